Context: an optimization exercise on an open-source flow, tuned for small area and a short achievable clock period. The choices shown serve that exercise and are no tape-out recipe. Only simulation tests tie the RTL to the original design; equivalence was not proved. Order is by start time. A run may have started before the one above it ended, and the first run may already hold edits. Not every run is shown, and edits may drop behaviour that the tests do not exercise. The clock cells of runs 5 to 9 come from the design's own scripts or RTL, not from TritonCTS. The flow treats the clock pin as an ideal source. Dropping or thinning the clock tree relies on that and would not hold on a real chip. Power is estimated from default activity; no workload was simulated.

`design/flow/run.sh`:
```
#!/bin/bash
# synth_recipe.tcl (not shown) runs the flow's synth.tcl, then flattens the netlist and writes it again
# the make line also repeats each setting of config.mk as NAME=value (left out here)
make -C /OpenROAD-flow-scripts/flow DESIGN_CONFIG=/design/flow/config.mk WORK_HOME=/design/flow/orfs CLKGATE_MAP_FILE= SYNTH_SCRIPT=/design/flow/synth_recipe.tcl finish
```
`design/flow/config.mk`:
```
export PLATFORM = sky130hd
export DESIGN_NAME = top
export DESIGN_NICKNAME = top
export VERILOG_FILES = /design/flow/design.v
export SDC_FILE = /design/flow/constraint.sdc
export NUM_CORES = 4
export LEC_CHECK = 0
export CAP_MARGIN = 20
export CORE_MARGIN = 2
export CORE_UTILIZATION = 40
export SLEW_MARGIN = 20
```
`design/flow/constraint.sdc`:
```
create_clock -name core_clock -period 8.5 [get_ports {clk}]
set_input_delay 1.7000 -clock core_clock [delete_from_list [all_inputs] [get_ports {clk}]]
set_output_delay 1.7000 -clock core_clock [all_outputs]
set_load 0.01 [all_outputs]
```
`design/flow/design.v`:
```
`timescale 1ns / 1ps
module top( clk, in_num1, in_num2, out_num);
    input clk;
    input [31:0] in_num1;
    input [31:0] in_num2;
    output reg [63:0] out_num;
    reg [31:0]in_num1_inp;
    reg [31:0]in_num2_inp;
    always@(posedge clk) begin
    in_num1_inp <= in_num1;
    in_num2_inp <= in_num2; 
    out_num <= in_num1_inp * in_num2_inp;
    end
endmodule
```
==> impl_metrics.toml, run 1 <==
[clock_network]
path_clk_slew_ns = 0.07
cts.path.max_buffers = 2
postCtsHoldBufs = 0
cts_tree = "done"
cts-htree-levels = 4
cts_root_buf = "clkbuf_16"
cts_made_buffers = 17
post_cts_buffers = 0
worstSkewPairLatency_ns = 0.54
ctsResizeCount = 0
clock_sinks = 128

[floorplan]
start_util_pct = 40.47
design.portCount = 129
core_um2 = 88510
die_w_um = 303.2
die_h_um = 303.2
fp.dieArea_um2 = 91950
fp-row-count = 109

[detailed_routing]
routedWlPerCell_um = 18.76
drt-vias-per-instance = 4.916
post-route-drc-count = 0
vias = 24859
wl_mm = 94.89
dr.first_iter.drc_count = 1175
ant_nets = 0
drtPass1Iterations = 5

[timing]
slew_violations = 0
finalSetupViolations = 0
finalCritPeriodShare_pct = 95.98
tightest_slew_ns = 0.9585
hold_viol = 0
fin_ws_ns = 0.3417
fmax_ghz = 0.1226
slew_headroom_pct = 36.10
tns_ns = 0
rsz0062_at_grt = "no"
period_needed_ns = 8.158
skew_ns = 0.03147

[grt]
grtUsageTotal_pct = 22.14
grt_pass1_wl_mm = 154.2
grt_pass1_vias = 27722
antenna_found_initial = 0
grt_remaining_overflow = 0
grt_max_degree = 33

[yosys]
synth_compound_area_share_pct = 3.710
synthXorXnorAreaFrac_pct = 1.516
synthMuxAreaShare_pct = 0.02795
synth_edf_count = 0
yosys_most_used_dff = "dfxtp_1"
synth_fp_nets = 5015
synth.yosys.seq_area_share_pct = 7.154
synth_area_um2 = 35820
synth-seq-cells = 128
synth_top_family_by_area = "adder cells"
synth_area_per_cell_um2 = 9.448
synth_simple_gate_area_share_pct = 16.82
synthArstFlopShare_pct = 0
ys_types = 71
yosys.area_share.adder_pct = 59.27
yosys_warnings = 1
synthCells = 3791

[layout]
final_util_pct = 44.62
layout_common_cells = "fa_1, inv_1, and2_1"
nNetsFinal = 5103
fin_area_um2 = 39500
layout-drive-gt1-share_pct = 6.064
final_common_cell = "fa_1"
n_antenna_cell = 0
syn_to_final_growth_pct = 10.27

[critical_path]
worstPathArrival_ns = 8.62
critPathMaxFanout = 17
cpMostUsedCell = "fa_1"
critPathRequiredTime_ns = 8.96
start_kind = "register"
worstSetupPathType = "register to register"
endpoint_kind = "register"
slowest_stage = "fa_1"
critPathMaxStageDelay_ns = 0.59

[placed_design]
place_congestion = 0.8685
port_buffers = 128
post-place-ws_ns = 0.03624
place_hpwl_mm = 80.64
place_area_um2 = 38880

[hold_path]
min_path_type = "register to register"

[status]
status = "no timing/DRC/antenna violations"

[run]
cap_violations = 0
==> final cells by class <==
type	instances	area, um2
flip-flops and latches	128	2613
repair buffers	283	2495
fillers	8676	49010
well taps	1165	1458
inverters	861	3232
clock inverters	14	132.6
multi-input cells	2588	29140
clock buffers	18	429.2
==> metal layers <==
layer | vias to the layer above | routed length, um | global-route usage, %
li1 | 11117 | - | -
met1 | 12990 | 38450 | 27.51
met2 | 603 | 49530 | 39.65
met3 | 149 | 3794 | 2.699
met4 | 0 | 3111 | 7.718
met5 | - | 0 | 0
==> through the flow <==
stage	hold slack, ns	cells
after floorplan	0.4869	3791
after global placement	0.7800	5025
after detailed placement	0.7763	5025
after CTS	0.7867	5057
after global routing	0.7890	5057
final	0.7146	5057
==> Yosys cell counts (3+ instances only) <==
library cell / instances / share of area, %
a211oi_1: 4 / 0.084
a21o_1: 32 / 0.67
a21oi_1: 65 / 0.91
a31oi_1: 15 / 0.26
and2_1: 599 / 10
and3_1: 8 / 0.14
buf_4: 4 / 0.084
clkbuf_1: 204 / 2.1
clkbuf_8: 3 / 0.12
dfxtp_1: 128 / 7.2
fa_1: 896 / 50
ha_1: 263 / 9.2
inv_1: 861 / 9.0
nand2_1: 473 / 5.0
nand2b_1: 3 / 0.052
nand3_1: 10 / 0.14
nand4_1: 18 / 0.31
nor2_1: 31 / 0.32
nor2b_1: 3 / 0.052
nor3_1: 7 / 0.098
o21a_1: 4 / 0.084
o21ai_0: 36 / 0.50
o21ai_1: 4 / 0.056
o21bai_1: 9 / 0.19
xnor2_1: 35 / 0.86
xor2_1: 27 / 0.66
==> state kept, by name, summed over array words and instances (netlist names) <==
signal,cells
in_num1_inp,32
out_num,64
in_num2_inp,32
==> worst max-delay path, delay by kind of cell (launching register included) <==
| kind | cells | cell delay (ns) |
|---|---|---|
| buffers and inverters | 6 | 1.04 |
| and+or+nand+nor | 2 | 0.30 |
| adders and majority gates | 9 | 4.37 |
| AOI/OAI and AO/OA | 7 | 1.75 |
| xor gates and xnor gates | 1 | 0.14 |
| DFF | 1 | 0.46 |
==> path summary, 6_finish.rpt <==
kind | start | endpoint | slack (ns) | cells after the start
min reg2reg | in_num1_inp[0]$_DFF_P_ | out_num[0]$_DFF_P_ | 0.71 | 1
min | in_num1_inp[0]$_DFF_P_ | out_num[0]$_DFF_P_ | 0.71 | 1
max | in_num2_inp[8]$_DFF_P_ | out_num[61]$_DFF_P_ | 0.34 | 25
max reg2reg | in_num2_inp[8]$_DFF_P_ | out_num[61]$_DFF_P_ | 0.34 | 25
==> cells by family (layout without fill, tap and decap cells) <==
group	Yosys count	count (layout)
xor gates and xnor gates	62	62
DFF	128	128
muxes	1	1
adders and majority gates	1159	1159
AOI/OAI and AO/OA	202	202
and+or+nand+nor	1164	1164
buffers and inverters	1075	1176
Power of run 1 is left out: the tool's default activity adds up to more than one toggle a clock period on the data nets, which glitch-free logic cannot reach.
--- run 2: outline of the changes from run 1 ---
design/flow/design.v: 14 -> 2370 lines; modules unchanged: 0
  top: edited, 13 -> 2369 lines, shown in part
==> module top, changes in run 2, first 37 of 2374 lines <==
@@ -4,10 +4,2366 @@
     input [31:0] in_num2;
-    output reg [63:0] out_num;
-    reg [31:0]in_num1_inp;
-    reg [31:0]in_num2_inp;
-    always@(posedge clk) begin
-    in_num1_inp <= in_num1;
-    in_num2_inp <= in_num2; 
-    out_num <= in_num1_inp * in_num2_inp;
+    output [63:0] out_num;
+    reg [31:0] a_q;
+    reg [33:1] t_q;                  
+    reg [15:0] s1, s2, s3;           
+    wire [33:0] t_d = {2'b00, in_num1} + {1'b0, in_num1, 1'b0};
+    integer i;
+    always @(posedge clk) begin
+        a_q <= in_num1;
+        t_q <= t_d[33:1];
+        for (i = 0; i < 16; i = i + 1) begin
+            s1[i] <= ~in_num2[2*i+1] &  in_num2[2*i];
+            s2[i] <=  in_num2[2*i+1] & ~in_num2[2*i];
+            s3[i] <=  in_num2[2*i+1] &  in_num2[2*i];
+        end
     end
+    wire [33:0] t = {t_q, a_q[0]};
+    wire p0_0 = (~s1[0] | ~a_q[0]) & (~s3[0] | ~t[0]);
+    wire p0_1 = (~s1[0] | ~a_q[1]) & (~s2[0] | ~a_q[0]) & (~s3[0] | ~t[1]);
+    wire p0_2 = (~s1[0] | ~a_q[2]) & (~s2[0] | ~a_q[1]) & (~s3[0] | ~t[2]);
+    wire p0_3 = (~s1[0] | ~a_q[3]) & (~s2[0] | ~a_q[2]) & (~s3[0] | ~t[3]);
+    wire p0_4 = (~s1[0] | ~a_q[4]) & (~s2[0] | ~a_q[3]) & (~s3[0] | ~t[4]);
+    wire p0_5 = (~s1[0] | ~a_q[5]) & (~s2[0] | ~a_q[4]) & (~s3[0] | ~t[5]);
+    wire p0_6 = (~s1[0] | ~a_q[6]) & (~s2[0] | ~a_q[5]) & (~s3[0] | ~t[6]);
+    wire p0_7 = (~s1[0] | ~a_q[7]) & (~s2[0] | ~a_q[6]) & (~s3[0] | ~t[7]);
+    wire p0_8 = (~s1[0] | ~a_q[8]) & (~s2[0] | ~a_q[7]) & (~s3[0] | ~t[8]);
+    wire p0_9 = (~s1[0] | ~a_q[9]) & (~s2[0] | ~a_q[8]) & (~s3[0] | ~t[9]);
+    wire p0_10 = (~s1[0] | ~a_q[10]) & (~s2[0] | ~a_q[9]) & (~s3[0] | ~t[10]);
+    wire p0_11 = (~s1[0] | ~a_q[11]) & (~s2[0] | ~a_q[10]) & (~s3[0] | ~t[11]);
removed: design/flow/run.sh
==> design/flow/flow/run.sh (new file) <==
#!/bin/bash
# Standard synthesis, then two netlist passes, each checked for equivalence
# with Yosys before it is used:
#   fapol.py  removes the inverters that Yosys's full-adder extraction leaves
#             around fa cells (flips full adders, writes half adders as gates)
#   addrep.py replaces the final adder (registers -> out_num) with a
#             Kogge-Stone adder in AOI/OAI cells
# then the standard layout from that netlist.  Registers are untouched.
# Each tool's output goes to a log file of its own in the work folder.
set -euo pipefail
W=$(pwd)
R=$W/orfs/results/$FLOW_PLATFORM/top/base
LIB=$FLOW_HOME/platforms/$FLOW_PLATFORM/lib/sky130_fd_sc_hd__tt_025C_1v80.lib

bash standard.sh synth > $W/flow_synth.log 2>&1
cp $R/1_2_yosys.v $W/netlist_standard.v

check() {  # check NAME NETLIST: equivalence of NETLIST with the standard netlist
  sed -e "s#@LIB@#$LIB#g" -e "s#@GOLD@#$W/netlist_standard.v#" -e "s#@GATE@#$2#" \
    flow/eq.ys > $W/eq_$1.ys
  yosys -l $W/flow_equiv_$1.log $W/eq_$1.ys > /dev/null 2>&1
}

CUR=$W/netlist_standard.v
if python3 flow/fapol.py $CUR $W/netlist_fapol.v > $W/flow_fapol.log 2>&1 \
   && check fapol $W/netlist_fapol.v; then
  CUR=$W/netlist_fapol.v
else
  echo "fapol not used" >> $W/flow_fapol.log
fi
if python3 flow/addrep.py $CUR flow/adder_map.json $W/netlist_addrep.v > $W/flow_addrep.log 2>&1 \
   && check addrep $W/netlist_addrep.v; then
  CUR=$W/netlist_addrep.v
else
  echo "addrep not used" >> $W/flow_addrep.log
fi
echo "layout netlist: $CUR" > $W/flow_netlist.log
if [[ $CUR != $W/netlist_standard.v ]]; then
  cp $CUR $R/1_2_yosys.v
  rm -f $R/1_synth.odb $R/1_synth.sdc
fi

bash standard.sh finish > $W/flow_layout.log 2>&1
==> design/flow/flow/adder_map.json (new file) <==
{
"out": "out_num",
"width": 64,
"inv": 1,
"x": [
[
"x_q",
0,
0
],
[
"x_q",
1,
1
],
[
"x_q",
2,
2
],
[
"x_q",
3,
3
],
[
"x_q",
4,
4
],
[
"x_q",
5,
5
],
[
"x_q",
6,
6
],
[
"x_q",
7,
7
],
[
"x_q",
8,
8
],
[
"x_q",
9,
9
],
[
"x_q",
10,
10
],
[
"x_q",
11,
11
],
[
"x_q",
12,
12
],
[
"x_q",
13,
13
],
[
"x_q",
14,
14
],
[
"x_q",
15,
15
],
[
"x_q",
16,
16
],
[
"x_q",
17,
17
],
[
"x_q",
18,
18
],
[
"x_q",
19,
19
],
[
"x_q",
20,
20
],
[
"x_q",
21,
21
],
[
"x_q",
22,
22
],
[
"x_q",
23,
23
],
[
"x_q",
24,
24
],
[
"x_q",
25,
25
],
[
"x_q",
26,
26
],
[
"x_q",
27,
27
],
[
"x_q",
28,
28
],
[
"x_q",
29,
29
],
[
"x_q",
30,
30
],
[
"x_q",
31,
31
],
[
"x_q",
32,
32
],
[
"x_q",
33,
33
],
[
"x_q",
34,
34
],
[
"x_q",
35,
35
],
[
"x_q",
36,
36
],
[
"x_q",
37,
37
],
[
"x_q",
38,
38
],
[
"x_q",
39,
39
],
[
"x_q",
40,
40
],
[
"x_q",
41,
41
],
[
"x_q",
42,
42
],
[
"x_q",
43,
43
],
[
"x_q",
44,
44
],
[
"x_q",
45,
45
],
[
"x_q",
46,
46
],
[
"x_q",
47,
47
],
[
"x_q",
48,
48
],
[
"x_q",
49,
49
],
[
"x_q",
50,
50
],
[
"x_q",
51,
51
],
[
"x_q",
52,
52
],
[
"x_q",
53,
53
],
[
"x_q",
54,
54
],
[
"x_q",
55,
55
],
[
"x_q",
56,
56
],
[
"x_q",
57,
57
],
[
"x_q",
58,
58
],
[
"x_q",
59,
59
],
[
"x_q",
60,
60
],
[
"x_q",
61,
61
],
[
"x_q",
62,
62
],
[
"x_q",
63,
63
]
],
"y": [
[
"y_q",
0,
2
],
[
"y_q",
1,
3
],
[
"y_q",
2,
4
],
[
"y_q",
3,
5
],
[
"y_q",
4,
6
],
[
"y_q",
5,
7
],
[
"y_q",
6,
8
],
[
"y_q",
7,
9
],
[
"y_q",
8,
10
],
[
"y_q",
9,
11
],
[
"y_q",
10,
12
],
[
"y_q",
11,
13
],
[
"y_q",
12,
14
],
[
"y_q",
13,
15
],
[
"y_q",
14,
16
],
[
"y_q",
15,
17
],
[
"y_q",
16,
18
],
[
"y_q",
17,
19
],
[
"y_q",
18,
20
],
[
"y_q",
19,
21
],
[
"y_q",
20,
22
],
[
"y_q",
21,
23
],
[
"y_q",
22,
24
],
[
"y_q",
23,
25
],
[
"y_q",
24,
26
],
[
"y_q",
25,
27
],
[
"y_q",
26,
28
],
[
"y_q",
27,
29
],
[
"y_q",
28,
30
],
[
"y_q",
29,
31
],
[
"y_q",
30,
32
],
[
"y_q",
31,
33
],
[
"y_q",
32,
34
],
[
"y_q",
33,
35
],
[
"y_q",
34,
36
],
[
"y_q",
35,
37
],
[
"y_q",
36,
38
],
[
"y_q",
37,
39
],
[
"y_q",
38,
40
],
[
"y_q",
39,
41
],
[
"y_q",
40,
42
],
[
"y_q",
41,
43
],
[
"y_q",
42,
44
],
[
"y_q",
43,
45
],
[
"y_q",
44,
46
],
[
"y_q",
45,
47
],
[
"y_q",
46,
48
],
[
"y_q",
47,
49
],
[
"y_q",
48,
50
],
[
"y_q",
49,
51
],
[
"y_q",
50,
52
],
[
"y_q",
51,
53
],
[
"y_q",
52,
54
],
[
"y_q",
53,
55
],
[
"y_q",
54,
56
],
[
"y_q",
55,
57
],
[
"y_q",
56,
58
],
[
"y_q",
57,
59
],
[
"y_q",
58,
60
],
[
"y_q",
59,
61
],
[
"y_q",
60,
62
]
]
}
==> design/flow/flow/addrep.py (new file) <==
#!/usr/bin/env python3
"""Replace the final adder of a flat sky130 netlist with a Kogge-Stone adder.

The final adder is the combinational cone that drives the output bus: it
reads only the registers listed in the map file (register base name and
index -> product column) and drives out_num.  This pass deletes that cone
and writes, cell by cell, a Kogge-Stone adder in alternating AOI/OAI logic
in its place.  Registers, ports and the rest of the netlist are unchanged.

usage: addrep.py in.v map.json out.v
"""
import json
import re
import sys

src = open(sys.argv[1]).read()
amap = json.load(open(sys.argv[2]))
OUT = amap.get('out', 'out_num')
W = amap['width']

inst_re = re.compile(r'^  (sky130_fd_sc_hd__\w+)\s+(\S+)\s*\((.*?)\);\n', re.S | re.M)
pin_re = re.compile(r'\.(\w+)\(\s*(.*?)\s*\)(?=,|\s*$)', re.S)
OUTPINS = {'X', 'Y', 'Q', 'Q_N', 'SUM', 'COUT', 'HI', 'LO'}

insts = []
for m in inst_re.finditer(src):
    pins = [(p, n.strip()) for p, n in pin_re.findall(m.group(3))]
    insts.append([m.group(1), m.group(2), pins, m.start(), m.end()])
driver = {}
loads = {}
for i, (typ, name, pins, _, _) in enumerate(insts):
    for p, n in pins:
        if p in OUTPINS:
            driver[n] = i
        else:
            loads.setdefault(n, []).append(i)

def is_ff(i):
    return 'dfxtp' in insts[i][0] or 'dfrtp' in insts[i][0]

if re.search(r'^\s*assign\b', src, re.M):
    sys.exit('netlist has assign statements; not handled')

# the register nets feeding the adder, by column
ffq = {}
for i, (typ, name, pins, _, _) in enumerate(insts):
    if is_ff(i):
        ffq[name] = dict(pins)['Q']
INV = amap.get('inv', 0)
xcol = {}
ycol = {}
for key, tab in (('x', xcol), ('y', ycol)):
    for reg, idx, col in amap[key]:
        nm = f'\\{reg}[{idx}]$_DFF_P_'
        if nm not in ffq:
            sys.exit(f'no register {nm}')
        tab[col] = ffq[nm]
leaves = set(xcol.values()) | set(ycol.values())

# the cone from the outputs back to the leaves
cone = set()
stack = [f'{OUT}[{b}]' for b in range(W)]
seen = set()
while stack:
    n = stack.pop()
    if n in seen or n in leaves:
        continue
    seen.add(n)
    if n not in driver:
        sys.exit(f'net {n} in the adder cone has no driver')
    i = driver[n]
    if is_ff(i):
        sys.exit(f'adder cone reaches register {insts[i][1]} outside the map')
    cone.add(i)
    for p, m in insts[i][2]:
        if p not in OUTPINS:
            stack.append(m)
# the cone must not drive anything outside it
outs = set(f'{OUT}[{b}]' for b in range(W))
for i in cone:
    for p, n in insts[i][2]:
        if p in OUTPINS:
            for j in loads.get(n, []):
                if j not in cone:
                    sys.exit(f'cone cell {insts[i][1]} drives {insts[j][1]} outside the cone')
# the leaves must drive only the cone
for n in leaves:
    for j in loads.get(n, []):
        if j not in cone:
            sys.exit(f'register {n} drives {insts[j][1]} outside the adder')

# ---- build the Kogge-Stone adder -------------------------------------
cells = []
wires = []
cnt = [0]

def esc(n):
    return n + ' ' if n.startswith('\\') else n

def new(prefix):
    cnt[0] += 1
    n = f'_ks_{prefix}{cnt[0]}_'
    wires.append(n)
    return n

def cell(typ, conns):
    cnt[0] += 1
    body = ',\n'.join(f'    .{p}({esc(n)})' for p, n in conns)
    cells.append(f'  sky130_fd_sc_hd__{typ} _ks_c{cnt[0]}_ (\n{body}\n  );\n')

# a signal is (net, inverted) or a constant 0/1
invcache = {}

def get(sig, want_inv):
    """net carrying sig in the requested polarity (want_inv=1: inverted)."""
    net, inv = sig
    if inv == want_inv:
        return net
    key = net
    if key not in invcache:
        o = new('i')
        cell('inv_1', [('A', net), ('Y', o)])
        invcache[key] = o
    return invcache[key]

# level 0: g = x&y (as nand: inverted), t = x|y (as nor: inverted), h = x^y
G = {}
T = {}
H = {}
for c in range(W):
    x = xcol.get(c)
    y = ycol.get(c)
    if x and y and not INV:
        g = new('g')
        cell('nand2_1', [('A', x), ('B', y), ('Y', g)])
        t = new('t')
        cell('nor2_1', [('A', x), ('B', y), ('Y', t)])
        h = new('h')
        cell('xor2_1', [('A', x), ('B', y), ('X', h)])
        G[c], T[c], H[c] = (g, 1), (t, 1), (h, 0)
    elif x and y:
        # registers hold the complements: g = nor, t = nand, h = xor
        g = new('g')
        cell('nor2_1', [('A', x), ('B', y), ('Y', g)])
        t = new('t')
        cell('nand2_1', [('A', x), ('B', y), ('Y', t)])
        h = new('h')
        cell('xor2_1', [('A', x), ('B', y), ('X', h)])
        G[c], T[c], H[c] = (g, 0), (t, 0), (h, 0)
    elif x or y:
        v = x or y
        G[c], T[c], H[c] = 0, (v, INV), (v, INV)
    else:
        G[c], T[c], H[c] = 0, 0, 0

def combine(gi, ti, gj, tj, need_t):
    """(gi, ti) o (gj, tj) -> (gi | ti&gj, ti&tj)."""
    # generate
    if gj == 0 or ti == 0:
        g = gi
    elif gi == 0:
        # ti & gj
        if ti[1] == 1 and gj[1] == 1:
            o = new('g')
            cell('nor2_1', [('A', ti[0]), ('B', gj[0]), ('Y', o)])
            g = (o, 0)
        else:
            o = new('g')
            cell('nand2_1', [('A', get(ti, 0)), ('B', get(gj, 0)), ('Y', o)])
            g = (o, 1)
    elif gi[1] == 1:
        # inverted inputs -> oai21: Y = !((A1|A2)&B1) = gi | ti&gj
        o = new('g')
        cell('o21ai_1', [('A1', get(ti, 1)), ('A2', get(gj, 1)), ('B1', gi[0]), ('Y', o)])
        g = (o, 0)
    else:
        # true inputs -> aoi21: Y = !((A1&A2)|B1)
        o = new('g')
        cell('a21oi_1', [('A1', get(ti, 0)), ('A2', get(gj, 0)), ('B1', gi[0]), ('Y', o)])
        g = (o, 1)
    if not need_t:
        return g, None
    if ti == 0 or tj == 0:
        t = 0
    elif ti[1] == 1 and tj[1] == 1:
        o = new('t')
        cell('nor2_1', [('A', ti[0]), ('B', tj[0]), ('Y', o)])
        t = (o, 0)
    elif ti[1] == 0 and tj[1] == 0:
        o = new('t')
        cell('nand2_1', [('A', ti[0]), ('B', tj[0]), ('Y', o)])
        t = (o, 1)
    else:
        # follow the polarity of gi's output: choose by majority
        if g != 0 and g[1] == 0:
            o = new('t')
            cell('nor2_1', [('A', get(ti, 1)), ('B', get(tj, 1)), ('Y', o)])
            t = (o, 0)
        else:
            o = new('t')
            cell('nand2_1', [('A', get(ti, 0)), ('B', get(tj, 0)), ('Y', o)])
            t = (o, 1)
    return g, t

d = 1
while d < W:
    nG, nT = dict(G), dict(T)
    for i in range(W):
        j = i - d
        if j < 0:
            continue
        need_t = (i - 2 * d) >= 0
        nG[i], nT[i] = combine(G[i], T[i], G[j], T[j], need_t)
    G, T = nG, nT
    d *= 2

# sums: s_i = h_i ^ carry_i, carry_i = G[i-1]
for c in range(W):
    o = f'{OUT}[{c}]'
    h = H[c]
    cin = G[c - 1] if c > 0 else 0
    if h == 0 and cin == 0:
        cell('conb_1', [('LO', o)])
    elif cin == 0:
        cell('buf_1', [('A', get(h, 0)), ('X', o)])
    elif h == 0:
        cell('buf_1', [('A', get(cin, 0)), ('X', o)])
    else:
        if h[1] ^ cin[1]:
            cell('xnor2_1', [('A', h[0]), ('B', cin[0]), ('Y', o)])
        else:
            cell('xor2_1', [('A', h[0]), ('B', cin[0]), ('X', o)])

# ---- rewrite -------------------------------------------------------------
out = []
pos = 0
for i, (typ, name, pins, st, en) in enumerate(insts):
    out.append(src[pos:st])
    pos = en
    if i in cone:
        continue
    out.append(src[st:en])
out.append(src[pos:])
res = ''.join(out)
k = res.rindex('endmodule')
res = res[:k] + ''.join(cells) + res[k:]
k = res.index(';', res.index('module')) + 2
res = res[:k] + ''.join(f'  wire {w};\n' for w in wires) + res[k:]
open(sys.argv[3], 'w').write(res)
print(f'adder cone of {len(cone)} cells replaced by {len(cells)} cells', file=sys.stderr)
==> design/flow/flow/eq.ys (new file) <==
read_liberty -ignore_miss_func @LIB@
read_verilog @GOLD@
rename top gold
read_verilog @GATE@
rename top gate
flatten gold gate
hierarchy -check
equiv_make gold gate equiv
hierarchy -top equiv
opt_clean
equiv_simple -seq 1
equiv_status -assert
==> design/flow/flow/fapol.py (new file) <==
#!/usr/bin/env python3
"""Remove inverters around full-adder cells in a flat sky130 gate netlist.

A full adder is self-dual: FA(~a,~b,~c) = (~cout, ~sum).  Yosys's extract_fa
often leaves an FA working in the opposite polarity to its neighbours, with
inverters on its inputs and outputs.  This pass chooses, for every fa_* cell,
whether to flip it (complement all its inputs and outputs) so that the number
of signals that need an inverter is smallest, then rebuilds the inverters.
Registers, ports and every other cell keep their names and functions.

usage: fapol.py in.v out.v
"""
import re
import sys
import random

src = open(sys.argv[1]).read()

inst_re = re.compile(r'^  (sky130_fd_sc_hd__\w+)\s+(\S+)\s*\((.*?)\);\n', re.S | re.M)
pin_re = re.compile(r'\.(\w+)\(\s*(.*?)\s*\)(?=,|\s*$)', re.S)

OUTPINS = {'X', 'Y', 'Q', 'Q_N', 'SUM', 'COUT', 'HI', 'LO'}

insts = []   # [type, name, [(pin, net)], start, end]
for m in inst_re.finditer(src):
    typ, name, body = m.group(1), m.group(2), m.group(3)
    pins = [(p, n.strip()) for p, n in pin_re.findall(body)]
    insts.append([typ, name, pins, m.start(), m.end()])

driver = {}          # net -> inst index
loads = {}           # net -> [(inst index, pin)]
for i, (typ, name, pins, _, _) in enumerate(insts):
    for p, n in pins:
        if p in OUTPINS:
            driver[n] = i
        else:
            loads.setdefault(n, []).append((i, p))

def is_inv(i):
    return re.match(r'sky130_fd_sc_hd__(inv|clkinv)_\d+$', insts[i][0]) is not None

def is_fa(i):
    return re.match(r'sky130_fd_sc_hd__fa_\d+$', insts[i][0]) is not None

def is_ha(i):
    return re.match(r'sky130_fd_sc_hd__ha_\d+$', insts[i][0]) is not None

# nets that are ports or otherwise referenced outside cells (assign statements)
body_wo_insts = inst_re.sub('', src)
port_like = set()
for tok in re.findall(r'assign\s+(.*?);', body_wo_insts, re.S):
    for n in re.findall(r'(\\\S+ |[A-Za-z_][\w\[\]]*)', tok):
        port_like.add(n.strip())
m = re.search(r'module\s+\w+\s*\((.*?)\);', src, re.S)
ports = [p.strip() for p in m.group(1).split(',')]
decl = {}
for d, rng, names in re.findall(r'^\s*(input|output)\s*(\[\d+:\d+\])?\s*(.*?);', src, re.M):
    for nm in names.split(','):
        nm = nm.strip()
        if rng:
            hi, lo = map(int, rng[1:-1].split(':'))
            for b in range(min(hi, lo), max(hi, lo) + 1):
                port_like.add(f'{nm}[{b}]')
        port_like.add(nm)

def base_of(net):
    """(base net, inversion) following inverter chains backwards."""
    inv = 0
    while net in driver and is_inv(driver[net]) and net not in port_like:
        i = driver[net]
        a = dict(insts[i][2])['A']
        net = a
        inv ^= 1
    return net, inv

# every inverter whose output is not a port is removable: its loads are
# re-expressed against the base signal.
removable = set(i for i in range(len(insts)) if is_inv(i)
                and dict(insts[i][2])['Y'] not in port_like)

# consumers: base net -> list of (consumer inst or None for port, pin, inv)
consumers = {}
for i, (typ, name, pins, _, _) in enumerate(insts):
    if i in removable:
        continue
    for p, n in pins:
        if p in OUTPINS:
            continue
        b, inv = base_of(n)
        consumers.setdefault(b, []).append((i, p, inv))
for n in port_like:
    if n in driver and not (is_inv(driver[n]) and driver[n] in removable):
        pass
# ports driven through removable inverters cannot happen (excluded above)

fa_idx = [i for i in range(len(insts)) if is_fa(i)]
ha_idx = [i for i in range(len(insts)) if is_ha(i)]
flip = {i: 0 for i in fa_idx}
hflip = {}                      # HA output net -> flip
for i in ha_idx:
    for p, n in insts[i][2]:
        if p in OUTPINS:
            hflip[n] = 0

def base_flip(b):
    if b in hflip:
        return hflip[b]
    i = driver.get(b)
    if i is not None and i in flip:
        return flip[i]
    return 0

def need_inv(b):
    """True if base net b needs an inverter under the current flips."""
    fb = base_flip(b)
    for (i, p, inv) in consumers.get(b, []):
        if i in ha_set:
            continue            # a half adder takes either polarity
        fc = flip.get(i, 0)
        if inv ^ fb ^ fc:
            return True
    return False
ha_set = set(ha_idx)

# nets touched by each FA
fa_nets = {}
for i in fa_idx:
    s = set()
    for p, n in insts[i][2]:
        if p in OUTPINS:
            s.add(n)
        else:
            s.add(base_of(n)[0])
    fa_nets[i] = s

def cost_nets(nets):
    return sum(1 for b in nets if need_inv(b))

all_bases = set(consumers.keys())
before = sum(1 for i in removable)
start = cost_nets(all_bases)

random.seed(1)
improved = True
rounds = 0
while improved and rounds < 50:
    improved = False
    rounds += 1
    order = fa_idx[:]
    random.shuffle(order)
    for i in order:
        nets = fa_nets[i]
        c0 = cost_nets(nets)
        flip[i] ^= 1
        c1 = cost_nets(nets)
        if c1 < c0:
            improved = True
        else:
            flip[i] ^= 1
    for b in hflip:
        c0 = cost_nets([b])
        hflip[b] ^= 1
        c1 = cost_nets([b])
        if c1 < c0:
            improved = True
        else:
            hflip[b] ^= 1
end = cost_nets(all_bases)
print(f'inverters before {before} (signals {start}), after {end}, '
      f'flipped {sum(flip.values())} of {len(fa_idx)} FAs, {len(ha_idx)} HAs as gates', file=sys.stderr)

# rebuild
newinv = {}
lines = []
cnt = 0
def inv_net(b):
    global cnt
    if b not in newinv:
        cnt += 1
        newinv[b] = f'_fapol_n{cnt}_'
    return newinv[b]

def esc(n):
    return n + ' ' if n.startswith('\\') else n

def cell(typ, name, conns):
    body = ',\n'.join(f'    .{p}({esc(n)})' for p, n in conns)
    return f'  sky130_fd_sc_hd__{typ} {name} (\n{body}\n  );\n'

def ha_gates(i, name, pins):
    """A half adder as two gates that take the base nets directly."""
    d = dict(pins)
    (ba, ia), (bb, ib) = base_of(d['A']), base_of(d['B'])
    ia ^= base_flip(ba)
    ib ^= base_flip(bb)
    co, so = d['COUT'], d['SUM']
    oc, os_ = hflip[co], hflip[so]
    res = ''
    if ia == ib:
        # cout = (A^ia) & (B^ia), output inverted if oc
        typ = {(0, 0): 'and2_1', (0, 1): 'nand2_1', (1, 0): 'nor2_1', (1, 1): 'or2_1'}[(ia, oc)]
        res += cell(typ, name + '_c', [('A', ba), ('B', bb), ('X' if typ in ('and2_1', 'or2_1') else 'Y', co)])
    else:
        if ia:                  # !A & B
            na, pb = ba, bb
        else:
            na, pb = bb, ba
        if not oc:              # nor2b: Y = !A & B_N
            res += cell('nor2b_1', name + '_c', [('A', na), ('B_N', pb), ('Y', co)])
        else:                   # nand2b: Y = A_N | !B
            res += cell('nand2b_1', name + '_c', [('A_N', na), ('B', pb), ('Y', co)])
    if ia ^ ib ^ os_:
        res += cell('xnor2_1', name + '_s', [('A', ba), ('B', bb), ('Y', so)])
    else:
        res += cell('xor2_1', name + '_s', [('A', ba), ('B', bb), ('X', so)])
    return res

out = []
pos = 0
for i, (typ, name, pins, st, en) in enumerate(insts):
    out.append(src[pos:st])
    pos = en
    if i in removable:
        continue
    if i in ha_set:
        out.append(ha_gates(i, name, pins))
        continue
    newpins = []
    for p, n in pins:
        if p in OUTPINS:
            newpins.append((p, n))
            continue
        b, inv = base_of(n)
        if i not in removable:
            fb = base_flip(b)
            fc = flip.get(i, 0)
            if inv ^ fb ^ fc:
                newpins.append((p, inv_net(b)))
            else:
                newpins.append((p, b))
    body = ',\n'.join(f'    .{p}({esc(n)})' for p, n in newpins)
    out.append(f'  {typ} {name} (\n{body}\n  );\n')
out.append(src[pos:])
res = ''.join(out)
add = []
decl_w = []
for b, n in newinv.items():
    decl_w.append(f'  wire {n};\n')
    add.append(f'  sky130_fd_sc_hd__inv_1 {n}inv (\n    .A({esc(b)}),\n    .Y({n})\n  );\n')
k = res.rindex('endmodule')
res = res[:k] + ''.join(add) + res[k:]
# declare new wires after the module header's port declarations
k = res.index(';', res.index('module')) + 2
res = res[:k] + ''.join(decl_w) + res[k:]
open(sys.argv[2], 'w').write(res)
==> design/flow/standard.sh (new file) <==
#!/bin/bash
# synth_recipe.tcl (not shown) runs the flow's synth.tcl, then flattens the netlist and writes it again
# the make line also repeats each setting of config.mk as NAME=value (left out here)
make -C /OpenROAD-flow-scripts/flow DESIGN_CONFIG=/design/flow/config.mk WORK_HOME=/design/flow/orfs CLKGATE_MAP_FILE= SYNTH_SCRIPT=/design/flow/synth_recipe.tcl "${@:-finish}"
--- a/design/flow/config.mk
+++ b/design/flow/config.mk
@@ -9,3 +9,5 @@
 export CORE_MARGIN = 2
-export CORE_UTILIZATION = 40
+export CORE_UTILIZATION = 30
+export PLACE_DENSITY = 0.5
+export SETUP_SLACK_MARGIN = 4.4
 export SLEW_MARGIN = 20
==> run 2 against run 1 <==
  * Setup slack better by 3.9 ns
  * Still clean on timing, DRC and antenna
  * Critical endpoint is now out_num[49]
  * Count of clock-buffer cells in the layout up 18
  * Global-route usage rose by 5.0 points
  * First-iteration DRC count grew to 6.1 times the previous value
  * Synthesized cell count shrank 13%
  * Register-to-register slack improved by 4.0 ns
  * Non-clock buffer count is 60 higher
  * Critical path depth down 16
==> impl_metrics.toml, run 2 <==
[grt]
grt_pass1_wl_mm = 197.3
grt_max_degree = 35
grt_pass1_vias = 29007
grtUsageTotal_pct = 27.11
grt_remaining_overflow = 0
antenna_found_initial = 15

[timing]
skew_ns = 0.01138
hold_viol = 0
slew_headroom_pct = 51.12
finalSetupViolations = 0
slew_violations = 0
tightest_slew_ns = 0.7307
finalCritPeriodShare_pct = 50.05
period_needed_ns = 4.254
tns_ns = 0
fin_ws_ns = 4.246
fmax_ghz = 0.2351
rsz0062_at_grt = "yes"

[clock_network]
clock_sinks = 238
worstSkewPairLatency_ns = 0.60
postCtsHoldBufs = 0
cts_tree = "done"
cts.path.max_buffers = 3
path_clk_slew_ns = 0.06
cts_root_buf = "clkbuf_16"
cts-htree-levels = 1
cts_made_buffers = 29

[placed_design]
place_congestion = 1.011
post-place-ws_ns = 3.436
place_hpwl_mm = 86.24
port_buffers = 128

[layout]
nNetsFinal = 3926
layout-drive-gt1-share_pct = 28.65
layout_common_cells = "inv_1, a222oi_1, fa_1"
fillerInstances = 9298
syn_to_final_growth_pct = 30.27
regMostFlops = "x_q"
reg_top3 = "x_q (64), y_q (61), t_q (33)"
largest_reg_flops = 64
final_common_cell = "inv_1"
final_util_pct = 39.56

[critical_path]
worstSetupPathType = "register to output pin"
worstSetupStartpoint = "x_q[28]$_DFF_P_"
r2r_start = "s1[12]$_DFF_P_"
critPathRequiredTime_ns = 6.80
critPathMaxFanout = 3
worstPathArrival_ns = 2.55
start_kind = "register"
endpoint_kind = "output pin"

[detailed_routing]
vias = 29030
ant_nets = 0
dr.first_iter.drc_count = 7178
post-route-drc-count = 0
wl_mm = 142.2
drtPass1Iterations = 17
drt-vias-per-instance = 6.234
routedWlPerCell_um = 30.52

[floorplan]
die_w_um = 311.8
start_util_pct = 30.37
fp-row-count = 112
fp.dieArea_um2 = 97230
die_h_um = 311.8
design.portCount = 129
core_um2 = 93610

[hold_path]
worst_hold_startpoint = "s3[15]$_DFF_P_"
min_path_type = "register to register"

[yosys]
synth_fp_nets = 3847
synth_area_per_cell_um2 = 8.614
synth_area_um2 = 28430
synthCells = 3300
yosys_warnings = 1

[status]
status = "no timing/DRC/antenna violations"

[run]
cap_violations = 0
## run 2: layout make-up
class	instances	area [um2]	area share [%]
clock inverters	16	191.4	0.5170
clock buffers	36	772.0	2.085
repair buffers	343	3383	9.137
flip-flops and latches	238	5110	13.80
inverters	736	2765	7.467
multi-input cells	2031	23230	62.74
well taps	1254	1569	4.237
diodes	3	7.507	0.02027
## run 2: stage by stage
step / cell area, um2 / hold WS, ns / std cells
global placement: 30880 / 0.6526 / 4476
CTS: 34630 / 0.6594 / 4598
detailed placement: 30880 / 0.6499 / 4476
global route: 37020 / 0.6570 / 4654
floorplan: 28430 / 0.5814 / 3300
finish: 37030 / 0.6548 / 4657
## run 2: path summary, 6_finish.rpt
path / end / slack (ns) / depth (start not counted)
max: out_num[49] / 4.25 / 9
min: x_q[63]$_DFF_P_ / 0.65 / 2
max reg2reg: y_q[25]$_DFF_P_ / 4.36 / 11
min reg2reg: x_q[63]$_DFF_P_ / 0.65 / 2
## run 2: critical path, cell delays in order (launching register included)
cell,delay [ns]
dfxtp_2,0.35
nand2_2,0.14
nand2_2,0.14
nor2_4,0.21
nand2_2,0.13
nor2_1,0.25
nand2_1,0.15
o21ai_4,0.23
xor2_2,0.19
clkbuf_2,0.16
## run 2: per-layer routing
metal | GRT usage (%) | share of wire, % | up-vias
met5 | 0 | 0.040 | -
met2 | 39.75 | 41 | 2622
li1 | - | - | 11654
met4 | 11.74 | 5.9 | 10
met1 | 35.38 | 37 | 14168
met3 | 10.36 | 16 | 576
## run 2: what timing repair did
action                     in CTS  in global routing
cloned                          4                  5
pin swaps                      94                184
gates resized for setup       740                545
setup endpoints to repair     102                 96
setup buffers                  66                 51
Power of run 2 is not shown: the default activity estimate is doubtful for this run.
==> run 3, diff against run 2 <==
--- a/design/flow/config.mk
+++ b/design/flow/config.mk
@@ -11,3 +11,2 @@
 export PLACE_DENSITY = 0.5
-export SETUP_SLACK_MARGIN = 4.4
 export SLEW_MARGIN = 20
==> run 3 against run 2 <==
  * Count of clock-buffer cells in the layout did not move
  * Die area is the same
  * First-iteration DRC count is 0.84% lower
  * Critical path depth did not move
  * Core utilization shrank 5.5 points
  * Synthesized area stayed put
  * Sequential share of layout area increased by 1.3 points
  * Register-to-register slack worse by 0.57 ns
  * Worst hold slack improved by 0.024 ns
  * Fmax is 20% lower
  * Via count fell by 4.6%
  * Critical endpoint is now out_num[50]
  * Largest cell class unchanged
==> impl_metrics.toml, run 3 <==
[status]
status = "no timing/DRC/antenna violations"

[grt]
grtUsageTotal_pct = 26.56
grt_pass1_vias = 28285
grt_pass1_wl_mm = 192.7
antenna_found_initial = 9
grt_max_degree = 35
grt_remaining_overflow = 0

[clock_network]
clock_sinks = 238
cts_tree = "done"
cts.path.max_buffers = 3
path_clk_slew_ns = 0.06
cts-htree-levels = 1
ctsResizeCount = 0
post_cts_buffers = 0
postCtsHoldBufs = 0
worstSkewPairLatency_ns = 0.60
cts_made_buffers = 29
cts_root_buf = "clkbuf_16"

[layout]
fin_area_um2 = 31840
syn_to_final_growth_pct = 12.03
layout_common_cells = "inv_1, a222oi_1, fa_1"
reg_top3 = "x_q (64), y_q (61), t_q (33)"
n_antenna_cell = 0
regMostFlops = "x_q"
layout-drive-gt1-share_pct = 5.284
final_common_cell = "inv_1"
largest_reg_flops = 64
nNetsFinal = 3800

[detailed_routing]
drtPass1Iterations = 17
met3_length_mm = 21.25
wl_met1_mm = 50.24
vias = 27709
dr.first_iter.drc_count = 7118
wl_mm = 133.4
ant_nets = 0
highest_layer = "met5"
post-route-drc-count = 0
drt-vias-per-instance = 6.119
routedWlPerCell_um = 29.46
wl_met2_mm = 55.63

[floorplan]
fp-row-count = 112
fp.dieArea_um2 = 97230
die_h_um = 311.8
core_um2 = 93610
start_util_pct = 30.37
die_w_um = 311.8
design.portCount = 129

[timing]
rsz0062_at_grt = "no"
tightest_slew_ns = 1.327
finalCritPeriodShare_pct = 62.19
period_needed_ns = 5.286
finalSetupViolations = 0
hold_viol = 0
skew_ns = 0.01652
slew_headroom_pct = 11.41
slew_violations = 0
tns_ns = 0
fmax_ghz = 0.1892

[yosys]
synth_area_per_cell_um2 = 8.614
synth_area_um2 = 28430
yosys_warnings = 1
synth_fp_nets = 3847
synthCells = 3300

[hold_path]
min_path_type = "register to register"

[placed_design]
place_area_um2 = 30880
port_buffers = 128
place_hpwl_mm = 86.24
place_congestion = 1.011

[critical_path]
start_kind = "register"
worstSetupPathType = "register to output pin"
worstPathArrival_ns = 3.59
endpoint_kind = "output pin"
critPathRequiredTime_ns = 6.80
critPathMaxFanout = 5

[run]
cap_violations = 0
-- run 3: critical path, cell delays in order (launching register included) --
cell and delay (ns):
dfxtp_1 0.32, nor2_1 0.34, a21oi_1 0.27, o21ai_1 0.38
a21oi_1 0.21, o21ai_1 0.40, inv_1 0.08, o21ai_1 0.26
xor2_1 0.18, clkdlybuf4s50_1 0.55
-- run 3: path summary, 6_finish.rpt --
kind	slack [ns]	endpoint	startpoint	depth (start not counted)
setup / recovery	3.21	out_num[50]	x_q[2]$_DFF_P_	9
hold / removal	0.68	x_q[63]$_DFF_P_	t_q[33]$_DFF_P_	2
hold reg to reg	0.68	x_q[63]$_DFF_P_	t_q[33]$_DFF_P_	2
setup reg to reg	3.79	y_q[36]$_DFF_P_	s1[13]$_DFF_P_	10
-- run 3: final cells by class --
type | count | area [um2]
multi-input cells | 2031 | 19790
fillers | 9889 | 61770
clock inverters | 16 | 191.4
inverters | 736 | 2763
well taps | 1254 | 1569
clock buffers | 36 | 772.0
repair buffers | 217 | 1949
flip-flops and latches | 238 | 4808
-- run 3: per-stage QoR --
stage | instances | util [%] | hold slack [ns] | setup slack [ns]
after floorplan | 3300 | - | 0.5814 | 4.593
after global placement | 4476 | 32.99 | 0.6526 | 3.401
after detailed placement | 4476 | 32.99 | 0.6499 | 3.436
after CTS | 4528 | 34.02 | 0.6596 | 3.227
after global routing | 4528 | 34.02 | 0.6872 | 2.966
final | 4528 | 34.02 | 0.6792 | 3.214
-- run 3: layer usage --
metal  global-route usage [%]  vias up
met4                    10.72        8
met1                    34.71    13396
met3                    9.943      439
li1                         -    11396
met2                    39.35     2470
met5                   0.3953        -
Power of run 3 is not shown: the default activity estimate is doubtful for this run.
==> run 4, diff against run 3 <==
--- a/design/flow/flow/run.sh
+++ b/design/flow/flow/run.sh
@@ -42,2 +42,3 @@
 
+export BUFFER_PORTS_ARGS="-buffer_cell sky130_fd_sc_hd__buf_2"
 bash standard.sh finish > $W/flow_layout.log 2>&1
--- a/design/flow/flow/adder_map.json
+++ b/design/flow/flow/adder_map.json
@@ -4,2 +4,3 @@
 "inv": 1,
+"arch": "ks",
 "x": [
--- a/design/flow/flow/addrep.py
+++ b/design/flow/flow/addrep.py
@@ -204,13 +204,37 @@
 
-d = 1
-while d < W:
+ARCH = amap.get('arch', 'ks')
+if ARCH == 'ks':
+    d = 1
+    while d < W:
+        nG, nT = dict(G), dict(T)
+        for i in range(W):
+            j = i - d
+            if j < 0:
+                continue
+            need_t = (i - 2 * d) >= 0
+            nG[i], nT[i] = combine(G[i], T[i], G[j], T[j], need_t)
+        G, T = nG, nT
+        d *= 2
+else:
+    # Han-Carlson: Kogge-Stone on the odd bits (after pairing each odd bit
+    # with the even bit below it), then one level for the even bits
     nG, nT = dict(G), dict(T)
-    for i in range(W):
-        j = i - d
-        if j < 0:
-            continue
-        need_t = (i - 2 * d) >= 0
-        nG[i], nT[i] = combine(G[i], T[i], G[j], T[j], need_t)
+    for i in range(1, W, 2):
+        nG[i], nT[i] = combine(G[i], T[i], G[i - 1], T[i - 1], i >= 3)
     G, T = nG, nT
-    d *= 2
+    d = 2
+    while d < W:
+        nG, nT = dict(G), dict(T)
+        for i in range(1, W, 2):
+            j = i - d
+            if j < 0:
+                continue
+            need_t = (i - 2 * d) >= 0
+            nG[i], nT[i] = combine(G[i], T[i], G[j], T[j], need_t)
+        G, T = nG, nT
+        d *= 2
+    nG = dict(G)
+    for i in range(2, W, 2):
+        nG[i], _ = combine(G[i], T[i], G[i - 1], None, False)
+    G = nG
 
--- a/design/flow/flow/eq.ys
+++ b/design/flow/flow/eq.ys
@@ -7,2 +7,3 @@
 hierarchy -check
+rename -hide w:* w:*.IQ %d i:* %d o:* %d
 equiv_make gold gate equiv
--- a/design/flow/flow/fapol.py
+++ b/design/flow/flow/fapol.py
@@ -142,2 +142,14 @@
 
+# cells whose outputs are ports keep their polarity
+pinned = set()
+for i in fa_idx + ha_idx:
+    for p, n in insts[i][2]:
+        if p in OUTPINS and n in port_like:
+            pinned.add(i)
+            if n in hflip:
+                hflip[n] = None
+pinned_nets = set(n for n, v in hflip.items() if v is None)
+for n in pinned_nets:
+    hflip[n] = 0
+
 random.seed(1)
@@ -151,2 +163,4 @@
     for i in order:
+        if i in pinned:
+            continue
         nets = fa_nets[i]
@@ -160,2 +174,4 @@
     for b in hflip:
+        if b in pinned_nets:
+            continue
         c0 = cost_nets([b])
--- a/design/flow/config.mk
+++ b/design/flow/config.mk
@@ -8,5 +8,6 @@
 export CAP_MARGIN = 20
+export CELL_PAD_IN_SITES_DETAIL_PLACEMENT = 1
 export CORE_MARGIN = 2
-export CORE_UTILIZATION = 30
-export PLACE_DENSITY = 0.5
+export CORE_UTILIZATION = 40
+export SETUP_SLACK_MARGIN = 4.2
 export SLEW_MARGIN = 20
==> run 4 against run 3 <==
  * Setup slack gained 0.94 ns
  * Fmax grew 22%
  * Sequential share of layout area grew 1.3 points
  * Critical path depth shrank 2
  * Via count shrank 3.9%
  * Global-route usage grew 9.8 points
  * Largest cell class unchanged
  * Final cell count shrank 23%
  * Clock skew grew 0.012 ns
  * Core utilization grew 12 points
==> impl_metrics.toml, run 4 <==
[timing]
finalSetupViolations = 0
rsz0062_at_grt = "yes"
tns_ns = 0
period_needed_ns = 4.346
tightest_slew_ns = 1.291
slew_violations = 0
skew_ns = 0.02867
slew_headroom_pct = 13.83
finalCritPeriodShare_pct = 51.13
fmax_ghz = 0.2301
hold_viol = 0

[layout]
final_cells = 3508
syn_to_final_growth_pct = 13.67
ff_latch_area_um2 = 4836
reg_top3 = "x_q (64), y_q (61), t_q (33)"
fin_area_um2 = 29520
nNetsFinal = 3118
final_util_pct = 45.87
largest_reg_flops = 64
fillerInstances = 7029
layout-drive-gt1-share_pct = 21.38
multi_input_area_um2 = 21100
final_common_cell = "a222oi_1"
layout_common_cells = "a222oi_1, fa_1, nand2_1"
regMostFlops = "x_q"

[hold_path]
hold-path-cell-count = 2
min_path_type = "register to register"
worst_hold_startpoint = "t_q[33]$_DFF_P_"
min_to = "x_q[63]$_DFF_P_"

[critical_path]
critPathRequiredTime_ns = 8.93
cpMostUsedCell = "fa_1"
r2r_setup_slack_ns = 4.15
reg2reg_depth = 7
rr_endpoint = "y_q[32]$_DFF_P_"
critPathMaxFanout = 32
start_kind = "register"
critPathMaxStageDelay_ns = 0.96
slowest_stage = "dfxtp_2"
r2r_start = "a_q[9]$_DFF_P_"
endpoint_kind = "register"
worstPathArrival_ns = 4.78
worstSetupPathType = "register to register"
worstPathCellList = "a222oi_1 > fa_1 > fa_1 > fa_1 > fa_1 > fa_1 > fa_1"

[clock_network]
path_clk_slew_ns = 0.06
worstSkewPairLatency_ns = 0.57
clock_sinks = 238
cts_tree = "done"
cts-htree-levels = 1
cts_root_buf = "clkbuf_16"
cts.path.max_buffers = 3
cts_made_buffers = 27
postCtsHoldBufs = 0

[grt]
grt_pass1_wl_mm = 182.3
grt.busiest_layer = "met2"
grtUsageTotal_pct = 36.37
grt_pass1_vias = 28460
use_met1_pct = 42.09
grt_max_degree = 35
grt_remaining_overflow = 0
use_met3_pct = 16.39
antenna_found_initial = 4
use_met2_pct = 55.74

[detailed_routing]
post-route-drc-count = 0
ant_nets = 0
drt-vias-per-instance = 7.593
wl_mm = 126.1
dr.first_iter.drc_count = 7392
vias = 26637
routedWlPerCell_um = 35.94
drtPass1Iterations = 19

[yosys]
synth_area_per_cell_um2 = 9.730
synth_area_um2 = 25970
yosys_warnings = 1
synth_fp_nets = 3154
synthCells = 2669

[placed_design]
place_congestion = 1.075
place_hpwl_mm = 80.35
dpl.cell_count = 3432
port_buffers = 128
place_area_um2 = 27180

[floorplan]
design.portCount = 129
die_w_um = 258.8
start_util_pct = 40.36
fp-row-count = 93
die_h_um = 258.8
fp.dieArea_um2 = 66980
core_um2 = 64350

[run]
cap_violations = 0

[status]
status = "no timing/DRC/antenna violations"
==> run 4: through the flow <==
stage / worst slack (ns) / hold slack, ns
final: 4.154 / 0.6862
after global routing: 4.051 / 0.6870
after CTS: 4.123 / 0.6589
after detailed placement: 3.563 / 0.6398
after global placement: 3.626 / 0.6346
after floorplan: 4.505 / 0.5814
==> run 4: how the worst max path moves through the flow <==
| stage | startpoint | endpoint | depth (start not counted) |
|---|---|---|---|
| after floorplan | in_num1[1] | t_q[29]$_DFF_P_ | 12 |
| after global placement | in_num1[1] | t_q[29]$_DFF_P_ | 13 |
| after detailed placement | in_num1[1] | t_q[29]$_DFF_P_ | 13 |
| after CTS | y_q[33]$_DFF_P_ | out_num[42] | 9 |
| after global routing | y_q[40]$_DFF_P_ | out_num[49] | 9 |
| final | a_q[9]$_DFF_P_ | y_q[32]$_DFF_P_ | 7 |
==> run 4: layout make-up <==
type,instances,area share [%]
Antenna cell,1,0.008477
Clock buffer,30,2.395
Clock inverter,18,0.7714
Inverter,45,0.5722
Multi-Input combinational cell,2091,71.48
Sequential cell,238,16.38
Tap cell,855,3.624
Timing Repair Buffer,230,4.764
==> run 4: critical path, delay by kind of cell (launching register included) <==
kind	cells	cell delay [ns]
fa+ha+maj	6	2.93
flops	1	0.96
compound gates	1	0.29
==> run 4: timing repair <==
| action | CTS | global route |
|---|---|---|
| pin swaps | 8 | 23 |
| buffers inserted | 16 | 11 |
| endpoints found under the setup margin | 51 | 49 |
| gates resized for setup | 146 | 166 |
==> run 4: layer usage <==
metal | share of wire (%) | vias to the layer above
met5 | 0.040 | -
met4 | 7.4 | 6
met3 | 16 | 790
met2 | 43 | 2712
met1 | 33 | 12990
li1 | - | 10139
Power of run 4 is not shown: the default activity estimate is doubtful for this run.
==> run 5, diff against run 4 <==
--- a/design/flow/flow/run.sh
+++ b/design/flow/flow/run.sh
@@ -2,8 +2,13 @@
 # Standard synthesis, then two netlist passes, each checked for equivalence
-# with Yosys before it is used:
-#   fapol.py  removes the inverters that Yosys's full-adder extraction leaves
-#             around fa cells (flips full adders, writes half adders as gates)
-#   addrep.py replaces the final adder (registers -> out_num) with a
-#             Kogge-Stone adder in AOI/OAI cells
-# then the standard layout from that netlist.  Registers are untouched.
+# with the standard netlist by Yosys before it is used:
+#   fapol.py    removes the inverters that Yosys's full-adder extraction
+#               leaves around fa cells (flips full adders, writes half adders
+#               as gates)
+#   conerep.py  rebuilds the final adder (registers -> out_num) as a
+#               Han-Carlson adder and the 3A adder (in_num1 -> t_q) as a
+#               Brent-Kung adder, in AOI/OAI cells, and the partial products
+#               and adder tree (first -> second registers) cell by cell, from
+#               the description gen.py (a copy of gen/gen.py) writes
+# then the standard layout from that netlist, with buf_2 port buffers and a
+# two-level clock network (post_cts.tcl).  Registers are untouched.
 # Each tool's output goes to a log file of its own in the work folder.
@@ -30,7 +35,8 @@
 fi
-if python3 flow/addrep.py $CUR flow/adder_map.json $W/netlist_addrep.v > $W/flow_addrep.log 2>&1 \
-   && check addrep $W/netlist_addrep.v; then
-  CUR=$W/netlist_addrep.v
+if python3 flow/gen.py sk $W/cone_spec.json hc > $W/gen_rtl.v 2> $W/flow_gen.log \
+   && python3 flow/conerep.py $CUR $W/cone_spec.json $W/netlist_conerep.v > $W/flow_conerep.log 2>&1 \
+   && check conerep $W/netlist_conerep.v; then
+  CUR=$W/netlist_conerep.v
 else
-  echo "addrep not used" >> $W/flow_addrep.log
+  echo "conerep not used" >> $W/flow_conerep.log
 fi
@@ -43,2 +49,3 @@
 export BUFFER_PORTS_ARGS="-buffer_cell sky130_fd_sc_hd__buf_2"
+export POST_CTS_TCL=$W/flow/post_cts.tcl
 bash standard.sh finish > $W/flow_layout.log 2>&1
==> design/flow/flow/conerep.py (new file) <==
#!/usr/bin/env python3
"""Rebuild the adders and the adder tree of a flat sky130 netlist cell by cell.

Each adder in the spec names its two operand rows (register outputs or input
ports, per product column, optionally stored inverted) and the nets its sum
bits must drive (output ports or register D pins).  The pass finds the
combinational cone between those, checks that it is closed (it reads only the
operands and drives only the sum nets), deletes it and writes a prefix adder
(Kogge-Stone, Han-Carlson, Sklansky or Brent-Kung) in AOI/OAI cells in its
place.  With a "tree" section it also rebuilds the partial products and the
full-adder tree between the first and second registers from the generator's
description (gen.py), choosing the cells and their pins.  Registers, ports
and the rest of the netlist are unchanged.

usage: conerep.py in.v spec.json out.v
"""
import json
import re
import sys

src = open(sys.argv[1]).read()
spec = json.load(open(sys.argv[2]))

inst_re = re.compile(r'^  (sky130_fd_sc_hd__\w+)\s+(\S+)\s*\((.*?)\);\n', re.S | re.M)
pin_re = re.compile(r'\.(\w+)\(\s*(.*?)\s*\)(?=,|\s*$)', re.S)
OUTPINS = {'X', 'Y', 'Q', 'Q_N', 'SUM', 'COUT', 'HI', 'LO'}

if re.search(r'^\s*assign\b', src, re.M):
    sys.exit('netlist has assign statements; not handled')

insts = []
for m in inst_re.finditer(src):
    pins = [(p, n.strip()) for p, n in pin_re.findall(m.group(3))]
    insts.append([m.group(1), m.group(2), pins, m.start(), m.end()])
driver = {}
loads = {}
byname = {}
for i, (typ, name, pins, _, _) in enumerate(insts):
    byname[name] = i
    for p, n in pins:
        if p in OUTPINS:
            driver[n] = i
        else:
            loads.setdefault(n, []).append(i)


def is_ff(i):
    return 'dfxtp' in insts[i][0]


def resolve(ns):
    """net name for a netspec."""
    if 'port' in ns:
        return ns['port']
    nm = '\\' + ns.get('ff_q', ns.get('ff_d')) + '$_DFF_P_'
    if nm not in byname:
        sys.exit(f'no register {nm}')
    return dict(insts[byname[nm]][2])['Q' if 'ff_q' in ns else 'D']


cells = []
wires = []
cnt = [0]
all_cone = set()


def esc(n):
    return n + ' ' if n.startswith('\\') else n


def new(prefix):
    cnt[0] += 1
    n = f'_cr_{prefix}{cnt[0]}_'
    wires.append(n)
    return n


def cell(typ, conns):
    cnt[0] += 1
    body = ',\n'.join(f'    .{p}({esc(n)})' for p, n in conns)
    cells.append(f'  sky130_fd_sc_hd__{typ} _cr_c{cnt[0]}_ (\n{body}\n  );\n')


invcache = {}


def get(sig, want_inv):
    """net carrying sig (net, inverted) in the requested polarity."""
    net, inv = sig
    if inv == want_inv:
        return net
    if net not in invcache:
        o = new('i')
        cell('inv_1', [('A', net), ('Y', o)])
        invcache[net] = o
    return invcache[net]


def gate_and(a, b):
    """a & b for signals (net, inv) or constants 0/1."""
    if a == 0 or b == 0:
        return 0
    if a == 1:
        return b
    if b == 1:
        return a
    o = new('t')
    if a[1] == 1 and b[1] == 1:
        cell('nor2_1', [('A', a[0]), ('B', b[0]), ('Y', o)])
        return (o, 0)
    cell('nand2_1', [('A', get(a, 0)), ('B', get(b, 0)), ('Y', o)])
    return (o, 1)


def combine(gi, ti, gj, tj, need_t):
    """(gi, ti) o (gj, tj) -> (gi | ti&gj, ti&tj)."""
    if gj == 0 or ti == 0:
        g = gi
    elif gi == 0:
        g = gate_and(ti, gj)
    elif gi[1] == 1:
        o = new('g')          # Y = !((A1|A2)&B1)
        cell('o21ai_1', [('A1', get(ti, 1)), ('A2', get(gj, 1)), ('B1', gi[0]), ('Y', o)])
        g = (o, 0)
    else:
        o = new('g')          # Y = !((A1&A2)|B1)
        cell('a21oi_1', [('A1', get(ti, 0)), ('A2', get(gj, 0)), ('B1', gi[0]), ('Y', o)])
        g = (o, 1)
    t = gate_and(ti, tj) if need_t else None
    return g, t


def build(ad):
    W = ad['width']
    arch = ad.get('arch', 'ks')
    xs = {c: (resolve(ns), inv) for c, ns, inv in ad['x']}
    ys = {c: (resolve(ns), inv) for c, ns, inv in ad['y']}
    outs = {c: resolve(ns) for c, ns in ad['outs']}
    leaves = set(n for n, _ in xs.values()) | set(n for n, _ in ys.values())

    # the cone between the sum nets and the operands
    cone = set()
    stack = list(outs.values())
    seen = set()
    while stack:
        n = stack.pop()
        if n in seen or n in leaves:
            continue
        seen.add(n)
        if n not in driver:
            sys.exit(f'{ad["name"]}: net {n} has no driver')
        i = driver[n]
        if is_ff(i):
            sys.exit(f'{ad["name"]}: cone reaches register {insts[i][1]}')
        cone.add(i)
        for p, m in insts[i][2]:
            if p not in OUTPINS:
                stack.append(m)
    outnets = set(outs.values())
    for i in cone:
        for p, n in insts[i][2]:
            if p in OUTPINS:
                for j in loads.get(n, []):
                    if j not in cone and not (n in outnets):
                        sys.exit(f'{ad["name"]}: cone cell {insts[i][1]} drives {insts[j][1]}')
                if n in outnets:
                    for j in loads.get(n, []):
                        if j in cone:
                            sys.exit(f'{ad["name"]}: sum net {n} feeds the cone')
    if cone & all_cone:
        sys.exit(f'{ad["name"]}: cones overlap')
    all_cone.update(cone)

    # level 0
    G, T, H, LO = {}, {}, {}, {}
    for c in range(W):
        x, y = xs.get(c), ys.get(c)
        LO[c] = c
        if x and y:
            if x[1] != y[1]:
                y = (get(y, x[1]), x[1])
            g = new('g')
            t = new('t')
            h = new('h')
            if x[1] == 0:
                cell('nand2_1', [('A', x[0]), ('B', y[0]), ('Y', g)])
                cell('nor2_1', [('A', x[0]), ('B', y[0]), ('Y', t)])
                G[c], T[c] = (g, 1), (t, 1)
            else:
                cell('nor2_1', [('A', x[0]), ('B', y[0]), ('Y', g)])
                cell('nand2_1', [('A', x[0]), ('B', y[0]), ('Y', t)])
                G[c], T[c] = (g, 0), (t, 0)
            cell('xor2_1', [('A', x[0]), ('B', y[0]), ('X', h)])
            H[c] = (h, 0)
        elif x or y:
            v = x or y
            G[c], T[c], H[c] = 0, v, v
        else:
            G[c], T[c], H[c] = 0, 0, 0

    def node(i, j):
        """combine node i with node j (j covers the bits just below i's)."""
        done = LO[j] == 0
        G[i], T[i] = combine(G[i], T[i], G[j], T[j], not done)
        LO[i] = LO[j]

    if arch == 'ks':
        d = 1
        while d < W:
            pairs = [(i, i - d) for i in range(W) if i - d >= 0 and LO[i] > 0]
            snap = {j: (G[j], T[j], LO[j]) for _, j in pairs}
            for i, j in pairs:
                gj, tj, lj = snap[j]
                G[i], T[i] = combine(G[i], T[i], gj, tj, lj > 0)
                LO[i] = lj
            d *= 2
    elif arch == 'hc':
        for i in range(1, W, 2):
            node(i, i - 1)
        d = 2
        while d < W:
            pairs = [(i, i - d) for i in range(1, W, 2) if i - d >= 0 and LO[i] > 0]
            snap = {j: (G[j], T[j], LO[j]) for _, j in pairs}
            for i, j in pairs:
                gj, tj, lj = snap[j]
                G[i], T[i] = combine(G[i], T[i], gj, tj, lj > 0)
                LO[i] = lj
            d *= 2
        for i in range(2, W, 2):
            node(i, i - 1)
    elif arch == 'sk':
        d = 1
        while d < W:
            for i in range(W):
                if (i // d) % 2 == 1:
                    node(i, (i // d) * d - 1)
            d *= 2
    elif arch == 'bk':
        d = 1
        while d < W:
            for i in range(2 * d - 1, W, 2 * d):
                node(i, i - d)
            d *= 2
        d //= 2
        while d >= 1:
            for i in range(3 * d - 1, W, 2 * d):
                node(i, i - d)
            d //= 2
    else:
        sys.exit(f'unknown arch {arch}')
    for c in range(W):
        if c > 0 and LO[c] != 0:
            sys.exit(f'{ad["name"]}: column {c} prefix incomplete ({LO[c]})')

    # sums: s_c = h_c ^ carry_c, carry_c = G[c-1]
    for c, o in outs.items():
        h = H.get(c, 0)
        cin = G[c - 1] if c > 0 else 0
        if h == 0 and cin == 0:
            cell('conb_1', [('LO', o)])
        elif cin == 0 or h == 0:
            v = h if cin == 0 else cin
            if v[1]:
                cell('inv_1', [('A', v[0]), ('Y', o)])
            else:
                cell('buf_1', [('A', v[0]), ('X', o)])
        elif h[1] ^ cin[1]:
            cell('xnor2_1', [('A', h[0]), ('B', cin[0]), ('Y', o)])
        else:
            cell('xor2_1', [('A', h[0]), ('B', cin[0]), ('X', o)])
    n0 = len(cells)
    print(f'{ad["name"]}: cone of {len(cone)} cells replaced ({arch})', file=sys.stderr)


def build_tree(tr):
    """The partial products and the adder tree, from the generator's netlist:
    pp cells are AOI gates (their outputs are the inverted partial products),
    full adders are fa cells with the latest input on CIN, half adders on
    inverted bits are an XNOR and an OR."""
    def ffq(name):
        nm = '\\' + name + '$_DFF_P_'
        if nm not in byname:
            sys.exit(f'tree: no register {nm}')
        return dict(insts[byname[nm]][2])['Q']

    outs = {sig: resolve({'ff_d': reg}) for sig, reg in tr['outs']}
    leaves = set()
    for pp in tr['pp']:
        for sel, a in pp['terms']:
            leaves.add(ffq(sel))
            leaves.add(ffq(a))
    cone = set()
    stack = list(outs.values())
    seen = set()
    while stack:
        n = stack.pop()
        if n in seen or n in leaves:
            continue
        seen.add(n)
        if n not in driver:
            sys.exit(f'tree: net {n} has no driver')
        i = driver[n]
        if is_ff(i):
            sys.exit(f'tree: cone reaches register {insts[i][1]}')
        cone.add(i)
        for p, m in insts[i][2]:
            if p not in OUTPINS:
                stack.append(m)
    outnets = set(outs.values())
    for i in cone:
        for p, n in insts[i][2]:
            if p in OUTPINS and n not in outnets:
                for j in loads.get(n, []):
                    if j not in cone:
                        sys.exit(f'tree: cone cell {insts[i][1]} drives {insts[j][1]}')
    for n in leaves:
        for j in loads.get(n, []):
            if j not in cone:
                sys.exit(f'tree: register output {n} drives {insts[j][1]} outside the tree')
    if cone & all_cone:
        sys.exit('tree: cones overlap')
    all_cone.update(cone)

    net = {}

    def sig(name):
        if name in outs:
            return outs[name]
        if name not in net:
            net[name] = new('s')
        return net[name]

    for pp in tr['pp']:
        o = sig(pp['out'])
        t = [(ffq(a), ffq(b)) for a, b in pp['terms']]
        if len(t) == 3:
            # the t_q term on the slow A inputs, the others on B and C
            t = [t[2], t[0], t[1]]
            cell('a222oi_1', [('A1', t[0][0]), ('A2', t[0][1]), ('B1', t[1][0]), ('B2', t[1][1]),
                              ('C1', t[2][0]), ('C2', t[2][1]), ('Y', o)])
        elif len(t) == 2:
            cell('a22oi_1', [('A1', t[0][0]), ('A2', t[0][1]), ('B1', t[1][0]), ('B2', t[1][1]), ('Y', o)])
        else:
            cell('nand2_1', [('A', t[0][0]), ('B', t[0][1]), ('Y', o)])
    for fa in tr['fa']:
        cell('fa_1', [('A', sig(fa['a'])), ('B', sig(fa['b'])), ('CIN', sig(fa['c'])),
                      ('COUT', sig(fa['co'])), ('SUM', sig(fa['s']))])
    for ha in tr['ha']:
        cell('xnor2_1', [('A', sig(ha['a'])), ('B', sig(ha['b'])), ('Y', sig(ha['s']))])
        cell('or2_1', [('A', sig(ha['a'])), ('B', sig(ha['b'])), ('X', sig(ha['co']))])
    print(f'tree: cone of {len(cone)} cells replaced', file=sys.stderr)


for ad in spec['adders']:
    build(ad)
if 'tree' in spec:
    build_tree(spec['tree'])

out = []
pos = 0
for i, (typ, name, pins, st, en) in enumerate(insts):
    out.append(src[pos:st])
    pos = en
    if i in all_cone:
        continue
    out.append(src[st:en])
out.append(src[pos:])
res = ''.join(out)
k = res.rindex('endmodule')
res = res[:k] + ''.join(cells) + res[k:]
k = res.index(';', res.index('module')) + 2
res = res[:k] + ''.join(f'  wire {w};\n' for w in wires) + res[k:]
open(sys.argv[3], 'w').write(res)
print(f'{len(all_cone)} cells replaced by {len(cells)}', file=sys.stderr)
==> design/flow/flow/gen.py (new file) <==
#!/usr/bin/env python3
"""Generate rtl/mult.v: a 32x32 unsigned multiplier with two-edge latency.

Edge 1 registers A, 3A and one-hot radix-4 digit selects of B.  Between the
edges: radix-4 partial products (digits 0..3 select 0, A, 2A, 3A) and a
Dadda tree of full and half adders, with the earliest bits of each column
taken first, down to two rows, registered at edge 2.  The two rows are
added after that register.  Partial products and the tree are kept
inverted (a full adder is self-dual; a half adder on inverted bits is
an OR and an XNOR).

usage: python3 gen.py > ../rtl/mult.v
"""
import sys

ADDER = sys.argv[1] if len(sys.argv) > 1 else 'plus'

N = 32
ROWS = N // 2
PPW = N + 2
W = 2 * N

# delay model (ns), sky130hd fa_1 worst edge, latest input on CIN
D_SUM = (0.56, 0.53, 0.51)
D_CARRY = (0.44, 0.42, 0.39)
HA_S, HA_C = 0.35, 0.30
D_PP = 0.40

out = []
emit = out.append
TREE = {"pp": [], "fa": [], "ha": [], "outs": []}

emit("`timescale 1ns / 1ps")
emit("")
emit("// 32x32 unsigned multiplier, two-edge latency, one result per cycle.")
emit("// Edge 1 registers A, 3A and one-hot radix-4 digit selects of B.")
emit("// Between the edges: partial products (digits 0..3 select 0, A, 2A, 3A)")
emit("// and a Dadda adder tree down to two rows, registered at edge 2.  The")
emit("// two rows are added after it.  Partial products and the tree are kept")
emit("// inverted (a full adder is self-dual).  Generated by gen/gen.py.")
emit("")
emit("module top( clk, in_num1, in_num2, out_num);")
emit("    input clk;")
emit("    input [31:0] in_num1;")
emit("    input [31:0] in_num2;")
emit("    output [63:0] out_num;")
emit("")
emit("    reg [31:0] a_q;")
emit("    reg [33:1] t_q;                 // 3A (bit 0 equals a_q[0])")
emit("    reg [15:0] s1, s2, s3;          // digit k of B is 1, 2 or 3")
emit("")
emit("    wire [33:0] t_d = {2'b00, in_num1} + {1'b0, in_num1, 1'b0};")
emit("")
emit("    integer i;")
emit("    always @(posedge clk) begin")
emit("        a_q <= in_num1;")
emit("        t_q <= t_d[33:1];")
emit("        for (i = 0; i < 16; i = i + 1) begin")
emit("            s1[i] <= ~in_num2[2*i+1] &  in_num2[2*i];")
emit("            s2[i] <=  in_num2[2*i+1] & ~in_num2[2*i];")
emit("            s3[i] <=  in_num2[2*i+1] &  in_num2[2*i];")
emit("        end")
emit("    end")
emit("")
emit("    wire [33:0] t = {t_q, a_q[0]};")
emit("")
emit("    // inverted partial products: pK_J has weight 2^(2K+J)")

cols = [[] for _ in range(W)]
for k in range(ROWS):
    for j in range(PPW):
        c = 2 * k + j
        if c >= W:
            continue
        terms = []
        tt = []
        if j < N:
            tt.append([f"s1[{k}]", f"a_q[{j}]"])
            terms.append(f"(~s1[{k}] | ~a_q[{j}])")
        if 1 <= j <= N:
            tt.append([f"s2[{k}]", f"a_q[{j-1}]"])
            terms.append(f"(~s2[{k}] | ~a_q[{j-1}])")
        tt.append([f"s3[{k}]", f"t_q[{j}]" if j > 0 else "a_q[0]"])
        terms.append(f"(~s3[{k}] | ~t[{j}])")
        TREE["pp"].append({"out": f"p{k}_{j}", "terms": tt})
        name = f"p{k}_{j}"
        emit(f"    wire {name} = {' & '.join(terms)};")
        cols[c].append((D_PP, name))

emit("")
emit("    // Dadda tree (inverted domain)")
hs = [2]
while hs[-1] * 3 // 2 < max(len(x) for x in cols):
    hs.append(hs[-1] * 3 // 2)
nfa = nha = 0
for h in reversed(hs):
    nxt = [[] for _ in range(W)]
    for c in range(W):
        cur = sorted(cols[c])
        while len(cur) + len(nxt[c]) > h:
            ex = len(cur) + len(nxt[c]) - h
            if ex >= 2 and len(cur) >= 3:
                (ta, a), (tb, b), (tc, cc) = cur[:3]
                del cur[:3]
                s, co = f"fs{nfa}", f"fc{nfa}"
                nfa += 1
                emit(f"    wire {s} = {a} ^ {b} ^ {cc};")
                TREE["fa"].append({"a": a, "b": b, "c": cc, "s": s, "co": co})
                emit(f"    wire {co} = ({a} & {b}) | ({a} & {cc}) | ({b} & {cc});")
                ts = max(ta + D_SUM[0], tb + D_SUM[1], tc + D_SUM[2])
                tco = max(ta + D_CARRY[0], tb + D_CARRY[1], tc + D_CARRY[2])
            elif len(cur) >= 2:
                (ta, a), (tb, b) = cur[:2]
                del cur[:2]
                s, co = f"hs{nha}", f"hc{nha}"
                nha += 1
                emit(f"    wire {s} = ~({a} ^ {b});")
                TREE["ha"].append({"a": a, "b": b, "s": s, "co": co})
                emit(f"    wire {co} = {a} | {b};")
                ts = max(ta, tb) + HA_S
                tco = max(ta, tb) + HA_C
            else:
                break
            nxt[c].append((ts, s))
            if c + 1 < W:
                nxt[c + 1].append((tco, co))
        nxt[c].extend(cur)
    cols = nxt

tmax = max(t for col in cols for t, _ in col)
r1 = [c for c in range(W) if len(cols[c]) >= 1]
r2 = [c for c in range(W) if len(cols[c]) >= 2]
emit("")
emit(f"    // {nfa} full adders, {nha} half adders, modelled tree delay {tmax:.2f} ns")
emit(f"    reg [{len(r1)-1}:0] x_q;         // complement of the two rows")
emit(f"    reg [{len(r2)-1}:0] y_q;")
emit("    always @(posedge clk) begin")
for i, c in enumerate(r1):
    emit(f"        x_q[{i}] <= {cols[c][0][1]};")
    TREE["outs"].append([cols[c][0][1], f"x_q[{i}]"])
for i, c in enumerate(r2):
    emit(f"        y_q[{i}] <= {cols[c][1][1]};")
    TREE["outs"].append([cols[c][1][1], f"y_q[{i}]"])
emit("    end")
emit("")
xs, ys = [], []
for c in reversed(range(W)):
    xs.append(f"~x_q[{r1.index(c)}]" if c in r1 else "1'b0")
    ys.append(f"~y_q[{r2.index(c)}]" if c in r2 else "1'b0")
emit("    wire [63:0] x = {" + ", ".join(xs) + "};")
emit("    wire [63:0] y = {" + ", ".join(ys) + "};")
if ADDER == 'plus':
    emit("    assign out_num = x + y;")
else:
    # explicit prefix adder
    emit("    wire [63:0] g0 = x & y;")
    emit("    wire [63:0] p0 = x ^ y;")
    lvl = 0
    g, p = "g0", "p0"
    d = 1
    while d < 64:
        lvl += 1
        emit(f"    wire [63:0] g{lvl}, p{lvl};")
        for i in range(64):
            if ADDER == 'ks':
                j = i - d
            else:  # sklansky
                j = (i // (2 * d)) * (2 * d) + d - 1 if (i // d) % 2 == 1 else -1
            if j >= 0:
                emit(f"    assign g{lvl}[{i}] = g{lvl-1}[{i}] | (p{lvl-1}[{i}] & g{lvl-1}[{j}]);")
                emit(f"    assign p{lvl}[{i}] = p{lvl-1}[{i}] & p{lvl-1}[{j}];")
            else:
                emit(f"    assign g{lvl}[{i}] = g{lvl-1}[{i}];")
                emit(f"    assign p{lvl}[{i}] = p{lvl-1}[{i}];")
        d *= 2
    emit(f"    assign out_num = p0 ^ {{g{lvl}[62:0], 1'b0}};")
emit("")
emit("endmodule")
print("\n".join(out))
if len(sys.argv) > 2:
    # the adders that flow/conerep.py rebuilds: the final adder (its operand
    # registers hold the complements of the two rows) and 3A = A + 2A
    import json
    fin = {"name": "final", "arch": sys.argv[3] if len(sys.argv) > 3 else "ks", "width": W,
           "x": [[c, {"ff_q": f"x_q[{i}]"}, 1] for i, c in enumerate(r1)],
           "y": [[c, {"ff_q": f"y_q[{i}]"}, 1] for i, c in enumerate(r2)],
           "outs": [[c, {"port": f"out_num[{c}]"}] for c in range(W)]}
    t3 = {"name": "times3", "arch": "bk", "width": 34,
          "x": [[i, {"port": f"in_num1[{i}]"}, 0] for i in range(32)],
          "y": [[i, {"port": f"in_num1[{i-1}]"}, 0] for i in range(1, 33)],
          "outs": [[k, {"ff_d": f"t_q[{k}]"}] for k in range(1, 34)]}
    json.dump({"adders": [fin, t3], "tree": TREE}, open(sys.argv[2], "w"))
==> design/flow/flow/post_cts.tcl (new file) <==
# Sourced by ORFS cts.tcl after clock_tree_synthesis and its timing repair
# (POST_CTS_TCL).  Rebuilds the clock network with two balanced levels of
# clkbuf_16: the clock port drives 4 root buffers, each drives 5 leaf
# buffers, each leaf drives one cluster of at most 13 registers.  CTS built
# three levels; two give a lower insertion delay for every register alike.

proc flat_clock_tree { nbuf master_name {nroot 0} {root_name ""} } {
  set block [ord::get_db_block]
  set db [ord::get_db]
  set master [$db findMaster $master_name]
  set clk_net [$block findNet clk]

  # registers: every CLK pin in the design
  set sinks {}
  foreach inst [$block getInsts] {
    set it [$inst findITerm CLK]
    if { $it != "NULL" } {
      lappend sinks $it
    }
  }
  # old clock buffers: instances driven (directly or not) from the clock net
  set old {}
  foreach inst [$block getInsts] {
    set m [[$inst getMaster] getName]
    if { [string match "sky130_fd_sc_hd__clkbuf_*" $m] || [string match "sky130_fd_sc_hd__clkinv_*" $m] } {
      set a [$inst findITerm A]
      if { $a != "NULL" && [$a getNet] != "NULL" } {
        set n [$a getNet]
        if { [$n getSigType] == "CLOCK" } {
          lappend old $inst
        }
      }
    }
  }
  # k-means on register locations
  set pts {}
  foreach it $sinks {
    set bb [[$it getInst] getBBox]
    lappend pts [list [expr {([$bb xMin] + [$bb xMax]) / 2.0}] [expr {([$bb yMin] + [$bb yMax]) / 2.0}]]
  }
  set n [llength $pts]
  set cents {}
  for { set k 0 } { $k < $nbuf } { incr k } {
    lappend cents [lindex $pts [expr {int(($k + 0.5) * $n / $nbuf)}]]
  }
  # seed by sorted x then y for a stable start
  set sorted [lsort -real -index 0 $pts]
  set cents {}
  for { set k 0 } { $k < $nbuf } { incr k } {
    lappend cents [lindex $sorted [expr {int(($k + 0.5) * $n / $nbuf)}]]
  }
  # capacitated k-means: each cluster takes at most cap registers; points
  # are assigned in order of how much they lose by not getting their
  # nearest centre
  set cap [expr {($n + $nbuf - 1) / $nbuf + 1}]
  for { set iter 0 } { $iter < 30 } { incr iter } {
    set cand {}
    set idx 0
    foreach p $pts {
      set ds {}
      for { set k 0 } { $k < $nbuf } { incr k } {
        set c [lindex $cents $k]
        lappend ds [list $k [expr {abs([lindex $p 0] - [lindex $c 0]) + abs([lindex $p 1] - [lindex $c 1])}]]
      }
      set ds [lsort -real -index 1 $ds]
      set regret [expr {[lindex $ds 1 1] - [lindex $ds 0 1]}]
      lappend cand [list $idx $regret $ds]
      incr idx
    }
    set cand [lsort -real -decreasing -index 1 $cand]
    set fill [lrepeat $nbuf 0]
    set assign [lrepeat $n 0]
    foreach cd $cand {
      foreach kd [lindex $cd 2] {
        set k [lindex $kd 0]
        if { [lindex $fill $k] < $cap } {
          lset assign [lindex $cd 0] $k
          lset fill $k [expr {[lindex $fill $k] + 1}]
          break
        }
      }
    }
    set sx [lrepeat $nbuf 0.0]
    set sy [lrepeat $nbuf 0.0]
    set sc [lrepeat $nbuf 0]
    set i 0
    foreach p $pts {
      set k [lindex $assign $i]
      lset sx $k [expr {[lindex $sx $k] + [lindex $p 0]}]
      lset sy $k [expr {[lindex $sy $k] + [lindex $p 1]}]
      lset sc $k [expr {[lindex $sc $k] + 1}]
      incr i
    }
    for { set k 0 } { $k < $nbuf } { incr k } {
      if { [lindex $sc $k] > 0 } {
        lset cents $k [list [expr {[lindex $sx $k] / [lindex $sc $k]}] [expr {[lindex $sy $k] / [lindex $sc $k]}]]
      }
    }
  }
  puts "clock clusters: $sc"
  # remove the old tree
  set old_nets {}
  foreach inst $old {
    set z [$inst findITerm X]
    if { $z == "NULL" } { set z [$inst findITerm Y] }
    if { [$z getNet] != "NULL" } { lappend old_nets [$z getNet] }
  }
  # dummy loads CTS hung on its nets (cells other than registers and the
  # old buffers) go too, or their inputs would float
  set dummies {}
  foreach net $old_nets {
    foreach it [$net getITerms] {
      set inst [$it getInst]
      if { [$inst findITerm CLK] == "NULL" && [lsearch -exact $old $inst] < 0
           && [lsearch -exact $dummies $inst] < 0 } {
        lappend dummies $inst
      }
    }
  }
  foreach it $sinks { $it disconnect }
  foreach inst $dummies { odb::dbInst_destroy $inst }
  foreach inst $old { odb::dbInst_destroy $inst }
  foreach net $old_nets {
    if { [$net getName] != "clk" } { odb::dbNet_destroy $net }
  }
  # new buffers
  set bufs {}
  for { set k 0 } { $k < $nbuf } { incr k } {
    set inst [odb::dbInst_create $block $master "clkbuf_flat_$k"]
    set net [odb::dbNet_create $block "clknet_flat_$k"]
    $net setSigType CLOCK
    [$inst findITerm A] connect $clk_net
    [$inst findITerm X] connect $net
    set c [lindex $cents $k]
    $inst setLocation [expr {int([lindex $c 0])}] [expr {int([lindex $c 1])}]
    $inst setPlacementStatus PLACED
    lappend bufs $net
  }
  set i 0
  foreach it $sinks {
    $it connect [lindex $bufs [lindex $assign $i]]
    incr i
  }
  if { $nroot > 0 } {
    # a root level: nroot buffers on the clock port, each driving the leaf
    # buffers nearest to it (leaves split by x)
    set order [lsort -integer -indices [lmap c $cents {expr {int([lindex $c 0])}}]]
    set per [expr {($nbuf + $nroot - 1) / $nroot}]
    for { set r 0 } { $r < $nroot } { incr r } {
      if { $root_name == "" } { set root_name $master_name }
      set inst [odb::dbInst_create $block [$db findMaster $root_name] "clkbuf_flat_root_$r"]
      set net [odb::dbNet_create $block "clknet_flat_root_$r"]
      $net setSigType CLOCK
      [$inst findITerm A] connect $clk_net
      [$inst findITerm X] connect $net
      set sx 0.0
      set sy 0.0
      set cnt 0
      foreach k [lrange $order [expr {$r * $per}] [expr {($r + 1) * $per - 1}]] {
        set leaf [$block findInst "clkbuf_flat_$k"]
        [$leaf findITerm A] disconnect
        [$leaf findITerm A] connect $net
        set c [lindex $cents $k]
        set sx [expr {$sx + [lindex $c 0]}]
        set sy [expr {$sy + [lindex $c 1]}]
        incr cnt
      }
      $inst setLocation [expr {int($sx / $cnt)}] [expr {int($sy / $cnt)}]
      $inst setPlacementStatus PLACED
    }
  }
  puts "flat clock tree: [llength $old] old buffers and [llength $dummies] dummy loads removed, $nbuf $master_name added for $n registers"
}

flat_clock_tree 20 sky130_fd_sc_hd__clkbuf_16 4 sky130_fd_sc_hd__clkbuf_16
set result [catch { detailed_placement } msg]
if { $result != 0 } {
  error "Detailed placement failed after the clock rebuild: $msg"
}
estimate_parasitics -placement
report_clock_latency
repair_timing_helper
set result [catch { detailed_placement } msg]
if { $result != 0 } {
  error "Detailed placement failed after the clock rebuild: $msg"
}
check_placement -verbose
--- a/design/flow/config.mk
+++ b/design/flow/config.mk
@@ -10,4 +10,7 @@
 export CORE_MARGIN = 2
-export CORE_UTILIZATION = 40
-export SETUP_SLACK_MARGIN = 4.2
+export CORE_UTILIZATION = 30
+export CTS_CLUSTER_DIAMETER = 150
+export CTS_CLUSTER_SIZE = 40
+export PLACE_DENSITY = 0.45
+export SETUP_SLACK_MARGIN = 4.4
 export SLEW_MARGIN = 20
removed: design/flow/flow/adder_map.json
removed: design/flow/flow/addrep.py
==> run 5 against run 4 <==
  * Still clean
  * Global-route usage down 5.3 points
  * Register-to-register slack better by 0.19 ns
  * Synthesized area down 10%
  * Via count down 10%
  * Critical path depth unchanged
  * Setup slack better by 0.19 ns
  * Flip-flop and latch count unchanged
  * Largest cell class unchanged
  * Routed wire length up 1.0%
  * Sequential share of layout area up 0.91 points
==> impl_metrics.toml, run 5 <==
[status]
status = "no timing/DRC/antenna violations"

[grt]
grt_pass1_vias = 26047
grt_remaining_overflow = 0
grt_pass1_wl_mm = 180.8
grt_max_degree = 49
antenna_found_initial = 7
grtUsageTotal_pct = 31.09

[timing]
tns_ns = 0
finalCritPeriodShare_pct = 48.90
finalSetupViolations = 0
tightest_slew_ns = 1.149
slew_violations = 0
fmax_ghz = 0.2406
rsz0062_at_grt = "yes"
skew_ns = 0.03831
slew_headroom_pct = 23.39
hold_viol = 0
period_needed_ns = 4.156

[clock_network]
path_clk_slew_ns = 0.06
worstSkewPairLatency_ns = 0.36
clock_sinks = 238

[critical_path]
worstSetupStartpoint = "a_q[25]$_DFF_P_"
critPathMaxFanout = 32
r2r_setup_slack_ns = 4.34
r2r_start = "a_q[25]$_DFF_P_"
start_kind = "register"
rr_endpoint = "y_q[26]$_DFF_P_"
worstSetupPathType = "register to register"
worstPathArrival_ns = 4.35
endpoint_kind = "register"
critPathRequiredTime_ns = 8.70
reg2reg_depth = 7

[layout]
nNetsFinal = 2870
regMostFlops = "x_q"
largest_reg_flops = 64
syn_to_final_growth_pct = 26.79
final_common_cell = "a222oi_1"
reg_top3 = "x_q (64), y_q (61), t_q (33)"
n_antenna_cell = 0
layout_common_cells = "a222oi_1, fa_1, xor2_1"
fillerInstances = 8304
layout-drive-gt1-share_pct = 32.84

[detailed_routing]
vias = 23971
ant_nets = 0
drtPass1Iterations = 20
post-route-drc-count = 0
routedWlPerCell_um = 37.20
drt-vias-per-instance = 7.001
dr.first_iter.drc_count = 6174
wl_mm = 127.4

[yosys]
synth_fp_nets = 2567
synthCells = 2083
synth_area_per_cell_um2 = 11.18
yosys_warnings = 1
synth_area_um2 = 23280

[hold_path]
worst_hold_startpoint = "t_q[33]$_DFF_P_"
min_path_type = "register to register"
min_to = "x_q[63]$_DFF_P_"
hold-path-cell-count = 2

[floorplan]
start_util_pct = 30.20
die_w_um = 282.6
fp.dieArea_um2 = 79850
design.portCount = 129
core_um2 = 77080
fp-row-count = 102
die_h_um = 282.6

[placed_design]
place_congestion = 0.9837
place_hpwl_mm = 76.25
port_buffers = 128

[run]
cap_violations = 0
==> run 5: cell count changes in the layout (fill, tap and decap cells not counted), sizes merged, moves of 22 or more <==
cell / previous run / this run
o21ai: 163 / 107
a21oi: 183 / 128
buf: 230 / 277
and2: 61 / 16
nand2: 217 / 185
a22oi: 7 / 32
inv: 49 / 27
==> run 5: metal layers <==
metal | share of wire [%] | track usage [%] | routed length, um | up-vias
met1 | 36 | 39.15 | 45240 | 12131
li1 | - | - | - | 9145
met3 | 15 | 10.98 | 18970 | 501
met4 | 6.3 | 16.08 | 7964 | 2
met2 | 43 | 46.88 | 55170 | 2192
met5 | 0.010 | 0 | 13 | -
==> run 5: area by class of cell <==
| cell class | instances | area (um2) | area share (%) |
|---|---|---|---|
| buffer | 24 | 600.6 | 2.035 |
| inverter | 27 | 101.3 | 0.3434 |
| multi-input combinational | 1816 | 20370 | 69.00 |
| sequential | 238 | 5104 | 17.29 |
| tap | 1040 | 1301 | 4.408 |
| timing repair buffer | 279 | 2043 | 6.922 |
==> run 5: metrics by stage <==
step / hold WS, ns / instance area (um2) / util (%) / cells / setup slack, ns
global route: 0.6795 / 29520 / 38.29 / 3424 / 4.367
detailed placement: 0.6510 / 25760 / 33.42 / 3313 / 3.625
finish: 0.6849 / 29520 / 38.29 / 3424 / 4.344
global placement: 0.6509 / 25760 / 33.42 / 3313 / 3.793
floorplan: 0.5307 / 23280 / - / 2083 / 4.573
==> run 5: worst max-delay path, cell delays in order, from the launching register on <==
cell	delay [ns]
dfxtp_2	1.05
a222oi_1	0.24
or2_1	0.36
fa_1	0.53
fa_1	0.43
fa_1	0.39
fa_1	0.56
fa_1	0.43
==> run 5: how the worst max path moves through the flow <==
stage               slack, ns               to
finish                   4.34  y_q[26]$_DFF_P_
detailed placement       3.63      out_num[59]
floorplan                4.57  y_q[30]$_DFF_P_
global route             4.37      out_num[37]
global placement         3.79      out_num[59]
Power of run 5 is not shown: the default activity estimate is doubtful for this run.
==> run 6, diff against run 5 <==
--- a/design/flow/config.mk
+++ b/design/flow/config.mk
@@ -11,6 +11,4 @@
 export CORE_UTILIZATION = 30
-export CTS_CLUSTER_DIAMETER = 150
-export CTS_CLUSTER_SIZE = 40
 export PLACE_DENSITY = 0.45
-export SETUP_SLACK_MARGIN = 4.4
+export SETUP_SLACK_MARGIN = 4.25
 export SLEW_MARGIN = 20
==> run 6 against run 5 <==
  * Critical endpoint is now y_q[41]$_DFF_P_
  * Setup slack got worse by 0.082 ns
  * Worst hold slack improved by 0.036 ns
  * Critical path depth is 1 lower
  * Via count decreased by 0.91%
  * Synthesized area unchanged
  * Critical path type unchanged
  * Still clean
  * Die area unchanged
  * Synthesized cell count stayed put
  * Routed wire length shrank 2.5%
  * Register-to-register slack worse by 0.08 ns
  * Flip-flop and latch count is the same
  * First-iteration DRC count is 3.8% higher
==> impl_metrics.toml, run 6 <==
[placed_design]
port_buffers = 128
place_hpwl_mm = 75.68
place_congestion = 0.9193

[floorplan]
core_um2 = 77080
start_util_pct = 30.20
fp.dieArea_um2 = 79850
design.portCount = 129
die_w_um = 282.6
fp-row-count = 102
die_h_um = 282.6

[clock_network]
clock_sinks = 238
path_clk_slew_ns = 0.07
worstSkewPairLatency_ns = 0.35

[detailed_routing]
drt-vias-per-instance = 7.032
ant_nets = 0
routedWlPerCell_um = 36.78
drtPass1Iterations = 17
post-route-drc-count = 0
dr.first_iter.drc_count = 6407
wl_mm = 124.2
vias = 23753

[layout]
reg_top3 = "x_q (64), y_q (61), t_q (33)"
final_common_cell = "a222oi_1"
layout_common_cells = "a222oi_1, fa_1, xor2_1"
syn_to_final_growth_pct = 22.20
nNetsFinal = 2822
largest_reg_flops = 64
layout-drive-gt1-share_pct = 27.87
regMostFlops = "x_q"

[grt]
grt_pass1_wl_mm = 177.7
grtUsageTotal_pct = 30.46
antenna_found_initial = 7
use_met1_pct = 37.56
grt_max_degree = 49
use_met2_pct = 47.22
use_met3_pct = 11.36
grt_pass1_vias = 25783
grt_remaining_overflow = 0
grt.busiest_layer = "met2"

[yosys]
synthCells = 2083
synth_area_per_cell_um2 = 11.18
synth_area_um2 = 23280
synth_fp_nets = 2567
yosys_warnings = 1

[timing]
slew_violations = 0
hold_viol = 0
period_needed_ns = 4.238
skew_ns = 0.03774
tightest_slew_ns = 1.188
rsz0062_at_grt = "no"
slew_headroom_pct = 20.80
fmax_ghz = 0.2359
finalSetupViolations = 0
tns_ns = 0
finalCritPeriodShare_pct = 49.86

[status]
status = "no timing/DRC/antenna violations"

[hold_path]
min_path_type = "register to register"

[critical_path]
worstSetupPathType = "register to register"
critPathRequiredTime_ns = 8.66
start_kind = "register"
endpoint_kind = "register"
critPathMaxFanout = 34
worstPathArrival_ns = 4.40

[run]
cap_violations = 0
[run 6: area by class of cell]
class / count / area, um2
Antenna cell: 2 / 5.005
Buffer: 24 / 600.6
Fill cell: 8484 / 48640
Inverter: 27 / 101.3
Multi-Input combinational cell: 1816 / 20040
Sequential cell: 238 / 4980
Tap cell: 1040 / 1301
Timing Repair Buffer: 231 / 1425
[run 6: worst paths after layout]
path / to / start / depth (start not counted) / slack [ns]
max reg2reg: y_q[41]$_DFF_P_ / s3[7]$_DFF_P_ / 6 / 4.26
max: y_q[41]$_DFF_P_ / s3[7]$_DFF_P_ / 6 / 4.26
min: x_q[63]$_DFF_P_ / t_q[33]$_DFF_P_ / 2 / 0.72
min reg2reg: x_q[63]$_DFF_P_ / t_q[33]$_DFF_P_ / 2 / 0.72
[run 6: layer usage]
layer	wire [um]	vias to the layer above	share of wire, %
li1	-	9053	-
met1	44070	12078	35
met2	54850	2158	44
met3	18580	456	15
met4	6653	8	5.4
met5	84	-	0.068
[run 6: worst max-delay path: stages, from the launching register on]
cell	delay, ns
dfxtp_2	1.04
a222oi_1	0.32
fa_1	0.61
fa_1	0.49
fa_1	0.43
fa_1	0.58
fa_1	0.53
[run 6: through the flow]
step,cells,setup WS (ns),area [um2],utilization [%],hold slack (ns)
floorplan,2083,4.372,23280,-,0.5307
global placement,3314,3.766,25770,33.43,0.6482
detailed placement,3314,3.761,25770,33.43,0.6515
global route,3376,4.251,28440,36.90,0.7369
finish,3378,4.262,28450,36.91,0.7207
Power of run 6 is not shown: the default activity estimate is doubtful for this run.
==> run 7, diff against run 6 <==
--- a/design/flow/config.mk
+++ b/design/flow/config.mk
@@ -12,3 +12,3 @@
 export PLACE_DENSITY = 0.45
-export SETUP_SLACK_MARGIN = 4.25
+export SETUP_SLACK_MARGIN = 4.1
 export SLEW_MARGIN = 20
==> run 7 against run 6 <==
  * Setup slack worse by 0.13 ns
  * Core utilization shrank 1.8 points
  * Worst hold slack got worse by 0.0043 ns
  * Critical endpoint is now y_q[35]$_DFF_P_
  * Die area stayed put
  * Routed wire length decreased by 0.35%
  * Still clean on timing, DRC and antenna
  * Via count decreased by 0.58%
  * Clock skew increased by 0.0020 ns
  * First-iteration DRC count grew 1.6%
  * Highest routed layer unchanged
  * Flip-flop and latch count is the same
==> impl_metrics.toml, run 7 <==
[critical_path]
worstSetupStartpoint = "s2[12]$_DFF_P_"
start_kind = "register"
worstPathArrival_ns = 4.55
critPathMaxFanout = 32
r2r_start = "s2[12]$_DFF_P_"
critPathRequiredTime_ns = 8.68
worstSetupPathType = "register to register"
endpoint_kind = "register"

[yosys]
synth_area_per_cell_um2 = 11.18
synth_fp_nets = 2567
synth_area_um2 = 23280
synthCells = 2083
yosys_warnings = 1

[floorplan]
fp-row-count = 102
fp.dieArea_um2 = 79850
start_util_pct = 30.20
die_w_um = 282.6
design.portCount = 129
core_um2 = 77080
die_h_um = 282.6

[grt]
grt_max_degree = 49
grtUsageTotal_pct = 30.28
grt_remaining_overflow = 0
grt_pass1_wl_mm = 176.2
antenna_found_initial = 7
grt_pass1_vias = 25501

[timing]
tns_ns = 0
slew_headroom_pct = 17.77
skew_ns = 0.03974
fmax_ghz = 0.2289
rsz0062_at_grt = "yes"
hold_viol = 0
slew_violations = 0
fin_hold_ws_ns = 0.7164
finalSetupViolations = 0
finalCritPeriodShare_pct = 51.41
tightest_slew_ns = 1.233
period_needed_ns = 4.370

[layout]
regMostFlops = "x_q"
final_util_pct = 35.14
nNetsFinal = 2798
syn_to_final_growth_pct = 16.35
layout-drive-gt1-share_pct = 17.52
largest_reg_flops = 64
n_antenna_cell = 0
layout_common_cells = "a222oi_1, fa_1, nand2_1"
reg_top3 = "x_q (64), y_q (61), t_q (33)"
final_common_cell = "a222oi_1"

[status]
status = "no timing/DRC/antenna violations"

[clock_network]
clock_sinks = 238
worstSkewPairLatency_ns = 0.35
path_clk_slew_ns = 0.07

[detailed_routing]
drtPass1Iterations = 17
drt-vias-per-instance = 7.045
routedWlPerCell_um = 36.93
wl_mm = 123.8
vias = 23615
ant_nets = 0
dr.first_iter.drc_count = 6511
post-route-drc-count = 0

[run]
cap_violations = 0

[placed_design]
port_buffers = 128
place_hpwl_mm = 75.68
place_congestion = 0.9193

[hold_path]
min_path_type = "register to register"
worst_hold_startpoint = "t_q[33]$_DFF_P_"
==> run 7: area by class of cell <==
cell class	count	area, um2
plain buffers	24	600.6
fillers	8594	50000
inverters	27	101.3
multi-input cells	1816	18990
flip-flops and latches	238	4860
well taps	1040	1301
repair buffers	207	1234
==> run 7: per-stage QoR <==
stage	instance area (um2)	setup WS, ns	std cells
2_1_floorplan	23280	4.372	2083
3_3_place_gp	25770	3.766	3314
3_5_place_dp	25770	3.761	3314
5_1_grt	27090	4.072	3352
6_report	27090	4.130	3352
==> run 7: per-layer routing <==
| layer | GRT usage [%] | share of wire (%) |
|---|---|---|
| met5 | 0.1221 | 0.045 |
| met4 | 14.64 | 5.5 |
| met3 | 11.27 | 15 |
| met2 | 46.19 | 44 |
| met1 | 37.70 | 36 |
==> run 7: worst max-delay path, cell delays in order, from the launching register on <==
cell	delay, ns
dfxtp_2	0.98
a222oi_1	0.24
fa_1	0.58
fa_1	0.44
fa_1	0.49
fa_1	0.40
fa_1	0.54
fa_1	0.47
==> run 7: worst paths after layout <==
| path | slack, ns | cells after the start | endpoint |
|---|---|---|---|
| worst max register to register | 4.13 | 7 | y_q[35]$_DFF_P_ |
| worst min-delay path | 0.72 | 2 | x_q[63]$_DFF_P_ |
| worst min register to register | 0.72 | 2 | x_q[63]$_DFF_P_ |
| worst max-delay path | 4.13 | 7 | y_q[35]$_DFF_P_ |
Power of run 7 is not shown: the default activity estimate is doubtful for this run.
==> run 8, diff against run 7 <==
--- a/design/flow/config.mk
+++ b/design/flow/config.mk
@@ -12,3 +12,3 @@
 export PLACE_DENSITY = 0.45
-export SETUP_SLACK_MARGIN = 4.1
+export SETUP_SLACK_MARGIN = 3.9
 export SLEW_MARGIN = 20
==> run 8 against run 7 <==
  * Die area is the same
  * Worst hold slack lost 0.00058 ns
  * Final cell count shrank 0.12%
  * Largest cell class unchanged
  * Register-to-register slack lost 0.11 ns
  * Clock skew is essentially flat
==> impl_metrics.toml, run 8 <==
[status]
status = "no timing/DRC/antenna violations"

[layout]
final_cells = 3348
largest_reg_flops = 64
nNetsFinal = 2794
reg_top3 = "x_q (64), y_q (61), t_q (33)"
final_util_pct = 34.63
final_common_cell = "a222oi_1"
syn_to_final_growth_pct = 14.67
regMostFlops = "x_q"
layout-drive-gt1-share_pct = 14.38
layout_common_cells = "a222oi_1, fa_1, nand2_1"
n_antenna_cell = 0

[timing]
fin_hold_ws_ns = 0.7158
slew_violations = 0
tightest_slew_ns = 1.226
fin_ws_ns = 4.024
rsz0062_at_grt = "no"
hold_viol = 0
period_needed_ns = 4.476
tns_ns = 0
finalCritPeriodShare_pct = 52.66
fmax_ghz = 0.2234
skew_ns = 0.03960
finalSetupViolations = 0
slew_headroom_pct = 18.24

[run]
cap_violations = 0

[power_and_ir_drop]
ir_worst_vdd_mv = 0.2728
power_leakage_nw = 8.856
power.density_nw_per_um2 = 474.6

[critical_path]
start_kind = "register"
worstPathArrival_ns = 4.65
reg2reg_depth = 7
r2r_setup_slack_ns = 4.02
r2r_start = "s3[13]$_DFF_P_"
critPathMaxFanout = 34
worstSetupPathType = "register to register"
rr_endpoint = "y_q[35]$_DFF_P_"
critPathRequiredTime_ns = 8.68
endpoint_kind = "register"

[grt]
grt_remaining_overflow = 0
grt_max_degree = 49
use_met1_pct = 37.36
grt.busiest_layer = "met2"
grt_pass1_wl_mm = 175.3
use_met2_pct = 45.68
grt_pass1_vias = 25419
use_met3_pct = 11.38
grtUsageTotal_pct = 30.13
antenna_found_initial = 7

[yosys]
synth_area_um2 = 23280
yosys_warnings = 1
synthCells = 2083
synth_area_per_cell_um2 = 11.18
synth_fp_nets = 2567

[detailed_routing]
post-route-drc-count = 0
drt-vias-per-instance = 7.027
dr.first_iter.drc_count = 6584
drtPass1Iterations = 17
ant_nets = 0
routedWlPerCell_um = 36.74
wl_mm = 123.0
vias = 23526

[clock_network]
worstSkewPairLatency_ns = 0.35
path_clk_slew_ns = 0.07
clock_sinks = 238

[floorplan]
design.portCount = 129
die_h_um = 282.6
die_w_um = 282.6
start_util_pct = 30.20
fp.dieArea_um2 = 79850
core_um2 = 77080
fp-row-count = 102

[placed_design]
place_hpwl_mm = 75.68
post-place-ws_ns = 3.761
place_congestion = 0.9193
port_buffers = 128
dpl.cell_count = 3314

[hold_path]
hold-path-cell-count = 2
min_path_type = "register to register"
worst_hold_startpoint = "t_q[33]$_DFF_P_"
min_to = "x_q[63]$_DFF_P_"
[run 8: metrics by stage]
stage,instance area (um2),total power [W]
6_report,26700,0.01267
2_1_floorplan,23280,0.006801
5_1_grt,26700,0.01349
3_3_place_gp,25770,0.01119
3_5_place_dp,25770,0.01129
[run 8: how the worst max path moves through the flow]
stage | start | to | slack [ns] | depth (start not counted)
after floorplan | a_q[0]$_DFF_P_ | y_q[31]$_DFF_P_ | 4.37 | 7
after global placement | x_q[2]$_DFF_P_ | out_num[47] | 3.77 | 10
after detailed placement | y_q[0]$_DFF_P_ | out_num[57] | 3.76 | 10
after global routing | y_q[23]$_DFF_P_ | out_num[37] | 3.95 | 10
final | s3[13]$_DFF_P_ | y_q[35]$_DFF_P_ | 4.02 | 7
[run 8: routing by layer]
layer / wire length [um] / up-vias
met3: 18660 / 486
met4: 7406 / 8
li1: - / 8996
met1: 43860 / 11886
met2: 52990 / 2150
met5: 89 / -
[run 8: report_power, final]
part | total (W) | internal [W] | switching [W]
combinational | 0.00963 | 0.00375 | 0.00588
clock | 0.000924 | 0.000499 | 0.000425
sequential | 0.00212 | 0.00159 | 0.000521
[run 8: final cells by class]
cell class / instances / area (um2)
fillers: 8639 / 50390
repair buffers: 203 / 1204
inverters: 27 / 101.3
plain buffers: 24 / 600.6
multi-input cells: 1816 / 18650
flip-flops and latches: 238 / 4837
well taps: 1040 / 1301
[run 8: worst max-delay path, cell delays in order (launching register included)]
cell,delay [ns]
dfxtp_2,1.02
a222oi_1,0.32
fa_1,0.52
fa_1,0.54
fa_1,0.45
fa_1,0.40
fa_1,0.53
fa_1,0.47
==> run 9, diff against run 8 <==
--- a/design/flow/config.mk
+++ b/design/flow/config.mk
@@ -7,3 +7,3 @@
 export LEC_CHECK = 0
-export CAP_MARGIN = 20
+export CAP_MARGIN = 10
 export CELL_PAD_IN_SITES_DETAIL_PLACEMENT = 1
@@ -13,2 +13,2 @@
 export SETUP_SLACK_MARGIN = 3.9
-export SLEW_MARGIN = 20
+export SLEW_MARGIN = 10
==> run 9 against run 8 <==
  * Synthesized cell count unchanged
  * Largest cell class unchanged
  * First-iteration DRC count down 0.93%
  * Combinational power about the same
  * Total power about the same
  * Still clean
  * Core utilization about the same
  * Clock power about the same
==> impl_metrics.toml, run 9 <==
[layout]
multi_input_area_um2 = 18650
syn_to_final_growth_pct = 14.66
largest_reg_flops = 64
final_common_cell = "a222oi_1"
fillerInstances = 8640
n_antenna_cell = 0
nNetsFinal = 2794
regMostFlops = "x_q"
ff_latch_area_um2 = 4836
reg_top3 = "x_q (64), y_q (61), t_q (33)"
layout-drive-gt1-share_pct = 14.34
layout_common_cells = "a222oi_1, fa_1, nand2_1"

[critical_path]
endpoint_kind = "register"
critPathMaxStageDelay_ns = 1.04
reg2reg_depth = 7
slowest_stage = "dfxtp_2"
critPathRequiredTime_ns = 8.68
r2r_start = "s3[13]$_DFF_P_"
critPathMaxFanout = 34
worstPathCellList = "a222oi_1 > fa_1 > fa_1 > fa_1 > fa_1 > fa_1 > fa_1"
rr_endpoint = "y_q[35]$_DFF_P_"
r2r_setup_slack_ns = 4.00
cpMostUsedCell = "fa_1"
worstPathArrival_ns = 4.67
start_kind = "register"
worstSetupStartpoint = "s3[13]$_DFF_P_"
critPathCapture = "y_q[35]$_DFF_P_"
worstSetupPathType = "register to register"

[floorplan]
fp.dieArea_um2 = 79850
core_um2 = 77080
die_h_um = 282.6
die_w_um = 282.6
start_util_pct = 30.20
design.portCount = 129
fp-row-count = 102

[run]
cap_violations = 0

[power_and_ir_drop]
power_w = 0.01266
combPwrFrac_pct = 76.0
p_int_w = 0.005844
power.density_nw_per_um2 = 474.2
p_sw_w = 0.006815
sequentialPowerShare_pct = 16.7
power_leakage_nw = 8.856
ir_worst_vdd_mv = 0.2670
clockPowerShare_pct = 7.3
p_sw_share_pct = 53.84

[timing]
fmax_ghz = 0.2224
slew_headroom_pct = 6.290
skew_ns = 0.04163
rsz0062_at_grt = "no"
period_needed_ns = 4.497
finalSetupViolations = 0
slew_violations = 0
tightest_slew_ns = 1.404
finalCritPeriodShare_pct = 52.91
hold_viol = 0
tns_ns = 0

[grt]
grt_pass1_vias = 25419
grt_pass1_wl_mm = 175.3
antenna_found_initial = 7
grtUsageTotal_pct = 30.13
grt_max_degree = 49
grt_remaining_overflow = 0

[detailed_routing]
vias = 23611
post-route-drc-count = 0
dr.first_iter.drc_count = 6523
wl_mm = 123.1
drtPass1Iterations = 16
routedWlPerCell_um = 36.78
ant_nets = 0
drt-vias-per-instance = 7.052

[yosys]
synthCells = 2083
yosys_warnings = 1
synth_area_um2 = 23280
synth_fp_nets = 2567
synth_area_per_cell_um2 = 11.18

[status]
status = "no timing/DRC/antenna violations"

[clock_network]
clock_sinks = 238
worstSkewPairLatency_ns = 0.35
path_clk_slew_ns = 0.07

[placed_design]
place_hpwl_mm = 75.68
place_congestion = 0.9193
port_buffers = 128

[hold_path]
min_path_type = "register to register"
run 9: changes by cell type in the layout (fill, tap and decap cells not counted):
cell	previous run	this run
dfxtp_2	58	57
dfxtp_1	180	181
run 9: area by class of cell:
class,instances,area share [%]
Multi-Input combinational cell,1816,69.87
Sequential cell,238,18.12
Tap cell,1040,4.875
Timing Repair Buffer,203,4.509
Buffer,24,2.250
Inverter,27,0.3797
run 9: per-layer routing:
layer	share of wire (%)	track usage [%]	vias up
met4	5.8	15.29	8
met3	15	11.38	509
met5	0.072	0.1221	-
met1	36	37.36	11940
li1	-	-	8994
met2	43	45.68	2160
run 9: power by group through the flow:
stage	clock, W	combinational [W]	sequential (W)
floorplan	0	0.00478	0.00202
global placement	0	0.00910	0.00208
finish	0.000925	0.00962	0.00212
detailed placement	0	0.00918	0.00211
global route	0.000992	0.0103	0.00215
run 9: worst max-delay path, delay by kind of cell, from the launching register on:
family / cells / cell delay (ns)
AO/OA/AOI/OAI: 1 / 0.31
flip-flops: 1 / 1.04
adder cells (fa/ha/maj): 6 / 2.93
run 9: metrics by stage:
step / area [um2] / worst slack (ns) / util [%] / hold WS (ns) / instances
finish: 26690 / 4.003 / 34.63 / 0.7149 / 3348
global placement: 25770 / 3.766 / 33.43 / 0.6482 / 3314
global route: 26690 / 3.954 / 34.63 / 0.7316 / 3348
detailed placement: 25770 / 3.761 / 33.43 / 0.6515 / 3314
floorplan: 23280 / 4.372 / - / 0.5307 / 2083
run 9: worst min path at each step:
stage	start	endpoint	slack (ns)	depth (start not counted)
6_report	t_q[33]$_DFF_P_	x_q[63]$_DFF_P_	0.71	2
5_1_grt	t_q[33]$_DFF_P_	x_q[63]$_DFF_P_	0.73	2
3_5_place_dp	t_q[33]$_DFF_P_	x_q[63]$_DFF_P_	0.65	2
3_3_place_gp	t_q[33]$_DFF_P_	x_q[63]$_DFF_P_	0.65	2
2_1_floorplan	t_q[33]$_DFF_P_	x_q[63]$_DFF_P_	0.53	1

separate check: timing with driven ports:
In the flow no input, the clock included, has a driving cell. The finished layouts below were timed again as built, in two steps.
Step 1 assumes that a clkbuf_16 drives the clock port and a buf_2 every other input.
Step 2, shift: input delay + t, output delay - t, t = (earliest + latest rising clock arrival at the registers) / 2. This alone moves slack from input paths to output paths.
Three values: ideal, step 1, step 2; two values: the first two.
| run | t, ns | setup slack, ns | worst hold slack (ns) | worst setup path after step 2 | cell pins on the clock port's net |
|---|---|---|---|---|---|
| run 1 | 0.595 | 0.342 / 0.342 / 0.342 | 0.715 / 0.715 / 0.715 | register to register | 1 |
| run 2 | 0.661 | 4.246 / 4.180 / 3.887 | 0.655 / 0.655 / 0.655 | input to register | 1 |
| run 3 | 0.655 | 3.214 / 3.149 / 3.463 | 0.679 / 0.679 / 0.679 | input to register | 1 |
| run 4 | 0.613 | 4.154 / 4.119 / 3.746 | 0.686 / 0.686 / 0.686 | input to register | 1 |
| run 5 | 0.457 | 4.344 / 4.296 / 4.344 | 0.685 / 0.685 / 0.685 | register to register | 4 |
| run 6 | 0.441 | 4.262 / 4.262 / 4.260 | 0.721 / 0.721 / 0.721 | input to register | 4 |
| run 7 | 0.457 | 4.130 / 4.117 / 4.130 | 0.716 / 0.716 / 0.716 | register to register | 4 |
| run 8 | 0.453 | 4.024 / 4.008 / 4.024 | 0.716 / 0.716 / 0.716 | register to register | 4 |
| run 9 | 0.456 | 4.003 / 4.003 / 4.003 | 0.715 / 0.715 / 0.715 | register to register | 4 |
After both steps setup and hold are still met in every run listed. For run 4, which loses most, drivers alone change the setup slack by -0.035 ns; drivers and shift together by -0.408 ns.
